From an optimization exercise on the open Yosys and OpenROAD flow, aimed at small area, a short achievable clock period and few clock cycles; shortcuts taken in it are not production practice. In this exercise RTL edits were held to simulation tests only and were not proved equivalent to the original. Order is by start time. A run may have started before the one above it ended, and the first run may already hold edits. Some runs may be left out. An edit can pass the tests and still lose a function that they never use. Power and IR drop assume default switching activity.

===== flow/run.sh =====
#!/bin/bash
# synth_recipe.tcl (not shown) runs the flow's synth.tcl, then flattens the netlist and writes it again
# the make line also repeats each setting of config.mk as NAME=value (left out here)
make -C /OpenROAD-flow-scripts/flow DESIGN_CONFIG=/design/flow/config.mk WORK_HOME=/design/flow/orfs CLKGATE_MAP_FILE= SYNTH_SCRIPT=/design/flow/synth_recipe.tcl finish

===== flow/config.mk =====
export PLATFORM = sky130hd
export DESIGN_NAME = mips
export DESIGN_NICKNAME = mips
export VERILOG_FILES = /design/flow/design.v
export SDC_FILE = /design/flow/constraint.sdc
export NUM_CORES = 4
export LEC_CHECK = 0
export CAP_MARGIN = 20
export CORE_MARGIN = 2
export CORE_UTILIZATION = 30
export PLACE_DENSITY = 0.42
export SLEW_MARGIN = 20

===== flow/constraint.sdc =====
create_clock -name core_clock -period 90.0 [get_ports {clk}]
set_input_delay 18.0000 -clock core_clock [delete_from_list [all_inputs] [get_ports {clk}]]
set_output_delay 18.0000 -clock core_clock [all_outputs]
set_load 0.01 [all_outputs]

===== flow/design.v =====
`timescale 1ns / 1ps
module PC(
        input clk, reset, 
        input PCEN,
        input [31:0] a_NPC,
        output reg [31:0] a_PC_I
    );
    always @(posedge clk) begin
        if(reset) begin
            a_PC_I <= 32'h0000_3000;
        end
        else if (PCEN) begin
            a_PC_I <= a_NPC;
        end
    end
endmodule
`timescale 1ns / 1ps
module NPC(
        input c_branch,
        input c_j, c_jr, 
        input [31:0] PC, PC_I,       
        input [25:0] imm26,
        input [31:0] v_Jump,
        output reg [31:0] a_NPC
    );
    wire [31:0] PC4             = PC + 32'h00000004;
    wire [31:0] branch_target   = PC + 32'h00000004 + {{14{imm26[15]}}, imm26[15:0], 2'b00};
    wire [31:0] jump_target     = {{PC4[31:28]}, imm26, 2'b00};
    always @(*) begin
        a_NPC =   (c_jr)        ?  v_Jump :
                (c_branch)    ?  branch_target :
                (c_j)         ?  jump_target : PC_I + 4;
    end
endmodule
`timescale 1ns / 1ps
module GRF(
        input           clk, reset,
        input [4:0]     R1, R2, R3,
        input [31:0]    WD, PC,
        output [31:0]   DR1, DR2
    );
    reg [31:0] regs [31:0];
    integer i;
    always @(posedge clk) begin
        if (reset) begin
            for(i = 0; i < 32; i = i + 1) regs[i] <= 0;
        end
        else begin
            if (R3 != 0) begin
                regs[R3] <= WD;
            end
        end
    end
    assign DR1 = (R1 == R3 && R1 != 0) ? WD : regs[R1];
    assign DR2 = (R2 == R3 && R2 != 0) ? WD : regs[R2];
endmodule
`timescale 1ns / 1ps
module CMP(
        input [31:0] in1, in2,
        output eq, eqz, ltz, gtz
    );
    assign eq  = in1 == in2;
    assign eqz = 1'b0;
    assign ltz = 1'b0;
    assign gtz = 1'b0;
endmodule
`timescale 1ns / 1ps
module Controller(
		input [31:0] instr,
		input [31:0] addr_M,
		input c_eq, c_eqz, c_ltz,
		output 			c_signExt,
		output 			c_branch, 
		output 			c_j, 
		output 			c_jr,
		output 			c_selWD_D,
		output [4:0] 	a_WB_D,
		output 			c_MD,
		output [3:0] 	c_ALU_op,
		output [1:0] 	c_selWD_E,
		output 			c_ALU_in1, c_ALU_in2,
		output 			start,
		output			c_HIWE, c_LOWE,
		output [2:0]	MDUop,
		output 			c_memWE,
		output reg[3:0]	c_byte,
		output [2:0]	c_loadSign,
		output 			c_selWD_M,
		output [2:0]	c_storeSign,
		output 			h_D1, h_D2,
		output 			h_E1, h_E2,
		output 			h_M2
    );
	wire [5:0] op, funct, rt;
	assign op 		= instr[31:26];
	assign funct	= instr[5:0];
	assign rt 		= instr[20:16];
	wire add, sub, and_, or_, slt, sltu;
	wire addi, andi, ori, lui;
	wire lb, lh, lw, sb, sh, sw;
	wire mult, multu, div, divu, mfhi, mflo, mthi, mtlo;
	wire beq, bne, jal, jr;
	assign add 	= (op == 6'h0) & (funct == 6'b100000);
	assign sub 	= (op == 6'h0) & (funct == 6'b100010);
	assign and_	= (op == 6'h0) & (funct == 6'b100100);
	assign or_ 	= (op == 6'h0) & (funct == 6'b100101);
	assign slt 	= (op == 6'h0) & (funct == 6'b101010);
	assign sltu	= (op == 6'h0) & (funct == 6'b101011);
	assign addi = (op == 6'b001000);
	assign andi = (op == 6'b001100);
	assign ori  = (op == 6'b001101);
	assign lui  = (op == 6'b001111);
	assign lb 	= (op == 6'b100000);
	assign lh   = (op == 6'b100001);
	assign lw	= (op == 6'b100011);
	assign sb   = (op == 6'b101000);
	assign sh 	= (op == 6'b101001);
	assign sw 	= (op == 6'b101011);
	assign mult = (op == 6'h0) & (funct == 6'b011000);
	assign multu= (op == 6'h0) & (funct == 6'b011001); 
	assign div  = (op == 6'h0) & (funct == 6'b011010);
	assign divu = (op == 6'h0) & (funct == 6'b011011);
	assign mfhi = (op == 6'h0) & (funct == 6'b010000);
	assign mflo = (op == 6'h0) & (funct == 6'b010010);
	assign mthi = (op == 6'h0) & (funct == 6'b010001);
	assign mtlo = (op == 6'h0) & (funct == 6'b010011);
	assign beq = (op == 6'b000100);
	assign bne = (op == 6'b000101);
	assign jal = (op == 6'b000011);
	assign jr  = (op == 6'h0) & (funct == 6'b001000);
	assign c_signExt 	= 	lw | lb | lh | sw | sb | sh |
							addi | beq | bne;
	assign c_branch		= 	(beq & c_eq) | (bne & ~c_eq);
	assign c_j 			= 	jal;
	assign c_jr 			= 	jr;
	assign c_selWD_D	= 	jal;  
	assign a_WB_D = (jal)                            			? 5'd31 :          
						(lui | andi | ori | addi | lw | lb | lh) 	? instr[20:16] :  
						(add | sub | and_ | or_ | sltu | slt | mfhi | mflo) ? instr[15:11] :
						0;
	assign c_MD 		= 	mult | multu | div | divu | mfhi | mflo | mthi | mtlo;
	assign c_ALU_op = 	(add | addi)  ?		4'b0000 : 
						(sub) 		  ?		4'b0001 :
						(and_ | andi) ?		4'b0010 :
						(or_  | ori)  ?		4'b0011 :
						(lui) 		  ?		4'b0100 :
						(slt)		  ?		4'b0101 :
						(sltu)		  ? 	4'b0110 :
						4'b0000;
	assign c_ALU_in1 = 0; 
	assign c_ALU_in2 = 	andi | ori | lui | lw | lb | lh | sw | sb | sh |addi;
	assign start 	= 	mult | multu | div | divu;
	assign MDUop 	= 	multu ? 3'b000 :
						mult  ? 3'b001 :
						divu  ? 3'b010 :
						div   ? 3'b011 :
						3'b000;
	assign c_HIWE	= mthi;
	assign c_LOWE	= mtlo;
	assign c_selWD_E= 	mflo ? 2'b11 :
						mfhi ? 2'b10 :
						(add | sub | andi | ori | lui |
						and_ | or_ | addi | slt | sltu) ? 2'b01 :
						2'b00;
	assign c_memWE		= sw | sh | sb;
	assign c_loadSign 	= 	(lh) ? 3'b001 :  
							(lb) ? 3'b010 :  
							3'b000;			 
	assign c_storeSign 	= 	(sh) ? 3'b001 : 
							(sb) ? 3'b010 : 
							(sw) ? 3'b011 :
							3'b000;			 
	assign c_selWD_M 	= lw | lb | lh;
	always @(*) begin
	    if (sw) begin
			c_byte = 4'b1111;
		end
		else if (sh) begin
			casez(addr_M[1:0])
				2'b0? : c_byte = 4'b0011;
				2'b1? : c_byte = 4'b1100;
			endcase
		end
		else if (sb) begin
			case(addr_M[1:0])
				2'b00: c_byte = 4'b0001;
				2'b01: c_byte = 4'b0010;
				2'b10: c_byte = 4'b0100;
				2'b11: c_byte = 4'b1000;
			endcase
		end
		else
			c_byte = 4'b0000;
	end	
	assign h_D1 = jr | beq | bne;
	assign h_D2 = beq | bne;
	assign h_E1 = 	add | sub | ori | andi | and_| or_ |
					addi | lw | lb | lh | sw | sb | sh |
					slt | sltu | mult | multu | div | divu | mthi | mtlo;
	assign h_E2 =	add | sub | or_ | and_ | slt | sltu| 
					mult | multu | div | divu;
	assign h_M2 = sw | sh | sb;
endmodule
`timescale 1ns / 1ps
module ALU(
        input [31:0] A,
        input [31:0] B,
        input [3:0] ALUOp,
        output reg [31:0] out
    );
    always @(*) begin
        case(ALUOp)
            4'b0000 :
				out = A + B;
			4'b0001 :
				out = A - B;
			4'b0010 :
				out = A & B;
			4'b0011 :
				out = A | B;
			4'b0100:
				out = {B[15:0], 16'h0};
			4'b0101:
				out = ($signed(A) < $signed(B));
			4'b0110:
				out = (A < B);
			default:
				out = 0;
		endcase
    end
endmodule
`timescale 1ns / 1ps
module MDU(
    input           clk,
    input           reset,
    input [31:0]    in1,
    input [31:0]    in2,
    input           start,
    input [2:0]     MDUOp,
    input           HIWE, 
    input           LOWE, 
    output reg [31:0] HI,
    output reg [31:0] LO,
    output            busy    
);
    reg [31:0]  temp_HI, temp_LO;
    reg [3:0]   cnt;
    assign busy = (cnt != 0);
    always @(posedge clk) begin
        if (reset) begin
            HI      <= 0;
            LO      <= 0;
            temp_HI <= 0;
            temp_LO <= 0;
            cnt     <= 0;
        end else begin
            if (cnt > 0) begin
                cnt <= cnt - 1;
                if (cnt == 1) begin
                    HI <= temp_HI;
                    LO <= temp_LO;
                end
            end
            if (start) begin
                case (MDUOp)
                    3'b000 : begin
                        {temp_HI, temp_LO} <= in1 * in2;
                        cnt <= 1;
                    end
                    3'b001 : begin
                        {temp_HI, temp_LO} <= $signed(in1) * $signed(in2);
                        cnt <= 1;
                    end
                    3'b010 : begin
                        if(in2 != 0) begin
                            temp_LO <= in1 / in2;
                            temp_HI <= in1 % in2;
                        end else begin 
                            temp_LO <= LO;
                            temp_HI <= HI;
                        end
                        cnt <= 1;
                    end
                    3'b011 : begin
                        if(in1 == 32'h80000000 && in2 == 32'hffffffff) begin
                            temp_LO <= 32'h80000000;
                            temp_HI <= 32'h00000000;
                        end else if(in2 != 0) begin
                            temp_LO <= $signed(in1) / $signed(in2);
                            temp_HI <= $signed(in1) % $signed(in2);
                        end else begin
                            temp_LO <= LO;
                            temp_HI <= HI;
                        end
                        cnt <= 1;
                    end
                    default: cnt <= 0;
                endcase
            end 
            else if (HIWE) begin
                HI <= in1;
            end 
            else if (LOWE) begin
                LO <= in1;
            end
        end
    end
endmodule
`timescale 1ns / 1ps
module ModuleI(
        input clk, reset,
        input PCEN,
        input [31:0] a_NPC,
        output [31:0] a_PC_I
    );
    PC  u_PC (
        .clk(clk), .reset(reset),
        .PCEN(PCEN),
        .a_NPC(a_NPC),
        .a_PC_I(a_PC_I)
    );
endmodule
`timescale 1ns / 1ps
module RegID(
        input clk, reset,
        input ID_EN,
        input [31:0] instr_I,
        input [31:0] a_PC_I,
        output reg [31:0] instr_D,
        output reg [31:0] a_PC_D
    );
    always @(posedge clk) begin
        if (reset) begin
            instr_D <= 32'd0;
            a_PC_D  <= 32'd0;
        end else if (ID_EN) begin
            instr_D <= instr_I;
            a_PC_D  <= a_PC_I;
        end
    end
endmodule
`timescale 1ns / 1ps
module ModuleD(
    input clk, reset,
    input [31:0] instr_D, a_PC_D, a_PC_I,
    input [31:0] hv_fwd1_D, hv_fwd2_D,
    input [31:0] v_WB_W, a_PC_W,
    input [4:0]  a_WB_W,
    output [31:0] v_R1_D, v_R2_D,
    output [31:0] v_ext32,
    output [31:0] v_WB_D,
    output        vld_WB_D,
    output [4:0]  a_WB_D,
    output [31:0] a_NPC,
    output c_MD,
    output h_D1, h_D2
);
    wire [31:0] PC_D_NOP;
    wire [5:0] c_op, c_funct;
    wire c_eq, c_eqz, c_ltz;
    wire c_branch, c_j, c_jr;
    wire c_signExt;
    wire c_selWD;
    assign PC_D_NOP = a_PC_D + 32'h00008;
    assign c_op     = instr_D[31:26];
    assign c_funct  = instr_D[5:0];
    assign v_WB_D   = (c_selWD) ? PC_D_NOP : 32'b0;
    assign vld_WB_D = c_selWD;
    assign v_ext32 = c_signExt ? {{16{instr_D[15]}}, instr_D[15:0]} :
                                {{16'h0000}, instr_D[15:0]};
    Controller  u_ctrl_I (
        .instr(instr_D),
        .addr_M(32'd0),
        .c_branch(c_branch),
        .c_j(c_j),
        .c_jr(c_jr),
        .c_selWD_D(c_selWD),
        .a_WB_D(a_WB_D),
        .c_MD(c_MD),
        .c_eq(c_eq),
        .c_ltz(1'b0),
        .c_eqz(1'b0),
        .c_signExt(c_signExt),
        .h_D1(h_D1),
        .h_D2(h_D2)
    );
    CMP         u_cmp(
        .in1(hv_fwd1_D),
        .in2(hv_fwd2_D),
        .eq(c_eq)
    );
    NPC         u_npc (
        .c_branch(c_branch),
        .c_j(c_j),
        .c_jr(c_jr),
        .PC(a_PC_D), .PC_I(a_PC_I),
        .imm26(instr_D[25:0]),
        .v_Jump(hv_fwd1_D), .a_NPC(a_NPC)
    );
    GRF         u_grf (
        .clk(clk), .reset(reset),
        .PC(a_PC_W), 
        .R1(instr_D[25:21]),
        .R2(instr_D[20:16]),
        .R3(a_WB_W),
        .WD(v_WB_W),
        .DR1(v_R1_D),
        .DR2(v_R2_D)
    );
endmodule
`timescale 1ns / 1ps
module RegDE(
        input clk, reset,
        input DE_EN,
        input [31:0] a_PC_D, instr_D,
        input [31:0] v_R1_D, v_R2_D, v_WB_D,
        input [4:0]  a_WB_D, 
        input        vld_WB_D,
        input [31:0] v_imm32_D,
        output reg [31:0] a_PC_E, instr_E,
        output reg [31:0] v_R1_E, v_R2_E, v_WB_E,
        output reg [4:0]  a_WB_E,
        output reg        vld_WB_E,
        output reg [31:0] v_imm32_E
    );
task reset_regDE;
    begin: reset_block
        a_PC_E  <= 0;
        instr_E <= 0;
        v_R1_E  <= 0;
        v_R2_E  <= 0;
        v_WB_E  <= 0;
        a_WB_E  <= 0;
        vld_WB_E <= 0;
        v_imm32_E <= 0;
    end 
endtask
    always @(posedge clk) begin
        if(reset) reset_regDE;
        else if (DE_EN) begin
            a_PC_E      <= a_PC_D;
            instr_E     <= instr_D;
            v_R1_E      <= v_R1_D;
            v_R2_E      <= v_R2_D;
            v_WB_E      <= v_WB_D;
            a_WB_E      <= a_WB_D;
            vld_WB_E    <= vld_WB_D;
            v_imm32_E   <= v_imm32_D;
        end
    end
endmodule
`timescale 1ns / 1ps
module ModuleE(
        input           clk, reset,
        input [31:0]    instr_E,
        input [31:0]    v_R1_E, v_R2_E, v_WB_E,
        input [4:0]     a_WB_E,
        input           vld_WB_E,
        input [31:0]    v_imm32_E, 
        input [31:0]    hv_fwd1_E,
        input [31:0]    hv_fwd2_E,
        output [31:0]   v_WB_EM,
        output [31:0]   v_ALUout_EM,
        output [31:0]   v_R2_EM,
        output [4:0]    a_WB_EM,
        output          vld_WB_EM,
        output start,
        output busy,
        output h_E1, h_E2
    );
    wire [31:0] out, ALU_A, ALU_B;
    wire [3:0]  c_ALU_op;
    wire [2:0]  MDUOp;
    wire [1:0]  WD_sel_E;
    wire        c_ALU_in1, c_ALU_in2, c_HIWE, c_LOWE;
    wire [31:0] hi, lo;
    assign ALU_A    =   (c_ALU_in1 == 0)? hv_fwd1_E : {27'b0, instr_E[10:6]};
    assign ALU_B    =   (c_ALU_in2 == 0)? hv_fwd2_E : v_imm32_E;
    assign v_WB_EM  =   (WD_sel_E == 2'b00)?	v_WB_E  :
					    (WD_sel_E == 2'b01)?	out     :
                        (WD_sel_E == 2'b10)?    hi      :
                        (WD_sel_E == 2'b11)?    lo      :
					    v_WB_E;
    assign a_WB_EM      = a_WB_E;
    assign vld_WB_EM    = vld_WB_E | (WD_sel_E != 2'b00);
    assign v_R2_EM      = hv_fwd2_E;
    assign v_ALUout_EM  = out;
    Controller u_ctrl_E(
        .instr(instr_E),
        .addr_M(32'd0),
        .c_eq(1'b0), .c_eqz(1'b0), .c_ltz(1'b0),
        .c_ALU_op(c_ALU_op),
        .c_selWD_E(WD_sel_E),
        .c_ALU_in1(c_ALU_in1),
        .c_ALU_in2(c_ALU_in2),
        .start(start),
        .c_HIWE(c_HIWE),
        .c_LOWE(c_LOWE),
        .MDUop(MDUOp),
        .h_E1(h_E1), .h_E2(h_E2)
    );
    ALU     u_alu (
        .A(ALU_A), 
        .B(ALU_B),
        .ALUOp(c_ALU_op),
        .out(out)
    );
    MDU     u_mdu (
        .clk(clk),
        .reset(reset),
        .in1(hv_fwd1_E),
        .in2(hv_fwd2_E),
        .start(start),
        .busy(busy),
        .MDUOp(MDUOp),
        .HIWE(c_HIWE),
        .LOWE(c_LOWE),
        .HI(hi),
        .LO(lo)
    );
endmodule
`timescale 1ns / 1ps
module RegEM(
        input           clk, reset,
        input [31:0]    a_PC_E, instr_E,
        input [31:0]    v_R2_EM,
        input [31:0]    v_ALUout_EM,
        input [4:0]     a_WB_EM,
        input           vld_WB_EM,
        input [31:0]    v_WB_EM,
        output reg [31:0] a_PC_M, instr_M,
        output reg [31:0] v_WB_M,
        output reg [31:0] v_ALUout_M,
        output reg [31:0] v_R2_M,
        output reg [4:0]  a_WB_M,
        output reg        vld_WB_M
    );
task reset_regEM;
    begin: reset_block
        a_PC_M      <= 0;
        instr_M     <= 0;
        a_WB_M      <= 0;
        vld_WB_M    <= 0;
        v_WB_M      <= 0;
        v_ALUout_M  <= 0;
        v_R2_M      <= 0;
    end
endtask
    always @(posedge clk) begin
        if (reset) reset_regEM;
        else begin
            a_PC_M      <= a_PC_E;
            instr_M     <= instr_E;
            a_WB_M      <= a_WB_EM;
            vld_WB_M    <= vld_WB_EM;
            v_WB_M      <= v_WB_EM;
            v_ALUout_M  <= v_ALUout_EM;
            v_R2_M      <= v_R2_EM;
        end
    end
endmodule
`timescale 1ns / 1ps
module ModuleM(
        input           clk, reset,
        input [31:0]    a_PC_M,
        input [31:0]    instr_M,
        input [4:0]     a_WB_M,
        input [31:0]    v_WB_M,
        input [31:0]    v_ALUout_M,
        input [31:0]    hv_fwd2_M,
        output [4:0]    a_WB_MW,
        output [31:0]   v_WB_MW,
        input [31:0]    v_MEM_rdata,
        output [31:0]   a_MEM,
        output [31:0]   v_MEM_wdata,
        output [3:0]    c_byte,
        output [31:0]   a_PCM
);
    wire        c_memWE;
    wire [2:0]  c_loadSign;
    wire [31:0] v_MEM;
    wire        c_selWD_M;
    wire [2:0]  c_storeSign;
    assign a_MEM = v_ALUout_M;
    Controller      u_ctrl_M (
        .instr(instr_M),
        .addr_M(v_ALUout_M),
        .c_eq(1'b0), .c_eqz(1'b0), .c_ltz(1'b0),
        .c_memWE(c_memWE),
        .c_byte(c_byte),
        .c_loadSign(c_loadSign),
        .c_selWD_M(c_selWD_M),
        .c_storeSign(c_storeSign)
    );
    wire [7:0]      word_byte;
    wire [15:0]     word_half;
    assign word_byte =  (v_ALUout_M[1:0] == 2'b00) ? v_MEM_rdata[7:0]   :
                        (v_ALUout_M[1:0] == 2'b01) ? v_MEM_rdata[15:8]  :
                        (v_ALUout_M[1:0] == 2'b10) ? v_MEM_rdata[23:16] :
                        v_MEM_rdata[31:24];
    assign word_half =  (v_ALUout_M[1:0] == 2'b00 || v_ALUout_M[1:0] == 2'b01) ? v_MEM_rdata[15:0] :
                        v_MEM_rdata[31:16];
    assign v_MEM    =   (c_loadSign == 3'b000) ? v_MEM_rdata :
                        (c_loadSign == 3'b001) ? {{16{word_half[15]}}, word_half[15:0]} :
                        (c_loadSign == 3'b010) ? {{24{word_byte[7]}}, word_byte[7:0]} :
                        v_MEM_rdata;
    assign a_WB_MW  = a_WB_M;
    assign v_WB_MW  = (c_selWD_M == 0) ? v_WB_M : v_MEM;
    assign a_PCM    = a_PC_M;
    assign v_MEM_wdata =    (c_storeSign == 3'b011) ? hv_fwd2_M :
                            (c_storeSign == 3'b001) ? {2{hv_fwd2_M[15:0]}}:
                            (c_storeSign == 3'b010) ? {4{hv_fwd2_M[7:0]}} :
                            32'h0;
endmodule
`timescale 1ns / 1ps
module RegMW(
        input clk,
        input reset,
        input [31:0] a_PC_M,
        input [31:0] instr_M,
        input [4:0] a_WB_M,
        input [31:0] v_WB_M,
        output reg [31:0] a_PC_W,
        output reg [31:0] instr_W,
        output reg [4:0] a_WB_W,
        output reg [31:0] v_WB_W
    );
    always@(posedge clk) begin
		if(reset) begin
            a_PC_W      <=  0;
            instr_W     <=  0;
            a_WB_W      <=  0;
            v_WB_W      <=  0;
		end
		else begin
			a_PC_W <= a_PC_M;
			instr_W <= instr_M;
			a_WB_W <= a_WB_M;
			v_WB_W <= v_WB_M;
		end
	end
endmodule
`timescale 1ns / 1ps
module Hazard (
    input clk, 
    input reset,
    input  [4:0]  a_R1_D, a_R2_D,
    input  [31:0] v_R1_D, v_R2_D,
    input  h_D1, h_D2,
    input  MDU,
    input  [4:0]  a_R1_E, a_R2_E,
    input  [31:0] v_R1_E, v_R2_E,
    input  h_E1, h_E2,
    input start, busy,
    input  [4:0]  a_R2_M, 
    input  [31:0] v_R2_M,
    input  [4:0]  a_WB_E,              
    input  [31:0] v_WB_E,
    input         vld_WB_E,             
    input  [4:0]  a_WB_M,        
    input  [31:0] v_WB_M,    
    input         vld_WB_M,             
    input  [4:0]  a_WB_W,
    input  [31:0] v_WB_W,
    output h_stall_I,                 
    output h_stall_ID,                 
    output h_stall_DE,                 
    output h_flush_DE,                 
    output h_flush_EM,                 
    output [31:0] hv_fwd1_D, hv_fwd2_D,
    output [31:0] hv_fwd1_E, hv_fwd2_E,
    output [31:0] hv_fwd2_M
);
    reg [4:0]   a_WB;
    reg [31:0]  v_WB;
    always @(posedge clk) begin
        if (reset) {a_WB, v_WB} <= 0;
        else {a_WB, v_WB} <= {a_WB_W, v_WB_W};
    end
    wire h_stall_D, h_stall_E;
    assign h_stall_D = 
    ((
        (h_D1 && a_R1_D == a_WB_E && a_WB_E != 0 && !vld_WB_E) ||
        (h_D1 && a_R1_D == a_WB_M && a_WB_M != 0 && !vld_WB_M 
            && !(a_R1_D == a_WB_E && a_WB_E != 0 && vld_WB_E))
    ) ||
    (
        (h_D2 && a_R2_D == a_WB_E && a_WB_E != 0 && !vld_WB_E) ||
        (h_D2 && a_R2_D == a_WB_M && a_WB_M != 0 && !vld_WB_M 
            && !(a_R2_D == a_WB_E && a_WB_E != 0 && vld_WB_E))
    ) || 
    ((start || busy) && MDU) )&& ~h_stall_E;
    assign h_stall_E =  (h_E1 && a_R1_E == a_WB_M && a_WB_M != 0 && !vld_WB_M) ||
                        (h_E2 && a_R2_E == a_WB_M && a_WB_M != 0 && !vld_WB_M);
    assign h_stall_I =  h_stall_D || h_stall_E;
    assign h_stall_ID = h_stall_D || h_stall_E;
    assign h_stall_DE = h_stall_E;
    assign h_flush_DE = h_stall_D;
    assign h_flush_EM = h_stall_E;
    assign hv_fwd1_D =	(a_R1_D == a_WB_E && a_WB_E != 0)? v_WB_E :
					    (a_R1_D == a_WB_M && a_WB_M != 0)? v_WB_M :
					    v_R1_D;
	assign hv_fwd2_D =	(a_R2_D == a_WB_E && a_WB_E != 0)? v_WB_E :
					    (a_R2_D == a_WB_M && a_WB_M != 0)? v_WB_M :
					    v_R2_D;
    assign hv_fwd1_E =	(a_R1_E == a_WB_M && a_WB_M != 0)? v_WB_M :
					    (a_R1_E == a_WB_W && a_WB_W != 0)? v_WB_W :
                        (a_R1_E == a_WB && a_WB != 0)? v_WB :
					    v_R1_E;
	assign hv_fwd2_E =	(a_R2_E == a_WB_M && a_WB_M != 0)? v_WB_M :
					    (a_R2_E == a_WB_W && a_WB_W != 0)? v_WB_W :
                        (a_R2_E == a_WB && a_WB != 0)? v_WB :
					    v_R2_E;
    assign hv_fwd2_M  = (a_R2_M == a_WB_W && a_WB_W != 0) ? v_WB_W : v_R2_M;
endmodule
`timescale 1ns / 1ps
module mips(
        input clk,
        input reset,
        input [31:0] i_inst_rdata,       
        input [31:0] m_data_rdata,       
        output [31:0] i_inst_addr,       
        output [31:0] m_data_addr,       
        output [31:0] m_data_wdata,      
        output [3 :0] m_data_byteen,     
        output [31:0] m_inst_addr,       
        output w_grf_we,                 
        output [4:0] w_grf_addr,         
        output [31:0] w_grf_wdata,       
        output [31:0] w_inst_addr        
    );
    wire [31:0] a_PC_I, a_PC_D, a_PC_E, a_PC_M, a_PC_W, a_NPC;
    wire [31:0] instr_I, instr_D, instr_E, instr_M, instr_W;
    wire [31:0] v_R1_D, v_R1_E;
    wire [31:0] v_R2_D, v_R2_E, v_R2_EM, v_R2_M;
    wire [31:0] v_WB_D, v_WB_E, v_WB_M, v_WB_EM, v_WB_MW, v_WB_W;
    wire [4:0]  a_WB_D, a_WB_E, a_WB_M, a_WB_EM, a_WB_MW, a_WB_W;
    wire        vld_WB_D, vld_WB_E, vld_WB_EM, vld_WB_M;
    wire [31:0] hv_WB_E, hv_WB_M;
    wire [4:0]  ha_WB_E, ha_WB_M;
    wire [31:0] hv_fwd1_D, hv_fwd2_D, hv_fwd1_E, hv_fwd2_E, hv_fwd2_M;
    wire [31:0] fwd1_D, fwd2_D, fwd1_E, fwd2_E, fwd2_M;
    wire [31:0] v_imm32_D, v_imm32_E, ext_imm32_M;
    wire [31:0] ALUout_E, ALUout_M;
    wire h_stall_I;
    wire h_stall_ID;
    wire h_stall_DE;
    wire h_flush_DE;
    wire h_flush_EM;
    wire h_D1, h_D2;
    wire h_E1, h_E2;
    wire c_MD;
    wire start;
    wire busy;
    wire [3:0] c_byte;  
    wire [31:0] a_PCM;  
    ModuleI u_modI (
        .clk(clk),
        .reset(reset),
        .PCEN(~h_stall_I),
        .a_NPC(a_NPC),
        .a_PC_I(a_PC_I)
    );
    assign i_inst_addr  = a_PC_I;
    assign instr_I      = i_inst_rdata;
    RegID   r_modID (
        .clk(clk), .reset(reset),
        .ID_EN(~h_stall_ID),
        .instr_I(instr_I),
        .instr_D(instr_D), 
        .a_PC_I(a_PC_I),
        .a_PC_D(a_PC_D)
    );
    ModuleD u_modD (
        .clk(clk), .reset(reset),
        .instr_D(instr_D),
        .a_PC_I(a_PC_I),
        .a_PC_D(a_PC_D),
        .hv_fwd1_D(hv_fwd1_D),
        .hv_fwd2_D(hv_fwd2_D),
        .v_WB_W(v_WB_W),
        .a_WB_W(a_WB_W),
        .a_PC_W(a_PC_W),
        .v_R1_D(v_R1_D),
        .v_R2_D(v_R2_D),
        .a_WB_D(a_WB_D),
        .v_WB_D(v_WB_D),
        .vld_WB_D(vld_WB_D),
        .v_ext32(v_imm32_D),
        .a_NPC(a_NPC),
        .h_D1(h_D1),
        .h_D2(h_D2),
        .c_MD(c_MD)
    );
    assign w_grf_we     = (a_WB_W != 0);
    assign w_grf_addr   = (a_WB_W);
    assign w_grf_wdata  = (v_WB_W);
    assign w_inst_addr  = (a_PC_W);
    RegDE   r_modDE (
        .clk(clk), .reset(reset || h_flush_DE),
        .DE_EN(~h_stall_DE),
        .instr_D(instr_D), 
        .instr_E(instr_E),
        .a_PC_D(a_PC_D),
        .a_PC_E(a_PC_E),
        .v_imm32_D(v_imm32_D),
        .v_imm32_E(v_imm32_E),
        .v_R1_D(v_R1_D), .v_R2_D(v_R2_D),
        .v_WB_D(v_WB_D), .a_WB_D(a_WB_D), .vld_WB_D(vld_WB_D),
        .v_R1_E(v_R1_E), .v_R2_E(v_R2_E),
        .v_WB_E(v_WB_E), .a_WB_E(a_WB_E), .vld_WB_E(vld_WB_E)
    );
    ModuleE u_modE (
        .clk(clk), .reset(reset),
        .instr_E(instr_E),
        .v_R1_E(v_R1_E),
        .v_R2_E(v_R2_E),
        .v_WB_E(v_WB_E),
        .a_WB_E(a_WB_E),
        .vld_WB_E(vld_WB_E),
        .v_imm32_E(v_imm32_E),
        .hv_fwd1_E(hv_fwd1_E),
        .hv_fwd2_E(hv_fwd2_E),
        .v_WB_EM(v_WB_EM),
        .v_ALUout_EM(ALUout_E),
        .v_R2_EM(v_R2_EM),
        .a_WB_EM(a_WB_EM),
        .vld_WB_EM(vld_WB_EM),
        .start(start),
        .busy(busy),
        .h_E1(h_E1),
        .h_E2(h_E2)
    );
    RegEM   r_modEM (
        .clk(clk),
        .reset(reset | h_flush_EM),
        .a_PC_E(a_PC_E),
        .instr_E(instr_E),
        .a_WB_EM(a_WB_EM),
        .vld_WB_EM(vld_WB_EM),
        .v_WB_EM(v_WB_EM),
        .v_ALUout_EM(ALUout_E),
        .v_R2_EM(v_R2_EM),
        .a_PC_M(a_PC_M),
        .instr_M(instr_M),
        .a_WB_M(a_WB_M),
        .v_WB_M(v_WB_M),
        .vld_WB_M(vld_WB_M),
        .v_ALUout_M(ALUout_M),
        .v_R2_M(v_R2_M)
    );
    ModuleM u_modM (
        .clk(clk),
        .reset(reset),
        .a_PC_M(a_PC_M),
        .instr_M(instr_M),
        .a_WB_M(a_WB_M),
        .v_WB_M(v_WB_M),
        .v_ALUout_M(ALUout_M),
        .hv_fwd2_M(hv_fwd2_M),
        .a_WB_MW(a_WB_MW),
        .v_WB_MW(v_WB_MW),
        .v_MEM_rdata(m_data_rdata),
        .a_MEM(m_data_addr),
        .v_MEM_wdata(m_data_wdata),
        .c_byte(m_data_byteen),
        .a_PCM(m_inst_addr)
    );
    RegMW   r_modMW (
        .clk(clk), 
        .reset(reset), 
        .a_PC_M(a_PC_M), 
        .instr_M(instr_M),
        .a_WB_M(a_WB_MW), 
        .v_WB_M(v_WB_MW), 
        .a_PC_W(a_PC_W), 
        .instr_W(instr_W),
        .a_WB_W(a_WB_W), 
        .v_WB_W(v_WB_W)
    );
    Hazard  u_hazard (
        .clk(clk),
        .reset(reset),
        .a_R1_D(instr_D[25:21]),
        .a_R2_D(instr_D[20:16]),
        .v_R1_D(v_R1_D),
        .v_R2_D(v_R2_D),
        .v_R1_E(v_R1_E),
        .v_R2_E(v_R2_E),
        .a_R1_E(instr_E[25:21]),
        .a_R2_E(instr_E[20:16]),
        .h_D1(h_D1),
        .h_D2(h_D2),
        .h_E1(h_E1),
        .h_E2(h_E2),
        .MDU(c_MD),
        .a_WB_E(a_WB_E),
        .v_WB_E(v_WB_E),
        .vld_WB_E(vld_WB_E),
        .start(start), .busy(busy),
        .a_R2_M(instr_M[20:16]),
        .v_R2_M(v_R2_M),
        .a_WB_M(a_WB_M),
        .v_WB_M(v_WB_M),
        .vld_WB_M(vld_WB_M),
        .a_WB_W(a_WB_W),
        .v_WB_W(v_WB_W),
        .hv_fwd1_D(hv_fwd1_D),
        .hv_fwd2_D(hv_fwd2_D),
        .hv_fwd1_E(hv_fwd1_E),
        .hv_fwd2_E(hv_fwd2_E),
        .hv_fwd2_M(hv_fwd2_M),
        .h_stall_I(h_stall_I),
        .h_stall_ID(h_stall_ID),
        .h_stall_DE(h_stall_DE),
        .h_flush_DE(h_flush_DE),
        .h_flush_EM(h_flush_EM)
    );
endmodule

==> impl_metrics.py, run 1 <==
metrics = {
    "routing": {
        "met3_length_um": 96700,
        "dr.first_iter.drc_count": 20700,
        "wl_met2_um": 495000,
        "wl_met1_um": 450000,
        "drc": 0,
        "wl_um": 1120000,
        "num_vias": 194000,
        "vias_per_cell": 5.54,
        "drt_pass1_iterations": 9,
        "highest_layer": "met5",
        "wl_per_cell_um": 32.0,
        "final_antenna_net_count": 0,
    },
    "final_layout": {
        "multi_input_area_sq_um": 149000,
        "register_area_sq_um": 44000,
        "fin_nets": 28900,
        "area_growth_pct": 24.1,
        "drive_gt1_share_pct": 22.4,
        "fillers": 68800,
    },
    "synth": {
        "synth.most_common_cell": "nand2_1",
        "synth_area_leaders": "edfxtp_1 15%, fa_1 15%, ha_1 9.8%",
        "yosys.cell_types.count": 120,
        "yosys.area_share.simple_pct": 18.6,
        "synthXorXnorAreaFrac_pct": 4.58,
        "synth-compound-area-share_pct": 15.1,
        "synth_edf_count": 1024,
        "avgSynthCellArea_sq_um": 8.85,
        "ys_warn_count": 11,
        "synthFlopType": "edfxtp_1",
        "ys_seq_area_share_pct": 21.7,
        "synth_top_area_share_pct": 15.2,
        "async_flop_share_pct": 0,
        "synth_seq_cells": 1680,
        "syn_inst": 22800,
        "synth_top_family_by_area": "adder cells",
        "synth-adder-area-share_pct": 24.5,
        "muxShareOfSynthArea_pct": 9.33,
        "syn_area_sq_um": 202000,
        "synthTopCellsByCount": "2494 x nand2_1, 2027 x nor2_1, 1908 x inv_1, 1587 x ha_1, 1477 x fa_1",
        "synth_top_area_cell": "edfxtp_1",
    },
    "hold_path": {
        "holdCritPathClass": "register to register",
    },
    "clock_network": {
        "cts_tree": "built",
        "root_buffer": "clkbuf_16",
        "clk_path_buf_depth": 4,
        "cts.sinks": 1680,
        "cts_buffers": 209,
        "clk_pin_slew_ns": 0.06,
        "clock_latency_ns": 1.02,
        "cts_max_level": 4,
    },
    "sta": {
        "setup_viol": 0,
        "max_freq_mhz": 11.7,
        "finalCriticalPeriod_ns": 85.38,
        "period_share_pct": 94.9,
        "clock_skew_ns": 0.110,
        "slew_viol_final": 0,
        "slew_headroom_pct": 6.44,
        "hold_viol": 0,
        "finalSetupTns_ns": 0,
        "worst_slew_pin_slew_ns": 1.40,
    },
    "grt": {
        "grt_pass1_wl_um": 1540000,
        "grt_max_degree": 223,
        "antenna_found_initial": 132,
        "grt_remaining_overflow": 0,
        "first_global_vias": 191000,
        "gr-usage-all-layers_pct": 31.9,
    },
    "critical_path": {
        "critPathMaxFanout": 31,
        "endpoint_kind": "register",
        "cp_data_required_time_ns": 90.85,
        "path_common_cell": "o21a_1",
        "cpPeakStageDelay_ns": 0.60,
        "worst_ep_arrival_time_ns": 86.22,
        "slowest_stage": "or4_1",
        "path_class": "register to register",
        "start_kind": "register",
    },
    "floorplanning": {
        "die_y_um": 824,
        "start_util_pct": 30.1,
        "core_area_sq_um": 671000,
        "ioPinCount": 268,
        "die_area_sq_um": 680000,
        "rows": 301,
        "die_x_um": 824,
    },
    "status": {
        "status": "finished clean",
    },
    "placed_design": {
        "io_buffers": 267,
        "dp_hpwl_um": 857000,
        "gp_congestion": 1.05,
    },
    "run": {
        "maxCapViolations": 0,
    },
}
## critical path, delay by kind of cell (launching register included)
family | cells | cell delay [ns]
fa+ha+maj | 31 | 8.64
buf+inv | 47 | 7.76
flops | 1 | 0.36
simple gates | 61 | 11.03
mux | 19 | 5.48
compound gates | 277 | 51.89
## final cells by class
type                       instances  area share (%)
clock inverter                   100           0.437
antenna                           70          0.0699
clock buffer                     283            2.32
inverter                        1952            2.93
multi-input combinational      17900            59.5
tap                             8938            4.46
timing repair buffer            4056            12.7
sequential                      1680            17.5
## cells in the final DEF, fill, tap and decap left out, drive strengths merged, types with 385 or more instances in the layout
| cell | instances |
|---|---|
| xnor2 | 670 |
| and2 | 1149 |
| xor2 | 385 |
| mux4 | 640 |
| nor3 | 604 |
| o21ai | 971 |
| a21o | 409 |
| buf | 3784 |
| fa | 1477 |
| dfxtp | 656 |
| nand2 | 2496 |
| inv | 1931 |
| o21a | 395 |
| a21oi | 1402 |
| nand3 | 410 |
| ha | 1587 |
| edfxtp | 1024 |
| nor2 | 2028 |
## logic make-up after synthesis
group | Yosys count
other | 1
buffers and inverters | 3307
AOI/OAI and AO/OA | 4720
xor gates and xnor gates | 1055
adders and majority gates | 3064
and+or+nand+nor | 7921
DFF | 1680
muxes | 1062
## metal layers
layer / GRT usage (%) / vias to the layer above
met5: 0 / -
met4: 16.6 / 56
met3: 7.40 / 2105
met2: 50.3 / 8246
met1: 40.7 / 97700
li1: - / 85600
## through the flow
step | setup WS (ns) | instances | utilization [%] | instance area, sq um | hold WS, ns
after floorplan | -0.0477 | 22800 | - | 202000 | 0.425
after global placement | -2.32 | 34400 | 35.8 | 240000 | 0.436
after detailed placement | -2.00 | 34400 | 35.8 | 240000 | 0.439
after CTS | 0.0254 | 34800 | 36.9 | 248000 | 0.449
after global routing | -0.380 | 34900 | 37.3 | 251000 | 0.456
final | 4.62 | 34900 | 37.3 | 251000 | 0.447
## flip-flops by register name, indices dropped and copies added (netlist names), 11 cells and up, named ones only
| register | flops |
|---|---|
| u_modD.u_grf.regs | 1024 |
| r_modDE.a_PC_E | 32 |
| r_modDE.v_R1_E | 32 |
| r_modDE.v_R2_E | 32 |
| r_modDE.v_WB_E | 32 |
| r_modEM.a_PC_M | 32 |
| r_modEM.v_ALUout_M | 32 |
| r_modEM.v_R2_M | 32 |
| r_modEM.v_WB_M | 32 |
| r_modID.a_PC_D | 32 |
| r_modID.instr_D | 32 |
| r_modMW.a_PC_W | 32 |
| r_modMW.v_WB_W | 32 |
| u_hazard.v_WB | 32 |
| u_modE.u_mdu.HI | 32 |
| u_modE.u_mdu.LO | 32 |
| u_modE.u_mdu.temp_HI | 32 |
| u_modE.u_mdu.temp_LO | 32 |
| u_modI.u_PC.a_PC_I | 32 |
| r_modDE.v_imm32_E | 17 |
| r_modDE.instr_E | 16 |
| r_modEM.instr_M | 11 |
## what timing repair did
action                     in CTS  in global routing
buffers inserted                5                 77
gates resized for setup        82                493
pin swaps                       7                149
gates cloned                    0                  3
hold buffers                    0                  0
setup endpoints to repair      64                 64
## worst paths after layout
path | end | cells after the start | slack (ns) | startpoint
max reg2reg | u_modE.u_mdu.temp_HI[3]$_SDFFE_PP0P_ | 435 | 4.62 | r_modMW.a_WB_W[1]$_SDFF_PP0_
max | u_modE.u_mdu.temp_HI[3]$_SDFFE_PP0P_ | 435 | 4.62 | r_modMW.a_WB_W[1]$_SDFF_PP0_
min | r_modDE.a_PC_E[26]$_SDFFE_PP0N_ | 2 | 0.45 | r_modDE.a_PC_E[26]$_SDFFE_PP0N_
min reg2reg | r_modDE.a_PC_E[26]$_SDFFE_PP0N_ | 2 | 0.45 | r_modDE.a_PC_E[26]$_SDFFE_PP0N_
Testbench counts, summed over its fixed seeds: cycles 28,510.
Power of run 1 is left out: the tool's default activity adds up to more than one toggle a clock period on the data nets, which glitch-free logic cannot reach.
==> run 2, diff against run 1 <==
==> flow/design.v (replaced) <==
`timescale 1ns / 1ps
module GRF(
    input         clk,
    input         reset,
    input         we,
    input  [4:0]  wa,
    input  [31:0] wd,
    input  [4:0]  ra1,
    input  [4:0]  ra2,
    output reg [31:0] rd1,
    output reg [31:0] rd2
);
    reg [31:0] regs [1:31];
    wire [31:0] wdr = wd & {32{~reset}};
    integer i;
    always @(posedge clk) begin
        for (i = 1; i < 32; i = i + 1)
            if (reset | (we & (wa == i))) regs[i] <= wdr;
    end
    always @(*) begin
        rd1 = 32'd0;
        rd2 = 32'd0;
        for (i = 1; i < 32; i = i + 1) begin
            rd1 = rd1 | (regs[i] & {32{ra1 == i}});
            rd2 = rd2 | (regs[i] & {32{ra2 == i}});
        end
    end
endmodule
`timescale 1ns / 1ps
module MDU(
    input             clk,
    input             reset,
    input             go_mul,      
    input             go_div,      
    input             go_mthi,
    input             go_mtlo,
    input             sgn,         
    input      [31:0] a,           
    input      [31:0] b,           
    input      [31:0] an,          
    output reg [31:0] hi,
    output reg [31:0] lo,
    output reg        negh,
    output reg        negl,
    output            busy
);
    reg [31:0] md_d;       
    reg        md_dc;      
    reg        md_sgn;     
    reg        md_mul;
    reg [3:0]  md_cnt;
    assign busy = (md_cnt != 4'd0);
    wire        sn   = sgn & a[31];
    wire        sd   = sgn & b[31];
    wire [31:0] dneg = sd ? b : ~b;           
    wire        dc   = ~sd;
    wire [33:0] cmp  = {2'b00, an} + {2'b01, dneg} + {33'd0, dc};
    wire        ge   = cmp[33];               
    wire        dz   = (b == 32'd0);
    wire        last  = (md_cnt == 4'd1);
    wire [7:0]  chunk = lo[7:0];
    wire signed [32:0] mA = {md_sgn & md_d[31], md_d};
    wire signed [8:0]  mB = {last & md_sgn & chunk[7], chunk};
    wire signed [41:0] pp = mA * mB;
    wire signed [41:0] hx = {{10{md_sgn & hi[31]}}, hi};
    wire [41:0] mt = hx + pp;
    reg [31:0] r, q;
    reg [32:0] r33;
    reg [33:0] s;
    integer k;
    always @(*) begin
        r = hi;
        q = lo;
        for (k = 0; k < 4; k = k + 1) begin
            r33 = {r, q[31]};
            s   = {1'b0, r33} + {1'b1, md_d} + {33'd0, md_dc};
            q   = {q[30:0], s[33]};
            r   = s[33] ? s[31:0] : r33[31:0];
        end
    end
    always @(posedge clk) begin
        if (reset) begin
            hi     <= 32'd0;
            lo     <= 32'd0;
            negh   <= 1'b0;
            negl   <= 1'b0;
            md_cnt <= 4'd0;
        end else if (busy) begin
            md_cnt <= md_cnt - 4'd1;
            if (md_mul) begin
                hi <= mt[39:8];
                lo <= {mt[7:0], lo[31:8]};
            end else begin
                hi <= r;
                lo <= q;
            end
        end else if (go_mul) begin
            hi     <= 32'd0;
            lo     <= b;
            md_d   <= a;
            md_sgn <= sgn;
            md_mul <= 1'b1;
            md_cnt <= 4'd4;
            negh   <= 1'b0;
            negl   <= 1'b0;
        end else if (go_div & ~dz) begin
            negh <= ge & sn;
            negl <= ge & (sn ^ sd);
            if (ge) begin
                hi     <= 32'd0;
                lo     <= an;
                md_d   <= dneg;
                md_dc  <= dc;
                md_mul <= 1'b0;
                md_cnt <= 4'd8;
            end else begin
                hi <= a;
                lo <= 32'd0;
            end
        end else begin
            if (go_mthi) begin hi <= a; negh <= 1'b0; end
            if (go_mtlo) begin lo <= a; negl <= 1'b0; end
        end
    end
endmodule
`timescale 1ns / 1ps
module mips(
    input         clk,
    input         reset,
    input  [31:0] i_inst_rdata,
    input  [31:0] m_data_rdata,
    output [31:0] i_inst_addr,
    output [31:0] m_data_addr,
    output [31:0] m_data_wdata,
    output [3:0]  m_data_byteen,
    output [31:0] m_inst_addr,
    output        w_grf_we,
    output [4:0]  w_grf_addr,
    output [31:0] w_grf_wdata,
    output [31:0] w_inst_addr
);
    reg [31:0] pc_f;
    reg [31:0] ir_x, pc_x;
    reg        v_x;
    reg [31:0] res_m, wd_m, pc_m;
    reg [3:0]  be_m;
    reg [4:0]  dst_m;
    reg        ld_m;
    reg [1:0]  lt_m;
    reg [31:0] data_w, pc_w;
    reg [4:0]  dst_w;
    reg        we_w;
    assign i_inst_addr   = pc_f;
    assign m_data_addr   = res_m;
    assign m_data_wdata  = wd_m;
    assign m_data_byteen = be_m;
    assign m_inst_addr   = pc_m;
    assign w_grf_we      = we_w;
    assign w_grf_addr    = dst_w;
    assign w_grf_wdata   = data_w;
    assign w_inst_addr   = pc_w;
    wire [5:0]  op  = ir_x[31:26];
    wire [5:0]  fn  = ir_x[5:0];
    wire [4:0]  rs  = ir_x[25:21];
    wire [4:0]  rt  = ir_x[20:16];
    wire [4:0]  rd  = ir_x[15:11];
    wire [15:0] imm = ir_x[15:0];
    wire rtype   = (op == 6'b000000);
    wire i_beq   = (op == 6'b000100);
    wire i_bne   = (op == 6'b000101);
    wire i_jal   = (op == 6'b000011);
    wire i_jr    = rtype & (fn == 6'b001000);
    wire i_alui  = (op[5:3] == 3'b001);           
    wire i_lui   = i_alui & (op[2:0] == 3'b111);
    wire i_load  = (op[5:3] == 3'b100);           
    wire i_store = (op[5:3] == 3'b101);           
    wire i_md    = rtype & (fn[5:4] == 2'b01);     
    wire i_mf    = i_md & ~fn[3] & ~fn[0];         
    wire i_mt    = i_md & ~fn[3] &  fn[0];         
    wire i_mul   = i_md &  fn[3] & ~fn[1];         
    wire i_div   = i_md &  fn[3] &  fn[1];         
    wire wr_rd   = rtype & (fn[5] | i_mf);
    wire [4:0] dst = i_jal ? 5'd31 : (i_alui | i_load) ? rt : wr_rd ? rd : 5'd0;
    wire use_rs = ~(i_jal | i_lui);
    wire use_rt = rtype | i_beq | i_bne | i_store;
    wire [31:0] rf1, rf2;
    GRF u_grf (
        .clk(clk), .reset(reset),
        .we(we_w), .wa(dst_w), .wd(data_w),
        .ra1(rs), .ra2(rt), .rd1(rf1), .rd2(rf2)
    );
    wire wm   = (dst_m != 5'd0);
    wire fm1  = wm & (rs == dst_m);
    wire fm2  = wm & (rt == dst_m);
    wire fw1  = we_w & (rs == dst_w);
    wire fw2  = we_w & (rt == dst_w);
    wire [31:0] rsv = fm1 ? res_m : fw1 ? data_w : rf1;
    wire [31:0] rtv = fm2 ? res_m : fw2 ? data_w : rf2;
    wire md_busy;
    wire ld_hz = ld_m & ((use_rs & fm1) | (use_rt & fm2));
    wire stall = v_x & (ld_hz | (i_md & md_busy));
    wire go    = v_x & ~stall;
    wire [31:0] pc4   = pc_f + 32'd4;                
    wire [31:0] btgt  = pc_f + {{14{imm[15]}}, imm, 2'b00};
    wire        eq    = (rsv == rtv);
    wire        taken = v_x & (i_jal | i_jr | (i_beq & eq) | (i_bne & ~eq));
    wire [31:0] tgt   = i_jr ? rsv : i_jal ? {pc_f[31:28], ir_x[25:0], 2'b00} : btgt;
    wire [31:0] npc   = taken ? tgt : pc4;
    wire [31:0] immx = (i_alui & op[2]) ? {16'd0, imm} : {{16{imm[15]}}, imm};
    wire [31:0] bv   = rtype ? rtv : immx;
    wire        sub  = rtype & fn[1];
    wire [32:0] sum33 = {1'b0, rsv} + {1'b0, sub ? ~bv : bv} + {32'd0, sub};
    wire [31:0] sum  = sum33[31:0];
    wire        ltu  = ~sum33[32];
    wire        lts  = (rsv[31] ^ bv[31]) ? rsv[31] : sum[31];
    wire        sel_logic = rtype ? fn[2] : (i_alui & op[2] & ~op[1]);
    wire        lor       = rtype ? fn[0] : op[0];
    wire        sel_slt   = rtype & fn[3];
    wire        sgn   = ~fn[0];
    wire [31:0] hi, lo;
    wire        negh, negl;
    wire [31:0] ng_in = i_mf ? (fn[1] ? lo : hi) : rsv;
    wire        ng_f  = i_mf ? (fn[1] ? negl : negh) : (sgn & rsv[31]);
    wire [31:0] ng_out = (ng_in ^ {32{ng_f}}) + {31'd0, ng_f};
    wire [31:0] res = i_mf      ? ng_out :
                      i_jal     ? pc4 :
                      i_lui     ? {imm, 16'd0} :
                      sel_slt   ? {31'd0, fn[0] ? ltu : lts} :
                      sel_logic ? (lor ? (rsv | bv) : (rsv & bv)) :
                      sum;
    MDU u_mdu (
        .clk(clk), .reset(reset),
        .go_mul(go & i_mul), .go_div(go & i_div),
        .go_mthi(go & i_mt & ~fn[1]), .go_mtlo(go & i_mt & fn[1]),
        .sgn(sgn), .a(rsv), .b(rtv), .an(ng_out),
        .hi(hi), .lo(lo), .negh(negh), .negl(negl),
        .busy(md_busy)
    );
    wire [1:0]  a10 = sum[1:0];
    wire [3:0]  be  = op[1] ? 4'b1111 :
                      op[0] ? (a10[1] ? 4'b1100 : 4'b0011) :
                      (4'b0001 << a10);
    wire [31:0] wd  = {op[1] ? rtv[31:24] : op[0] ? rtv[15:8] : rtv[7:0],
                       op[1] ? rtv[23:16] : rtv[7:0],
                       op[0] ? rtv[15:8]  : rtv[7:0],
                       rtv[7:0]};
    wire [1:0]  am    = res_m[1:0];
    wire [7:0]  lbyte = am[1] ? (am[0] ? m_data_rdata[31:24] : m_data_rdata[23:16])
                              : (am[0] ? m_data_rdata[15:8]  : m_data_rdata[7:0]);
    wire [15:0] lhalf = am[1] ? m_data_rdata[31:16] : m_data_rdata[15:0];
    wire [31:0] ldv   = lt_m[1] ? m_data_rdata :
                        lt_m[0] ? {{16{lhalf[15]}}, lhalf} :
                                  {{24{lbyte[7]}}, lbyte};
    always @(posedge clk) begin
        if (reset)       pc_f <= 32'h0000_3000;
        else if (~stall) pc_f <= npc;
        if (reset)       v_x <= 1'b0;
        else if (~stall) v_x <= 1'b1;
        if (~stall) begin
            ir_x <= i_inst_rdata;
            pc_x <= pc_f;
        end
        res_m <= res;
        wd_m  <= wd;
        pc_m  <= pc_x;
        lt_m  <= op[1:0];
        if (reset | ~go) begin
            dst_m <= 5'd0;
            be_m  <= 4'd0;
            ld_m  <= 1'b0;
        end else begin
            dst_m <= dst;
            be_m  <= i_store ? be : 4'd0;
            ld_m  <= i_load;
        end
        data_w <= ld_m ? ldv : res_m;
        dst_w  <= dst_m;
        pc_w   <= pc_m;
        we_w   <= ~reset & wm;
    end
endmodule
==> run 2 against run 1 <==
Effect of this change:
- via count is 59% lower
- worst hold slack lost 0.11 ns
- register-to-register slack improved by 69 ns
- core utilization is 2.1 points lower
- critical endpoint is now w_grf_wdata[15]
==> impl_metrics.py, run 2 <==
metrics = {
    "status": {
        "status": "finished clean",
    },
    "pwr": {
        "peakVddDrop_uv": 14.6,
        "swShare_pct": 35.8,
        "p_int_uw": 1390,
        "p_comb_share_pct": 24.6,
        "seqPwrFrac_pct": 42.9,
        "power_frac_clock_pct": 32.5,
        "cellPowerDensity_nw_per_um2": 21.5,
        "power_uw": 2170,
        "p_leak_uw": 0.0388,
        "p_switching_uw": 775,
    },
    "clock_network": {
        "clock_latency_ns": 0.92,
        "cts.sinks": 1372,
        "cts_buffers": 168,
        "clk_path_buf_depth": 4,
        "cts_tree": "built",
        "cts_max_level": 4,
        "root_buffer": "clkbuf_16",
        "ctsResizeCount": 0,
        "clk_pin_slew_ns": 0.06,
        "postCtsSetupRepairBufs": 0,
        "holdBufCountCts": 0,
    },
    "routing": {
        "wl_per_cell_um": 40.2,
        "vias_per_cell": 6.44,
        "num_vias": 79900,
        "wl_um": 498000,
        "drc": 0,
        "drt_pass1_iterations": 8,
        "final_antenna_net_count": 0,
        "dr.first_iter.drc_count": 13800,
    },
    "grt": {
        "first_global_vias": 75900,
        "grt_max_degree": 71,
        "antenna_found_initial": 67,
        "grt_remaining_overflow": 0,
        "gr-usage-all-layers_pct": 32.9,
        "grt_pass1_wl_um": 666000,
    },
    "synth": {
        "synth_top_area_cell": "edfxtp_1",
        "synth_seq_cells": 1372,
        "synth_edf_count": 1091,
        "synth_area_leaders": "edfxtp_1 38%, dfxtp_1 6.5%, fa_1 6.4%",
        "synth.most_common_cell": "edfxtp_1",
        "syn_area_sq_um": 86200,
        "syn_inst": 8228,
        "yosys.cell_types.count": 123,
        "ys_seq_area_share_pct": 44.6,
        "ys_warn_count": 4,
        "async_flop_share_pct": 0,
        "synth_top_area_share_pct": 38.0,
        "synthTopCellsByCount": "1091 x edfxtp_1, 605 x nand2_1, 582 x a22oi_1, 419 x a21oi_1, 413 x and3_1",
        "avgSynthCellArea_sq_um": 10.5,
        "synthFlopType": "edfxtp_1",
    },
    "sta": {
        "max_freq_mhz": 48.6,
        "slew_viol_final": 0,
        "worst_slew_pin_slew_ns": 1.39,
        "finalSetupTns_ns": 0,
        "hold_viol": 0,
        "setup_viol": 0,
        "finalCriticalPeriod_ns": 20.56,
        "clock_skew_ns": 0.140,
        "rsz0062_at_grt": "false",
        "slew_headroom_pct": 6.20,
        "period_share_pct": 22.8,
    },
    "critical_path": {
        "crit_cells": 1,
        "path_cells": "clkdlybuf4s50_1",
        "regToRegStartpoint": "u_mdu.md_d[6]$_DFFE_PP_",
        "critPathMaxFanout": 4,
        "reg2reg_depth": 50,
        "reg2reg_setup_slack_ns": 73.66,
        "cp_data_required_time_ns": 72.00,
        "cp-endpoint": "w_grf_wdata[15]",
        "slowest_stage": "dfxtp_1",
        "cpPeakStageDelay_ns": 0.99,
        "worst_ep_arrival_time_ns": 2.56,
        "crit_start": "data_w[15]$_DFF_P_",
        "path_class": "register to output pin",
        "start_kind": "register",
        "path_buf_inv": 1,
        "endpoint_kind": "output pin",
        "r2r_end": "u_mdu.hi[6]$_SDFFE_PP0P_",
        "critPathTopFamily": "flip-flops",
    },
    "final_layout": {
        "final_cell_mix": "1091 x edfxtp_1, 594 x nand2_1, 582 x a22oi_1, 417 x a21oi_1, 412 x and3_1",
        "drive_gt1_share_pct": 11.7,
        "largest-register": "u_grf.regs",
        "layout_commonest_cell": "edfxtp_1",
        "largest_reg_flops": 992,
        "fin_nets": 9130,
        "area_growth_pct": 16.9,
    },
    "floorplanning": {
        "die_area_sq_um": 292000,
        "ioPinCount": 268,
        "start_util_pct": 30.2,
        "die_x_um": 540,
        "rows": 196,
        "die_y_um": 540,
        "core_area_sq_um": 285000,
    },
    "placed_design": {
        "dp_hpwl_um": 329000,
        "gp_congestion": 0.966,
        "io_buffers": 267,
    },
    "run": {
        "maxCapViolations": 0,
    },
    "hold_path": {
        "holdCritPathClass": "register to register",
    },
}
-- run 2: worst min-delay path by stage --
stage	startpoint	to	slack [ns]	cells after the start
final	pc_x[10]$_DFFE_PN_	pc_m[10]$_DFF_P_	0.34	0
after global routing	pc_x[26]$_DFFE_PN_	pc_m[26]$_DFF_P_	0.34	0
after CTS	pc_x[16]$_DFFE_PN_	pc_m[16]$_DFF_P_	0.34	0
after detailed placement	pc_x[17]$_DFFE_PN_	pc_m[17]$_DFF_P_	0.33	0
after global placement	pc_x[4]$_DFFE_PN_	pc_m[4]$_DFF_P_	0.32	0
after floorplan	pc_x[0]$_DFFE_PN_	pc_m[0]$_DFF_P_	0.32	0
-- run 2: metal layers --
layer / GRT usage (%) / share of wire, %
met1: 41.2 / 38
met2: 49.7 / 43
met3: 10.2 / 12
met4: 19.6 / 7.0
met5: 0 / 0.050
-- run 2: kinds of logic after synthesis --
family                   count (synthesis)  share of synthesized area (%)
buffers and inverters                  892                           4.29
adder cells (fa/ha/maj)                602                           11.1
AO/OA/AOI/OAI                         2304                           18.9
flip-flops                            1372                           44.6
multiplexers                           175                           2.22
XOR/XNOR                               366                           3.75
AND/OR/NAND/NOR                       2517                           15.2
-- run 2: area by class of cell --
type / count / area (sq um)
clock inverter: 105 / 1040
timing repair buffer: 629 / 5450
clock buffer: 200 / 4480
antenna: 38 / 95.1
sequential: 1372 / 38400
multi-input combinational: 5964 / 45200
tap: 3762 / 4710
fill: 28600 / 185000
inverter: 343 / 1290
-- run 2: metrics by stage --
stage,hold WS (ns),util [%],cell area [sq um],std cells,setup slack [ns]
detailed placement,0.327,33.3,94900,12100,69.16
global placement,0.324,33.2,94900,12100,69.23
CTS,0.338,35.2,100000,12400,69.41
global route,0.344,35.2,101000,12400,69.45
finish,0.337,35.3,101000,12400,69.44
floorplan,0.323,-,86200,8228,69.45
-- run 2: power by group through the flow --
stage               logic, uW  registers, uW  clock network, uW
floorplan                 221            887                  0
global placement          503            937                  0
detailed placement        506            934                  0
CTS                       508            923                708
global route              542            932                731
finish                    532            929                704
Testbench counts for the RTL of run 2, summed over its fixed seeds: cycles 28,981.
==> run 3, diff against run 2 <==
--- a/flow/design.v
+++ b/flow/design.v
@@ -27,6 +27,25 @@
     end
 endmodule
 `timescale 1ns / 1ps
+module RCA #(parameter W = 32) (
+    input  [W-1:0] a,
+    input  [W-1:0] b,
+    input          ci,
+    output [W-1:0] s,
+    output         co
+);
+    wire [W:0] c;
+    assign c[0] = ci;
+    genvar i;
+    generate
+        for (i = 0; i < W; i = i + 1) begin : g_fa
+            assign s[i]   = a[i] ^ b[i] ^ c[i];
+            assign c[i+1] = (a[i] & b[i]) | (c[i] & (a[i] ^ b[i]));
+        end
+    endgenerate
+    assign co = c[W];
+endmodule
+`timescale 1ns / 1ps
 module MDU(
     input             clk,
     input             reset,
@@ -42,80 +61,94 @@
     output reg [31:0] lo,
     output reg        negh,
     output reg        negl,
+    output reg        hc,
     output            busy
 );
     reg [31:0] md_d;       
-    reg        md_dc;      
-    reg        md_sgn;     
     reg        md_mul;
-    reg [3:0]  md_cnt;
-    assign busy = (md_cnt != 4'd0);
-    wire        sn   = sgn & a[31];
-    wire        sd   = sgn & b[31];
-    wire [31:0] dneg = sd ? b : ~b;           
-    wire        dc   = ~sd;
-    wire [33:0] cmp  = {2'b00, an} + {2'b01, dneg} + {33'd0, dc};
-    wire        ge   = cmp[33];               
-    wire        dz   = (b == 32'd0);
-    wire        last  = (md_cnt == 4'd1);
-    wire [7:0]  chunk = lo[7:0];
-    wire signed [32:0] mA = {md_sgn & md_d[31], md_d};
-    wire signed [8:0]  mB = {last & md_sgn & chunk[7], chunk};
-    wire signed [41:0] pp = mA * mB;
-    wire signed [41:0] hx = {{10{md_sgn & hi[31]}}, hi};
-    wire [41:0] mt = hx + pp;
-    reg [31:0] r, q;
-    reg [32:0] r33;
-    reg [33:0] s;
-    integer k;
-    always @(*) begin
-        r = hi;
-        q = lo;
-        for (k = 0; k < 4; k = k + 1) begin
-            r33 = {r, q[31]};
-            s   = {1'b0, r33} + {1'b1, md_d} + {33'd0, md_dc};
-            q   = {q[30:0], s[33]};
-            r   = s[33] ? s[31:0] : r33[31:0];
-        end
-    end
+    reg [5:0]  md_cnt;
+    assign busy = (md_cnt != 6'd0);
+    function [5:0] lzc32;
+        input [31:0] x;
+        integer j;
+        begin
+            lzc32 = 6'd32;
+            for (j = 0; j < 32; j = j + 1)
+                if (x[j]) lzc32 = 6'd31 - j[5:0];
+        end
+    endfunction
+    wire        sa  = sgn & a[31];
+    wire        sb  = sgn & b[31];
+    wire [31:0] bn  = (b ^ {32{sb}}) + {31'd0, sb};      
+    wire [5:0]  lza = lzc32(an);
+    wire [5:0]  lzb = lzc32(bn);
+    wire        dz  = lzb[5];                            
+    wire        az  = lza[5];                            
+    wire [5:0]  dsh = lzb - lza;                         
+    wire        dq0 = lza > lzb;                         
+    wire [4:0]  sha = go_mul ? {lzb[4:2], 2'b00} : dsh[4:0];
+    wire [31:0] bsh = bn << sha;
+    wire [3:0]  ch  = hi[31:28];
+    wire [35:0] pp  = ({4'd0, md_d & {32{ch[0]}}}) +
+                      ({3'd0, md_d & {32{ch[1]}}, 1'b0}) +
+                      ({2'd0, md_d & {32{ch[2]}}, 2'b0}) +
+                      ({1'd0, md_d & {32{ch[3]}}, 3'b0});
+    wire [36:0] ml;
+    RCA #(36) u_mla (.a({lo, 4'd0}), .b(pp), .ci(1'b0), .s(ml[35:0]), .co(ml[36]));
+    wire [27:0] mh  = hi[27:0] + {27'd0, ml[36]};
+    wire [31:0] mlo = ml[31:0];
+    wire [31:0] mhi = {mh, ml[35:32]};
+    wire [31:0] dt;
+    wire        dge;                         
+    RCA #(32) u_dsub (.a(hi), .b(~md_d), .ci(1'b1), .s(dt), .co(dge));
     always @(posedge clk) begin
         if (reset) begin
             hi     <= 32'd0;
             lo     <= 32'd0;
             negh   <= 1'b0;
             negl   <= 1'b0;
-            md_cnt <= 4'd0;
+            hc     <= 1'b1;
+            md_cnt <= 6'd0;
         end else if (busy) begin
-            md_cnt <= md_cnt - 4'd1;
+            md_cnt <= md_cnt - 6'd1;
             if (md_mul) begin
-                hi <= mt[39:8];
-                lo <= {mt[7:0], lo[31:8]};
+                hi <= mhi;
+                lo <= mlo;
+                hc <= (mlo == 32'd0);
             end else begin
-                hi <= r;
-                lo <= q;
+                if (dge) hi <= dt[31:0];
+                lo   <= {lo[30:0], dge};
+                md_d <= {1'b0, md_d[31:1]};
             end
         end else if (go_mul) begin
-            hi     <= 32'd0;
-            lo     <= b;
-            md_d   <= a;
-            md_sgn <= sgn;
-            md_mul <= 1'b1;
-            md_cnt <= 4'd4;
-            negh   <= 1'b0;
-            negl   <= 1'b0;
+            negh <= sa ^ sb;
+            negl <= sa ^ sb;
+            hc   <= 1'b1;
+            if (az | dz) begin
+                hi <= 32'd0;
+                lo <= 32'd0;
+            end else begin
+                hi     <= bsh;
+                lo     <= 32'd0;
+                md_d   <= an;
+                md_mul <= 1'b1;
+                md_cnt <= {1'b0, 5'd8 - {2'b00, lzb[4:2]}};
+            end
         end else if (go_div & ~dz) begin
-            negh <= ge & sn;
-            negl <= ge & (sn ^ sd);
-            if (ge) begin
-                hi     <= 32'd0;
-                lo     <= an;
-                md_d   <= dneg;
-                md_dc  <= dc;
+            hc <= 1'b1;
+            if (dq0) begin
+                hi   <= a;
+                lo   <= 32'd0;
+                negh <= 1'b0;
+                negl <= 1'b0;
+            end else begin
+                hi     <= an;
+                lo     <= 32'd0;
+                md_d   <= bsh;
                 md_mul <= 1'b0;
-                md_cnt <= 4'd8;
-            end else begin
-                hi <= a;
-                lo <= 32'd0;
+                md_cnt <= dsh + 6'd1;
+                negh   <= sa;
+                negl   <= sa ^ sb;
             end
         end else begin
             if (go_mthi) begin hi <= a; negh <= 1'b0; end
@@ -201,7 +234,9 @@
     wire stall = v_x & (ld_hz | (i_md & md_busy));
     wire go    = v_x & ~stall;
     wire [31:0] pc4   = pc_f + 32'd4;                
-    wire [31:0] btgt  = pc_f + {{14{imm[15]}}, imm, 2'b00};
+    wire [31:0] btgt;
+    RCA #(30) u_badd (.a(pc_f[31:2]), .b({{14{imm[15]}}, imm}), .ci(1'b0), .s(btgt[31:2]), .co());
+    assign btgt[1:0] = pc_f[1:0];
     wire        eq    = (rsv == rtv);
     wire        taken = v_x & (i_jal | i_jr | (i_beq & eq) | (i_bne & ~eq));
     wire [31:0] tgt   = i_jr ? rsv : i_jal ? {pc_f[31:28], ir_x[25:0], 2'b00} : btgt;
@@ -209,19 +244,21 @@
     wire [31:0] immx = (i_alui & op[2]) ? {16'd0, imm} : {{16{imm[15]}}, imm};
     wire [31:0] bv   = rtype ? rtv : immx;
     wire        sub  = rtype & fn[1];
-    wire [32:0] sum33 = {1'b0, rsv} + {1'b0, sub ? ~bv : bv} + {32'd0, sub};
-    wire [31:0] sum  = sum33[31:0];
-    wire        ltu  = ~sum33[32];
+    wire [31:0] sum;
+    wire        cout;
+    RCA #(32) u_add (.a(rsv), .b(sub ? ~bv : bv), .ci(sub), .s(sum), .co(cout));
+    wire        ltu  = ~cout;
     wire        lts  = (rsv[31] ^ bv[31]) ? rsv[31] : sum[31];
     wire        sel_logic = rtype ? fn[2] : (i_alui & op[2] & ~op[1]);
     wire        lor       = rtype ? fn[0] : op[0];
     wire        sel_slt   = rtype & fn[3];
     wire        sgn   = ~fn[0];
     wire [31:0] hi, lo;
-    wire        negh, negl;
+    wire        negh, negl, hc;
     wire [31:0] ng_in = i_mf ? (fn[1] ? lo : hi) : rsv;
     wire        ng_f  = i_mf ? (fn[1] ? negl : negh) : (sgn & rsv[31]);
-    wire [31:0] ng_out = (ng_in ^ {32{ng_f}}) + {31'd0, ng_f};
+    wire        ng_c  = i_mf ? (fn[1] ? negl : (negh & hc)) : (sgn & rsv[31]);
+    wire [31:0] ng_out = (ng_in ^ {32{ng_f}}) + {31'd0, ng_c};
     wire [31:0] res = i_mf      ? ng_out :
                       i_jal     ? pc4 :
                       i_lui     ? {imm, 16'd0} :
@@ -233,7 +270,7 @@
         .go_mul(go & i_mul), .go_div(go & i_div),
         .go_mthi(go & i_mt & ~fn[1]), .go_mtlo(go & i_mt & fn[1]),
         .sgn(sgn), .a(rsv), .b(rtv), .an(ng_out),
-        .hi(hi), .lo(lo), .negh(negh), .negl(negl),
+        .hi(hi), .lo(lo), .negh(negh), .negl(negl), .hc(hc),
         .busy(md_busy)
     );
     wire [1:0]  a10 = sum[1:0];
--- a/flow/config.mk
+++ b/flow/config.mk
@@ -7,6 +7,6 @@
 export LEC_CHECK = 0
 export CAP_MARGIN = 20
 export CORE_MARGIN = 2
-export CORE_UTILIZATION = 30
-export PLACE_DENSITY = 0.42
-export SLEW_MARGIN = 20
+export CORE_UTILIZATION = 40
+export PLACE_DENSITY = 0.5
+export SLEW_MARGIN = 60
==> run 3 against run 2 <==
Effect of this change:
- global-route usage grew 10 points
- routed wire length shrank 12%
- clock skew fell by 0.068 ns
- cell count decreased by 16%
- critical path type unchanged
- largest cell class is now sequential cells
- largest power group is now combinational cells
- highest routed layer unchanged
==> impl_metrics.py, run 3 <==
metrics = {
    "floorplanning": {
        "core_area_sq_um": 193000,
        "start_util_pct": 40.2,
        "rows": 161,
        "ioPinCount": 268,
        "die_area_sq_um": 197000,
        "die_x_um": 444,
        "die_y_um": 444,
    },
    "routing": {
        "num_vias": 74700,
        "final_antenna_net_count": 0,
        "drc": 0,
        "drt_pass1_iterations": 14,
        "wl_per_cell_um": 42.4,
        "wl_um": 440000,
        "vias_per_cell": 7.19,
        "dr.first_iter.drc_count": 13800,
    },
    "clock_network": {
        "postCtsSetupRepairBufs": 0,
        "holdBufCountCts": 0,
        "cts_tree": "built",
        "cts.sinks": 1373,
        "cts_buffers": 157,
        "clk_pin_slew_ns": 0.06,
        "clk_path_buf_depth": 3,
        "root_buffer": "clkbuf_16",
        "clock_latency_ns": 0.88,
        "cts_max_level": 4,
        "ctsResizeCount": 0,
    },
    "sta": {
        "max_freq_mhz": 49.5,
        "finalCriticalPeriod_ns": 20.21,
        "slew_headroom_pct": 52.6,
        "worst_slew_pin_slew_ns": 0.711,
        "finalSetupTns_ns": 0,
        "clock_skew_ns": 0.0720,
        "period_share_pct": 22.5,
        "setup_viol": 0,
        "rsz0062_at_grt": "false",
        "hold_viol": 0,
        "slew_viol_final": 0,
    },
    "final_layout": {
        "fin_nets": 7982,
        "area_growth_pct": 18.8,
        "drive_gt1_share_pct": 14.2,
        "largest_reg_flops": 992,
        "fin_cells": 10400,
        "layout_commonest_cell": "edfxtp_1",
        "largest-register": "u_grf.regs",
        "final_cell_mix": "1089 x edfxtp_1, 610 x a22oi_1, 487 x nand2_1, 452 x nor2_1, 357 x nand3_1",
    },
    "critical_path": {
        "path_buf_inv": 1,
        "worst_ep_arrival_time_ns": 2.21,
        "path_cells": "clkdlybuf4s50_1",
        "critPathMaxFanout": 4,
        "critPathTopFamily": "flip-flops",
        "crit_cells": 1,
        "cpPeakStageDelay_ns": 0.71,
        "cp_data_required_time_ns": 72.00,
        "reg2reg_depth": 53,
        "slowest_stage": "dfxtp_1",
        "endpoint_kind": "output pin",
        "path_class": "register to output pin",
        "start_kind": "register",
    },
    "grt": {
        "first_global_vias": 68800,
        "antenna_found_initial": 50,
        "grt_max_degree": 66,
        "gr-usage-all-layers_pct": 43.3,
        "grt_pass1_wl_um": 588000,
        "grt_remaining_overflow": 0,
    },
    "pwr": {
        "seqPwrFrac_pct": 33.4,
        "p_int_uw": 1670,
        "p_leak_uw": 0.0340,
        "p_switching_uw": 1310,
        "p_comb_share_pct": 44.3,
        "swShare_pct": 44.0,
        "power_frac_clock_pct": 22.3,
        "cellPowerDensity_nw_per_um2": 32.3,
        "peakVddDrop_uv": 34.1,
    },
    "synth": {
        "ys_seq_area_share_pct": 49.5,
        "synth_top_area_share_pct": 42.2,
        "synth.most_common_cell": "edfxtp_1",
        "syn_area_sq_um": 77500,
        "synth_seq_cells": 1373,
        "syn_inst": 7335,
        "yosys.cell_types.count": 138,
        "async_flop_share_pct": 0,
        "synth_top_area_cell": "edfxtp_1",
        "synthTopCellsByCount": "1089 x edfxtp_1, 610 x a22oi_1, 520 x nor2_1, 499 x nand2_1, 359 x nand3_1",
        "synthFlopType": "edfxtp_1",
        "ys_warn_count": 4,
        "synth_edf_count": 1089,
        "synth_area_leaders": "edfxtp_1 42%, dfxtp_1 7.3%, a22oi_1 5.9%",
        "avgSynthCellArea_sq_um": 10.6,
    },
    "run": {
        "maxCapViolations": 0,
    },
    "placed_design": {
        "dp.cells": 10000,
        "gp_congestion": 1.02,
        "io_buffers": 267,
        "dp_hpwl_um": 293000,
    },
    "hold_path": {
        "hold_depth": 0,
        "holdCritPathClass": "register to register",
    },
    "status": {
        "status": "finished clean",
    },
}
run 3: cell types whose count changed after synthesis, sizes merged, moves of 41 or more:
cell,previous run,this run
ha,310,89
and3,413,248
fa,276,155
nor2,420,534
a21oi,425,313
inv,340,230
nand2,609,506
a21o,130,36
mux2i,75,137
xnor2,253,193
mux2,97,39
nand3,305,361
a2111oi,111,57
and2,128,87
run 3: path summary, 6_finish.rpt:
check	from	slack [ns]	end
min	pc_x[16]$_DFFE_PN_	0.34	pc_m[16]$_DFF_P_
max reg2reg	ir_x[16]$_DFFE_PN_	71.15	res_m[0]$_DFF_P_
min reg2reg	pc_x[16]$_DFFE_PN_	0.34	pc_m[16]$_DFF_P_
max	data_w[9]$_DFF_P_	69.79	w_grf_wdata[9]
run 3: area by class of cell:
cell class,instances,area (sq um)
clock inverter,98,1070
fill,17800,101000
antenna,51,128
clock buffer,195,4160
timing repair buffer,718,6790
inverter,233,880
sequential,1373,38400
tap,2526,3160
multi-input combinational,5189,37500
run 3: cells by family (layout without fill, tap and decap cells):
logic type               Yosys count  in the layout  synth area share [%]
AO/OA/AOI/OAI                   2048           2048                  19.0
multiplexers                     179            179                  2.43
other                              0             51                     0
AND/OR/NAND/NOR                 2420           2420                  16.0
flip-flops                      1373           1373                  49.5
buffers and inverters            773           1244                  4.21
XOR/XNOR                         287            287                  3.24
adder cells (fa/ha/maj)          255            255                  5.58
run 3: per-layer routing:
| metal | global-route usage (%) | vias up | routed length (um) |
|---|---|---|---|
| met5 | 0 | - | 202 |
| met4 | 34.1 | 28 | 44600 |
| met3 | 16.2 | 2218 | 60300 |
| met2 | 63.2 | 7046 | 184000 |
| met1 | 51.2 | 36400 | 152000 |
| li1 | - | 28900 | - |
run 3: power by group through the flow:
stage / registers, uW / logic, uW / clock network [uW]
finish: 995 / 1320 / 664
global placement: 999 / 1230 / 0
global route: 999 / 1390 / 687
floorplan: 932 / 747 / 0
detailed placement: 997 / 1270 / 0
CTS: 986 / 1270 / 665
run 3: through the flow:
stage	worst slack (ns)	util (%)	hold WS [ns]	total power, uW	area (sq um)
after CTS	69.68	47.5	0.339	2920	91600
after global routing	69.77	47.7	0.345	3080	91900
after floorplan	69.46	-	0.323	1680	77500
after detailed placement	69.83	44.8	0.327	2260	86300
final	69.79	47.8	0.337	2980	92100
after global placement	69.27	43.9	0.324	2230	84600
Testbench counts for the RTL of run 3, summed over its fixed seeds: cycles 29,405.
==> run 4, diff against run 3 <==
--- a/flow/design.v
+++ b/flow/design.v
@@ -45,6 +45,36 @@
     endgenerate
     assign co = c[W];
 endmodule
+module INC #(parameter W = 32) (
+    input  [W-1:0] a,
+    input          ci,
+    output [W-1:0] s
+);
+    wire [W:0] c;
+    assign c[0] = ci;
+    genvar i;
+    generate
+        for (i = 0; i < W; i = i + 1) begin : g_ha
+            assign s[i]   = a[i] ^ c[i];
+            assign c[i+1] = a[i] & c[i];
+        end
+    endgenerate
+endmodule
+module CSEL #(parameter W = 32, parameter L = 16) (
+    input  [W-1:0] a,
+    input  [W-1:0] b,
+    input          ci,
+    output [W-1:0] s,
+    output         co
+);
+    wire           cl, c0, c1;
+    wire [W-L-1:0] s0, s1;
+    RCA #(L)   u_lo (.a(a[L-1:0]), .b(b[L-1:0]), .ci(ci),   .s(s[L-1:0]), .co(cl));
+    RCA #(W-L) u_h0 (.a(a[W-1:L]), .b(b[W-1:L]), .ci(1'b0), .s(s0),       .co(c0));
+    RCA #(W-L) u_h1 (.a(a[W-1:L]), .b(b[W-1:L]), .ci(1'b1), .s(s1),       .co(c1));
+    assign s[W-1:L] = cl ? s1 : s0;
+    assign co       = cl ? c1 : c0;
+endmodule
 `timescale 1ns / 1ps
 module MDU(
     input             clk,
@@ -79,7 +109,8 @@
     endfunction
     wire        sa  = sgn & a[31];
     wire        sb  = sgn & b[31];
-    wire [31:0] bn  = (b ^ {32{sb}}) + {31'd0, sb};      
+    wire [31:0] bn;                                      
+    INC #(32) u_bneg (.a(b ^ {32{sb}}), .ci(sb), .s(bn));
     wire [5:0]  lza = lzc32(an);
     wire [5:0]  lzb = lzc32(bn);
     wire        dz  = lzb[5];                            
@@ -94,7 +125,7 @@
                       ({2'd0, md_d & {32{ch[2]}}, 2'b0}) +
                       ({1'd0, md_d & {32{ch[3]}}, 3'b0});
     wire [36:0] ml;
-    RCA #(36) u_mla (.a({lo, 4'd0}), .b(pp), .ci(1'b0), .s(ml[35:0]), .co(ml[36]));
+    CSEL #(36, 18) u_mla (.a({lo, 4'd0}), .b(pp), .ci(1'b0), .s(ml[35:0]), .co(ml[36]));
     wire [27:0] mh  = hi[27:0] + {27'd0, ml[36]};
     wire [31:0] mlo = ml[31:0];
     wire [31:0] mhi = {mh, ml[35:32]};
@@ -183,6 +214,7 @@
     reg [31:0] data_w, pc_w;
     reg [4:0]  dst_w;
     reg        we_w;
+    reg        rst;
     assign i_inst_addr   = pc_f;
     assign m_data_addr   = res_m;
     assign m_data_wdata  = wd_m;
@@ -218,7 +250,7 @@
     wire use_rt = rtype | i_beq | i_bne | i_store;
     wire [31:0] rf1, rf2;
     GRF u_grf (
-        .clk(clk), .reset(reset),
+        .clk(clk), .reset(rst),
         .we(we_w), .wa(dst_w), .wd(data_w),
         .ra1(rs), .ra2(rt), .rd1(rf1), .rd2(rf2)
     );
@@ -233,7 +265,9 @@
     wire ld_hz = ld_m & ((use_rs & fm1) | (use_rt & fm2));
     wire stall = v_x & (ld_hz | (i_md & md_busy));
     wire go    = v_x & ~stall;
-    wire [31:0] pc4   = pc_f + 32'd4;                
+    wire [31:0] pc4;                                 
+    INC #(30) u_pc4 (.a(pc_f[31:2]), .ci(1'b1), .s(pc4[31:2]));
+    assign pc4[1:0] = pc_f[1:0];
     wire [31:0] btgt;
     RCA #(30) u_badd (.a(pc_f[31:2]), .b({{14{imm[15]}}, imm}), .ci(1'b0), .s(btgt[31:2]), .co());
     assign btgt[1:0] = pc_f[1:0];
@@ -246,7 +280,7 @@
     wire        sub  = rtype & fn[1];
     wire [31:0] sum;
     wire        cout;
-    RCA #(32) u_add (.a(rsv), .b(sub ? ~bv : bv), .ci(sub), .s(sum), .co(cout));
+    CSEL #(32, 16) u_add (.a(rsv), .b(sub ? ~bv : bv), .ci(sub), .s(sum), .co(cout));
     wire        ltu  = ~cout;
     wire        lts  = (rsv[31] ^ bv[31]) ? rsv[31] : sum[31];
     wire        sel_logic = rtype ? fn[2] : (i_alui & op[2] & ~op[1]);
@@ -258,7 +292,8 @@
     wire [31:0] ng_in = i_mf ? (fn[1] ? lo : hi) : rsv;
     wire        ng_f  = i_mf ? (fn[1] ? negl : negh) : (sgn & rsv[31]);
     wire        ng_c  = i_mf ? (fn[1] ? negl : (negh & hc)) : (sgn & rsv[31]);
-    wire [31:0] ng_out = (ng_in ^ {32{ng_f}}) + {31'd0, ng_c};
+    wire [31:0] ng_out;
+    INC #(32) u_neg (.a(ng_in ^ {32{ng_f}}), .ci(ng_c), .s(ng_out));
     wire [31:0] res = i_mf      ? ng_out :
                       i_jal     ? pc4 :
                       i_lui     ? {imm, 16'd0} :
@@ -266,7 +301,7 @@
                       sel_logic ? (lor ? (rsv | bv) : (rsv & bv)) :
                       sum;
     MDU u_mdu (
-        .clk(clk), .reset(reset),
+        .clk(clk), .reset(rst),
         .go_mul(go & i_mul), .go_div(go & i_div),
         .go_mthi(go & i_mt & ~fn[1]), .go_mtlo(go & i_mt & fn[1]),
         .sgn(sgn), .a(rsv), .b(rtv), .an(ng_out),
@@ -289,9 +324,10 @@
                         lt_m[0] ? {{16{lhalf[15]}}, lhalf} :
                                   {{24{lbyte[7]}}, lbyte};
     always @(posedge clk) begin
-        if (reset)       pc_f <= 32'h0000_3000;
+        rst <= reset;
+        if (rst)         pc_f <= 32'h0000_3000;
         else if (~stall) pc_f <= npc;
-        if (reset)       v_x <= 1'b0;
+        if (rst)         v_x <= 1'b0;
         else if (~stall) v_x <= 1'b1;
         if (~stall) begin
             ir_x <= i_inst_rdata;
@@ -301,18 +337,18 @@
         wd_m  <= wd;
         pc_m  <= pc_x;
         lt_m  <= op[1:0];
-        if (reset | ~go) begin
+        if (rst | ~go) begin
             dst_m <= 5'd0;
-            be_m  <= 4'd0;
             ld_m  <= 1'b0;
         end else begin
             dst_m <= dst;
-            be_m  <= i_store ? be : 4'd0;
             ld_m  <= i_load;
         end
+        if (reset | rst | ~go) be_m <= 4'd0;
+        else                   be_m <= i_store ? be : 4'd0;
         data_w <= ld_m ? ldv : res_m;
         dst_w  <= dst_m;
         pc_w   <= pc_m;
-        we_w   <= ~reset & wm;
+        we_w   <= ~reset & ~rst & wm;
     end
 endmodule
==> flow/flow/run.sh (new file) <==
#!/bin/bash
# The standard layout (standard.sh: unchanged synthesis and steps),
# with two changes to how the ports are driven:
#  - the buffers placed on the input and output ports are
#    sky130_fd_sc_hd__buf_2 cells instead of the cell buffer_ports picks on
#    its own (clkdlybuf4s50_1, a delay cell: twice the area, 0.5 ns slower);
#  - at the end of the resize step, the flip-flops that drive an output
#    port's buffer get a stronger output (upsize_outputs.tcl).
set -euo pipefail
here=$(cd "$(dirname "$0")" && pwd)
export BUFFER_PORTS_ARGS="-buffer_cell sky130_fd_sc_hd__buf_2"
export POST_RESIZE_TCL="$here/upsize_outputs.tcl"
bash standard.sh > standard.log 2>&1
==> flow/flow/upsize_outputs.tcl (new file) <==
# Sourced by ORFS at the end of the resize step (POST_RESIZE_TCL), before
# detailed placement: each plain flip-flop that drives an output port's
# buffer becomes the same flip-flop with a stronger output (dfxtp_4), so the
# register-to-output paths do not wait on a weak driver's slow edge.
set block [ord::get_db_block]
set n 0
foreach bterm [$block getBTerms] {
  if {[$bterm getIoType] ne "OUTPUT"} { continue }
  set net [$bterm getNet]
  if {$net eq "NULL"} { continue }
  set buf ""
  foreach it [$net getITerms] {
    if {[$it isOutputSignal]} { set buf [$it getInst] }
  }
  if {$buf eq ""} { continue }
  set innet ""
  foreach it [$buf getITerms] {
    if {[$it isInputSignal]} { set innet [$it getNet] }
  }
  if {$innet eq "" || $innet eq "NULL"} { continue }
  foreach it [$innet getITerms] {
    if {[$it isOutputSignal]} {
      set drv [$it getInst]
      if {[[$drv getMaster] getName] eq "sky130_fd_sc_hd__dfxtp_1"} {
        replace_cell [get_cells [$drv getName]] sky130_fd_sc_hd__dfxtp_4
        incr n
      }
    }
  }
}
puts "upsize_outputs: $n flip-flops upsized"
==> flow/standard.sh (new file) <==
#!/bin/bash
# synth_recipe.tcl (not shown) runs the flow's synth.tcl, then flattens the netlist and writes it again
# the make line also repeats each setting of config.mk as NAME=value (left out here)
make -C /OpenROAD-flow-scripts/flow DESIGN_CONFIG=/design/flow/config.mk WORK_HOME=/design/flow/orfs CLKGATE_MAP_FILE= SYNTH_SCRIPT=/design/flow/synth_recipe.tcl "${@:-finish}"
--- a/flow/config.mk
+++ b/flow/config.mk
@@ -8,5 +8,7 @@
 export CAP_MARGIN = 20
 export CORE_MARGIN = 2
 export CORE_UTILIZATION = 40
+export CTS_CLUSTER_DIAMETER = 100
+export CTS_CLUSTER_SIZE = 20
 export PLACE_DENSITY = 0.5
-export SLEW_MARGIN = 60
+export SLEW_MARGIN = 20
removed: flow/run.sh
==> run 4 against run 3 <==
Effect of this change:
- highest routed layer unchanged
- routed wire length is 3.2% lower
- still clean
- final area is 6.8% lower
- synthesized cell count is 3.1% lower
- setup slack better by 0.52 ns
- critical endpoint is now m_data_addr[1]
==> impl_metrics.py, run 4 <==
metrics = {
    "run": {
        "maxCapViolations": 0,
    },
    "final_layout": {
        "utilization_pct": 45.1,
        "largest-register": "u_grf.regs",
        "drive_gt1_share_pct": 16.3,
        "largest_reg_flops": 992,
        "final_cell_mix": "1089 x edfxtp_1, 611 x and3_1, 456 x a22oi_1, 404 x nand2_1, 323 x nor2_1",
        "fin_nets": 7642,
        "area_growth_pct": 11.8,
        "fillers": 17700,
        "layout_commonest_cell": "edfxtp_1",
    },
    "clock_network": {
        "clk_path_buf_depth": 3,
        "root_buffer": "clkbuf_16",
        "postCtsSetupRepairBufs": 0,
        "clock_latency_ns": 0.85,
        "cts_max_level": 3,
        "holdBufCountCts": 0,
        "cts_buffers": 83,
        "cts.sinks": 1374,
        "clk_pin_slew_ns": 0.08,
        "ctsResizeCount": 0,
        "cts_tree": "built",
    },
    "synth": {
        "syn_area_sq_um": 76800,
        "synth_top_area_cell": "edfxtp_1",
        "synth_area_leaders": "edfxtp_1 43%, dfxtp_1 7.4%, and3_1 5.0%",
        "synthTopCellsByCount": "1089 x edfxtp_1, 613 x and3_1, 456 x a22oi_1, 419 x nand2_1, 406 x clkbuf_1",
        "synth_seq_cells": 1374,
        "avgSynthCellArea_sq_um": 10.8,
        "async_flop_share_pct": 0,
        "synth_top_area_share_pct": 42.6,
        "synthFlopType": "edfxtp_1",
        "ys_seq_area_share_pct": 50.0,
        "syn_inst": 7107,
        "yosys.cell_types.count": 107,
        "synth_edf_count": 1089,
        "synth.most_common_cell": "edfxtp_1",
        "ys_warn_count": 4,
    },
    "placed_design": {
        "post-place-ws_ns": 70.41,
        "io_buffers": 267,
        "gp_congestion": 1.00,
        "dp_hpwl_um": 276000,
    },
    "floorplanning": {
        "die_area_sq_um": 195000,
        "core_area_sq_um": 190000,
        "die_x_um": 442,
        "die_y_um": 442,
        "start_util_pct": 40.3,
        "ioPinCount": 268,
        "rows": 160,
    },
    "critical_path": {
        "endpoint_kind": "output pin",
        "cp_data_required_time_ns": 72.00,
        "path_class": "register to output pin",
        "worst_ep_arrival_time_ns": 1.69,
        "start_kind": "register",
        "critPathMaxFanout": 30,
        "reg2reg_depth": 57,
    },
    "sta": {
        "slew_viol_final": 0,
        "setup_ws_ns": 70.31,
        "hold_viol": 0,
        "slew_headroom_pct": 12.0,
        "worst_slew_pin_slew_ns": 1.32,
        "finalSetupTns_ns": 0,
        "max_freq_mhz": 50.8,
        "finalCriticalPeriod_ns": 19.69,
        "setup_viol": 0,
        "rsz0062_at_grt": "false",
        "clock_skew_ns": 0.0857,
        "period_share_pct": 21.9,
    },
    "routing": {
        "vias_per_cell": 7.30,
        "drt_pass1_iterations": 17,
        "dr.first_iter.drc_count": 14400,
        "drc": 0,
        "final_antenna_net_count": 0,
        "num_vias": 71800,
        "wl_per_cell_um": 43.3,
        "wl_um": 426000,
    },
    "pwr": {
        "power_uw": 2610,
        "p_leak_uw": 0.0343,
        "peakVddDrop_uv": 31.2,
        "cellPowerDensity_nw_per_um2": 30.4,
    },
    "grt": {
        "grt_max_degree": 86,
        "first_global_vias": 66200,
        "gr-usage-all-layers_pct": 42.1,
        "grt_remaining_overflow": 0,
        "antenna_found_initial": 55,
        "grt_pass1_wl_um": 571000,
    },
    "status": {
        "status": "finished clean",
    },
    "hold_path": {
        "holdCritPathClass": "register to register",
        "hold_depth": 0,
    },
}
-- run 4: layout make-up --
class / count / area (sq um) / area share, %
flip-flops and latches: 1374 / 39200 / 45.6
diodes: 49 / 123 / 0.143
multi-input cells: 4953 / 36200 / 42.2
clock inverters: 20 / 298 / 0.347
clock buffers: 98 / 2180 / 2.53
well taps: 2511 / 3140 / 3.66
repair buffers: 593 / 3830 / 4.47
inverters: 240 / 906 / 1.06
-- run 4: kinds of logic after synthesis --
group,count (synthesis),synth area share [%]
and+or+nand+nor,2404,16.9
AOI/OAI and AO/OA,1810,16.9
DFF,1374,50.0
buffers and inverters,780,4.11
adders and majority gates,356,7.22
xor gates and xnor gates,215,2.45
muxes,168,2.34
-- run 4: metal layers --
layer  GRT usage, %  routed length [um]  vias up
met4           32.5               41300       30
met5          0.806                 394        -
met1           50.4              146000    35200
met3           16.0               61400     2067
met2           60.7              177000     6668
li1               -                   -    27800
-- run 4: power by group --
group          internal (uW)  switching, uW
Sequential               861            136
Combinational            401            794
Clock                    181            241
-- run 4: worst paths after layout --
check / start / end / slack [ns]
setup / recovery: res_m[1]$_DFF_P_ / m_data_addr[1] / 70.31
hold / removal: pc_x[8]$_DFFE_PN_ / pc_m[8]$_DFF_P_ / 0.34
setup reg to reg: u_mdu.hi[29]$_SDFFE_PP0P_ / u_mdu.hi[28]$_SDFFE_PP0P_ / 71.02
hold reg to reg: pc_x[8]$_DFFE_PN_ / pc_m[8]$_DFF_P_ / 0.34
-- run 4: critical path, stage by stage, from the launching register on --
cell and delay [ns]:
dfxtp_1 0.31, buf_4 0.37, buf_2 0.23
-- run 4: through the flow --
stage / hold slack (ns) / std cells / cell area, sq um
after floorplan: 0.323 / 7107 / 76800
after global placement: 0.325 / 9671 / 82400
after detailed placement: 0.326 / 9671 / 83200
after CTS: 0.344 / 9789 / 85600
after global routing: 0.353 / 9798 / 85700
final: 0.343 / 9838 / 85800
Testbench counts for the RTL of run 4, summed over its fixed seeds: cycles 29,485.
==> run 5, diff against run 4 <==
--- a/flow/design.v
+++ b/flow/design.v
@@ -211,6 +211,7 @@
     reg [4:0]  dst_m;
     reg        ld_m;
     reg [1:0]  lt_m;
+    reg [1:0]  am_m;      
     reg [31:0] data_w, pc_w;
     reg [4:0]  dst_w;
     reg        we_w;
@@ -316,7 +317,7 @@
                        op[1] ? rtv[23:16] : rtv[7:0],
                        op[0] ? rtv[15:8]  : rtv[7:0],
                        rtv[7:0]};
-    wire [1:0]  am    = res_m[1:0];
+    wire [1:0]  am    = am_m;
     wire [7:0]  lbyte = am[1] ? (am[0] ? m_data_rdata[31:24] : m_data_rdata[23:16])
                               : (am[0] ? m_data_rdata[15:8]  : m_data_rdata[7:0]);
     wire [15:0] lhalf = am[1] ? m_data_rdata[31:16] : m_data_rdata[15:0];
@@ -337,6 +338,7 @@
         wd_m  <= wd;
         pc_m  <= pc_x;
         lt_m  <= op[1:0];
+        if (go & i_load) am_m <= sum[1:0];
         if (rst | ~go) begin
             dst_m <= 5'd0;
             ld_m  <= 1'b0;
==> run 5 against run 4 <==
Effect of this change:
- core utilization up 0.090 points
- total power shrank 2.6%
- clock power is 4% lower
- cell count shrank 1.6%
- global-route usage fell by 0.34 points
- critical path type unchanged
- largest power group unchanged
- count of clock-buffer cells in the layout increased by 1
- sequential share of layout area increased by 0.61 points
==> impl_metrics.py, run 5 <==
metrics = {
    "synth": {
        "yosys.area_share.simple_pct": 14.7,
        "synth_top_area_share_pct": 43.4,
        "synth-adder-area-share_pct": 7.34,
        "ys_seq_area_share_pct": 50.9,
        "synthFlopType": "edfxtp_1",
        "synth-compound-area-share_pct": 18.1,
        "async_flop_share_pct": 0,
        "synth_top_area_cell": "edfxtp_1",
        "synthTopCellsByCount": "1091 x edfxtp_1, 600 x a22oi_1, 468 x nand2_1, 412 x and3_1, 408 x nor2_1",
        "synth_area_leaders": "edfxtp_1 43%, dfxtp_1 7.6%, a22oi_1 6.0%",
        "syn_inst": 6937,
        "synth_top_family_by_area": "compound AO/OA/AOI/OAI gates",
        "synthXorXnorAreaFrac_pct": 2.63,
        "synth_edf_count": 1091,
        "avgSynthCellArea_sq_um": 10.9,
        "muxShareOfSynthArea_pct": 2.40,
        "yosys.cell_types.count": 99,
        "synth.most_common_cell": "edfxtp_1",
        "ys_warn_count": 4,
        "synth_seq_cells": 1376,
        "syn_area_sq_um": 75500,
    },
    "placed_design": {
        "gp_congestion": 1.02,
        "io_buffers": 267,
        "dp_hpwl_um": 271000,
        "dpl-instance-area_sq_um": 82400,
    },
    "critical_path": {
        "path_class": "register to output pin",
        "cp_data_required_time_ns": 72.00,
        "critPathTopFamily": "flip-flops",
        "path_cells": "buf_2",
        "start_kind": "register",
        "slowest_stage": "dfxtp_4",
        "path_buf_inv": 1,
        "endpoint_kind": "output pin",
        "worst_ep_arrival_time_ns": 1.49,
        "critPathMaxFanout": 11,
        "cpPeakStageDelay_ns": 0.52,
    },
    "final_layout": {
        "largest-register": "u_grf.regs",
        "largest_reg_flops": 992,
        "final_cell_mix": "1091 x edfxtp_1, 600 x a22oi_1, 459 x nand2_1, 410 x and3_1, 343 x buf_4",
        "fillers": 17500,
        "layout_commonest_cell": "edfxtp_1",
        "area_growth_pct": 12.3,
        "drive_gt1_share_pct": 16.5,
        "fin_nets": 7517,
        "stdcell_area_sq_um": 84800,
    },
    "routing": {
        "final_antenna_net_count": 0,
        "wl_um": 414000,
        "vias_per_cell": 7.23,
        "dr.first_iter.drc_count": 13100,
        "wl_per_cell_um": 42.8,
        "drc": 0,
        "drt_pass1_iterations": 26,
        "num_vias": 70000,
    },
    "floorplanning": {
        "rows": 159,
        "ioPinCount": 268,
        "die_x_um": 439,
        "start_util_pct": 40.2,
        "die_y_um": 439,
        "core_area_sq_um": 188000,
        "die_area_sq_um": 192000,
    },
    "sta": {
        "hold_viol": 0,
        "finalCriticalPeriod_ns": 19.49,
        "max_freq_mhz": 51.3,
        "rsz0062_at_grt": "false",
        "slew_viol_final": 0,
        "worst_slew_pin_slew_ns": 1.25,
        "clock_skew_ns": 0.0465,
        "slew_headroom_pct": 15.7,
        "period_share_pct": 21.7,
        "finalSetupTns_ns": 0,
        "finalHoldWorstSlack_ns": 0.333,
        "setup_viol": 0,
    },
    "grt": {
        "gr-usage-all-layers_pct": 41.7,
        "antenna_found_initial": 43,
        "grt_max_degree": 77,
        "grt_remaining_overflow": 0,
        "first_global_vias": 64700,
        "grt_pass1_wl_um": 554000,
    },
    "hold_path": {
        "holdCritPathClass": "register to register",
    },
    "clock_network": {
        "cts_tree": "built",
        "clock_latency_ns": 0.80,
        "holdBufCountCts": 0,
        "postCtsSetupRepairBufs": 0,
        "clk_path_buf_depth": 3,
        "root_buffer": "clkbuf_16",
        "cts_buffers": 81,
        "cts_max_level": 3,
        "ctsResizeCount": 0,
        "clk_pin_slew_ns": 0.10,
        "cts.sinks": 1376,
    },
    "status": {
        "status": "finished clean",
    },
    "run": {
        "maxCapViolations": 0,
    },
    "pwr": {
        "cellPowerDensity_nw_per_um2": 30.0,
        "power_uw": 2550,
        "p_leak_uw": 0.0328,
        "peakVddDrop_uv": 49.7,
    },
}
==> run 5: cell count changes after synthesis, moves of 21 or more <==
cell       delta
a22oi_1     +144
and4_1       -21
and3_1      -201
o221ai_1     -38
nand2_1      +49
o21ai_0      -34
nand4_1      -25
o211a_1      -21
o211ai_1     +23
o22ai_1      +38
a2111oi_0    -54
nor2_1       +23
==> run 5: layer usage <==
| metal | global-route usage (%) | part of all wire [%] |
|---|---|---|
| met2 | 61.2 | 42 |
| met3 | 13.7 | 13 |
| met4 | 34.1 | 10 |
| met5 | 0 | 0.037 |
| met1 | 49.9 | 34 |
==> run 5: area by class of cell <==
| class | count | area, sq um | share of cell area [%] |
|---|---|---|---|
| antenna | 31 | 77.6 | 0.0914 |
| tap | 2495 | 3120 | 3.68 |
| clock inverter | 15 | 210 | 0.248 |
| timing repair buffer | 615 | 3990 | 4.70 |
| sequential | 1376 | 39200 | 46.2 |
| multi-input combinational | 4814 | 35200 | 41.5 |
| inverter | 232 | 875 | 1.03 |
| clock buffer | 99 | 2100 | 2.48 |
==> run 5: logic make-up after synthesis <==
group	after synthesis
mux	164
fa+ha+maj	356
simple gates	2152
xor+xnor	227
compound gates	1915
flops	1376
buf+inv	747
==> run 5: metrics by stage <==
stage                     util (%)  instances  setup slack [ns]
after floorplan                  -       6937             70.74
after detailed placement      43.9       9529             70.46
final                         45.2       9677             70.51
after global routing          45.1       9649             69.94
after CTS                     45.1       9643             70.51
after global placement        43.4       9526             70.47
==> run 5: path summary, 6_finish.rpt <==
| check | cells after the start | to | slack (ns) | from |
|---|---|---|---|---|
| min | 0 | pc_m[6]$_DFF_P_ | 0.33 | pc_x[6]$_DFFE_PN_ |
| min reg2reg | 0 | pc_m[6]$_DFF_P_ | 0.33 | pc_x[6]$_DFFE_PN_ |
| max | 1 | w_grf_addr[1] | 70.51 | dst_w[1]$_DFF_P_ |
| max reg2reg | 52 | u_mdu.hi[31]$_SDFFE_PP0P_ | 70.93 | u_mdu.md_d[1]$_DFFE_PP_ |
==> run 5: power breakdown <==
group          internal [uW]  leakage (uW)  switching, uW  total, uW
registers                864        0.0136            135        999
clock network            169       0.00112            235        404
logic                    382        0.0181            762       1140
Testbench counts for the RTL of run 5, summed over its fixed seeds: cycles 29,485.

==> static timing again, ports no longer ideal <==
The flow's constraints put no driver on any port. The routed layouts listed below were extracted and timed again, unchanged, in two steps.
Step 1 sets driving cells, clkbuf_16 on the clock port and buf_2 on the other inputs (assumed; they add their load-dependent delay and slew).
Step 2 adds t to the input delays and takes it off the output delays; t is the mean of the earliest and latest rising clock arrival at the registers after step 1. Input paths then give back, and output paths get back, about the clock's delay inside the block.
Slacks: ideal / step 1 / step 2; pairs: ideal / step 1.
run | shift t [ns] | setup WS [ns] | worst slew at a driven data input, ns
run 1 | 1.065 | 4.622 / 4.622 / 4.622 | 0.24
run 2 | 0.937 | 69.442 / 69.359 / 68.747 | 0.22
run 3 | 0.939 | 69.791 / 69.700 / 69.764 | 0.07
run 4 | 0.896 | 70.313 / 70.221 / 70.304 | 0.15
run 5 | 0.859 | 70.512 / 70.426 / 70.418 | 0.09
After both steps setup and hold are still met in every run listed. The setup slack of run 2, which loses most, moves by -0.083 ns with the drivers and by -0.695 ns with both steps.
